From an optimization exercise on the open Yosys and OpenROAD flow, aimed at small area; shortcuts taken in it are not production practice. Where RTL was checked, it was by simulation tests only, not by an equivalence proof against the original. Order is by start time. A run may have started before the one above it ended, and the first run may already hold edits. Some runs may be left out. An edit can pass the tests and still lose a function that they never use. Function not checked in run 2: the RTL went through the layout flow alone. The clock cells of runs 4 to 12 come from the design's own scripts or RTL, not from TritonCTS. The clock input has no modelled driver; a real chip could not lean on it and would need a root buffer or a full tree. Power is estimated from default activity; no workload was simulated.

$ cat design/flow/run.sh
#!/bin/bash
# synth_recipe.tcl (not shown) runs the flow's synth.tcl, then flattens the netlist and writes it again
# the make line also repeats each setting of config.mk as NAME=value (left out here)
make -C /OpenROAD-flow-scripts/flow DESIGN_CONFIG=/design/flow/config.mk WORK_HOME=/design/flow/orfs CLKGATE_MAP_FILE= SYNTH_SCRIPT=/design/flow/synth_recipe.tcl finish
$ cat design/flow/config.mk
export PLATFORM = sky130hd
export DESIGN_NAME = TinyCPU
export DESIGN_NICKNAME = TinyCPU
export VERILOG_FILES = /design/flow/design.v
export SDC_FILE = /design/flow/constraint.sdc
export NUM_CORES = 4
export LEC_CHECK = 0
export ABC_AREA = 1
export CAP_MARGIN = 20
export CORE_MARGIN = 2
export CORE_UTILIZATION = 40
export SLEW_MARGIN = 20
$ cat design/flow/constraint.sdc
create_clock -name core_clock -period 5.0 [get_ports {Clk}]
set_input_delay 1.0000 -clock core_clock [delete_from_list [all_inputs] [get_ports {Clk}]]
set_output_delay 1.0000 -clock core_clock [all_outputs]
set_load 0.01 [all_outputs]
$ cat design/flow/design.v
`timescale 1ns / 1ps
module TinyCPU(In,Clk,Result);
	input [11:0] In;
	input Clk;
	output [7:0] Result;
	wire [7:0] data;
	wire [3:0] instruction;
	wire clear,enableA,enableB,enableOut;
	wire s0,s1,s2,s3;
	wire [7:0] QoutA;
	wire [7:0] QoutB;
	wire [7:0] mux2;
	wire [7:0] mux8;
	wire [63:0] ALUout;
	BusSplit split(
		.In(In),
		.data(data),
		.instruction(instruction)
	);
	InstructionDecoder decoder(
		.instruction(instruction),
		.clear(clear),
		.enableA(enableA),
		.enableB(enableB),
		.enableOut(enableOut),
		.s0(s0),
		.s1(s1),
		.s2(s2),
		.s3(s3)
	);
	Register8bit regA(
		.D(data),
		.En(enableA),
		.Clk(Clk),
		.CLR(clear),
		.Qout(QoutA)
	);
	Mux2To1 mux21(
		.A(data),
		.B(Result),
		.Sel(s0),
		.Y(mux2)
	);
	Register8bit regB(
		.D(mux2),
		.En(enableB),
		.Clk(Clk),
		.CLR(clear),
		.Qout(QoutB)
	);
	ALU alu(
		.A(QoutA),
		.B(QoutB),
		.Out(ALUout)
	);
	Mux8To1 mux81(
		.A(ALUout[7:0]),
		.B(ALUout[15:8]),
		.C(ALUout[23:16]),
		.D(ALUout[31:24]),
		.E(ALUout[39:32]),
		.F(ALUout[47:40]),
		.G(ALUout[55:48]),
		.H(ALUout[63:56]),
		.Sel({s1,s2,s3}),
		.Y(mux8)
	);
	Register8bit regOut(
		.D(mux8),
		.En(enableOut),
		.Clk(Clk),
		.CLR(clear),
		.Qout(Result)
	);
endmodule 
module ALU(A,B,Out);
	input [7:0] A,B;
	output [63:0] Out;
	Adder add(
		.A(A),
		.B(B),
		.Out0(Out[7:0])
	);
	ShiftLeft shiftL(
		.A(A),
		.Out1(Out[15:8])
	);
	ShiftRight shiftR(
		.A(A),
		.Out2(Out[23:16])
	);
	assign Out[31:24] = A & B;
   assign Out[39:32] = A | B;
	assign Out[47:40] = A ^ B;
   assign Out[55:48] = ~(A & B);
	Comparator compare(
		.A(A),
		.B(B),
		.Out7(Out[63:56])
	);
endmodule 
module InstructionDecoder(instruction,clear,enableA,enableB,enableOut,s0,s1,s2,s3);
	input [3:0] instruction;
	output clear, enableA, enableB, enableOut, s0, s1, s2, s3;
	reg clear, enableA, enableB, enableOut, s0, s1, s2, s3;
	always@(instruction) begin 
		if(instruction == 4'b0000) begin
			clear = 1;
			enableA = 1;
			enableB = 1;
			enableOut = 1;
			s0 = 1'b0;
			s1 = 1'b0;
			s2 = 1'b0;
			s3 = 1'b0;
		end else if (instruction == 4'b0001) begin 
			clear = 0;
			enableA = 1;
			enableB = 0;
			enableOut = 0;
			s0 = 1'b0;
			s1 = 1'b0;
			s2 = 1'b0;
			s3 = 1'b0;
		end else if (instruction == 4'b0010) begin 
			clear = 0;
			enableA = 0;	
			enableB = 1;
			enableOut = 0;
			s0 = 1'b0;
			s1 = 1'b0;
			s2 = 1'b0;
			s3 = 1'b0;
		end else if (instruction == 4'b0011) begin 
			clear = 0;
			enableA = 0;
			enableB = 1;
			enableOut = 0;
			s0 = 1'b1;
			s1 = 1'b0;
			s2 = 1'b0;
			s3 = 1'b0;
		end else if (instruction == 4'b0100) begin 
			clear = 0;
			enableA = 0;
			enableB = 0;
			enableOut = 1;
			s0 = 1'b0;
			s1 = 1'b0;
			s2 = 1'b0;
			s3 = 1'b0;
		end else if (instruction == 4'b0101) begin 
			clear = 0;
			enableA = 0;
			enableB = 0;
			enableOut = 1;
			s0 = 1'b0;
			s1 = 1'b0;
			s2 = 1'b0;
			s3 = 1'b1;
		end else if (instruction == 4'b0110) begin 
			clear = 0;
			enableA = 0;
			enableB = 0;
			enableOut = 1;
			s0 = 1'b0;
			s1 = 1'b0;
			s2 = 1'b1;
			s3 = 1'b0;
		end else if (instruction == 4'b0111) begin 		
			clear = 0;
			enableA = 0;
			enableB = 0;
			enableOut = 1;
			s0 = 1'b0;
			s1 = 1'b0;
			s2 = 1'b1;
			s3 = 1'b1;
		end else if (instruction == 4'b1000) begin 
			clear = 0;
			enableA = 0;
			enableB = 0;
			enableOut = 1;
			s0 = 1'b0;
			s1 = 1'b1;
			s2 = 1'b0;
			s3 = 1'b0;
		end else if (instruction == 4'b1001) begin 
			clear = 0;
			enableA = 0;
			enableB = 0;
			enableOut = 1;
			s0 = 1'b0;
			s1 = 1'b1;
			s2 = 1'b0;
			s3 = 1'b1;
		end else if (instruction == 4'b1010) begin 
			clear = 0;
			enableA = 0;
			enableB = 0;
			enableOut = 1;
			s0 = 1'b0;
			s1 = 1'b1;
			s2 = 1'b1;
			s3 = 1'b0;
		end else if (instruction == 4'b1011) begin 
			clear = 0;
			enableA = 0;
			enableB = 0;
			enableOut = 1;
			s0 = 1'b0;
			s1 = 1'b1;
			s2 = 1'b1;
			s3 = 1'b1;
		end else begin
			clear = 0;
			enableA = 0;
			enableB = 0;
			enableOut = 0;
			s0 = 1'b0;
			s1 = 1'b0;
			s2 = 1'b0;
			s3 = 1'b0;
		end  
	end 
endmodule 
module BusSplit(In,data,instruction);
	input [11:0] In;
	output [7:0] data;
	output [3:0] instruction;
	assign data = In[7:0];
	assign instruction = In[11:8];
endmodule 
module Mux2To1(A,B,Sel,Y);
	input [7:0] A,B;
	input Sel;
	output [7:0] Y;
	assign Y = ({8{~Sel}} & A) | ({8{Sel}} & B);
endmodule 
module Mux8To1(A,B,C,D,E,F,G,H,Sel,Y);
	input [7:0] A,B,C,D,E,F,G,H;
	input [2:0] Sel;
	output [7:0] Y;
	wire [7:0] out1,out2,out3,out4,out5,out6;
	assign out1 = ({8{~Sel[0]}} & A) | ({8{Sel[0]}} & B);
	assign out2 = ({8{~Sel[0]}} & C) | ({8{Sel[0]}} & D);
	assign out3 = ({8{~Sel[0]}} & E) | ({8{Sel[0]}} & F);
	assign out4 = ({8{~Sel[0]}} & G) | ({8{Sel[0]}} & H);
	assign out5 = ({8{~Sel[1]}} & out1) | ({8{Sel[1]}} & out2);
	assign out6 = ({8{~Sel[1]}} & out3) | ({8{Sel[1]}} & out4);
	assign Y = ({8{~Sel[2]}} & out5) | ({8{Sel[2]}} & out6);
endmodule 
module Adder(A,B,Out0);
	input [7:0] A,B;
	output [7:0] Out0;
	reg [7:0] Out0;
	always@(A or B) begin
		Out0 <= A + B;
	end 
endmodule 
module Comparator(A,B,Out7);
	input [7:0] A,B;
	output [7:0] Out7;
	reg [7:0] Out7;
	always@(A or B) begin 
		if(A >= B)
			Out7 <= 8'b11111111;
		else 
			Out7 <= 8'b00000000;
	end 
endmodule 
module ShiftRight(A,Out2);
	input [7:0] A;
	output [7:0] Out2;
	assign Out2 = A >> 1;
endmodule 
module ShiftLeft(A,Out1);
	input [7:0] A;
	output [7:0] Out1;
	assign Out1 = A << 1;
endmodule 
module Register8bit(D,En,Clk,CLR,Qout);
	input [7:0] D;
	input En;
	input Clk,CLR;
	output [7:0] Qout;
	reg [7:0] Qout;
	always@(posedge Clk) begin 
		if(En) begin 
			if(CLR)
				Qout <= 8'b00000000;
			else 
				Qout <= D;
		end 
	end 
endmodule 
==> results.txt, run 1 <==
Max IR drop VDD=about 0.00018 V; most common cell after layout, fill and taps aside=nand2_1; via count=2000; power per cell area=208 nW/um2; first-pass iteration count of the detailed router=4; Arr. time, crit path=3.28 ns; Setup crit start kind=input port; M2 GR Usage=29.6%; FF/Latch Area=721 um2; CP max FO=14; All-Layer GR Usage=18.4%; final WL=5440 um; area of the core=5540 um2; Mapped Area=2300 um2; status=finished clean; I/O Buffers=20; Multi-input gate area=around 1300 um2; # IOs=21; Layout Cells excl Fill=402; final setup TNS=0 ns; Initial Utilization=41.4%; first-pass GRT wire length=9300 um; Max-Cap Viols=0; CP max-delay cell=clkdlybuf4s50_1; CTS clk-pin slew, worst paths=approximately 0.08 ns; Synth cell types=29; initial antenna violation count=0; Post-CTS Resized=0; syn_area_per_cell=7.29 um2; maximum root-to-sink buffer count=2; DRC viols=0; met3 Use GR=under 10%; Worst path max stage delay=0.49 ns; CTS H-tree depth=1; vias per inst=between 4 and 5; Hold Path Class=register to register; Worst Hold Launch=regOut.Qout[4]; Routed WL per cell=around 14 um; buffer count from post-CTS setup fixing=0; GRT overflow=0; Max Transition Viols Final=0; largest net degree at the start of global routing=29; worst path cell trace=clkdlybuf4s50_1, inv_1, ha_1, inv_2, nor2_1, buf_4, nand2_1, inv_1, or2_2; RSZ-0062 raised after global routing=no; FMAX=0.305 GHz; worst setup path class=input port to register; syn nets=~360; worst r2r src=regA.Qout[0]; Fillers=574; Reg2Reg Setup Slack=approximately 2.8 ns; Final nets=373; Final Wtd Congestion=roughly 0.83; reg-to-reg endpoint=regOut.Qout[4]; final hold viol count=0; CTS Hold Buffers Added=0; vias in the first global route=1928; most used routing layer=met2; die area=between 6000 and 7000 um2; relative slew slack=39.7%; Seq/Total Area, Yosys=a little under a third; count of final setup violators=0; total CTS buffers=3; most frequent cells in the layout=nand2_1 (79), inv_1 (54), a21oi_1 (36); Routed Antenna Nets=0; Final Cycle Share=65.6%; row cnt=27; worst reg2reg path depth=11; overall power=0.536 mW; Util after Layout=roughly 46%; layout cells sized above 1=5.76%; DRT iter0 DRCs=180; worst slew pin tran=0.905 ns; Worst EP required=4.99 ns; HPWL Detailed=4260 um; clk latency of the worst-skew pair=~0.26 ns; Leakage Power=1.27 nW; Min-Delay Path Depth=2; M1 GR Usage=27.3%; Die Ht=79.8 um; die width=~80 um; Tmin final=3.28 ns; Clock Tree Root=clkbuf_8; clk_skew=0.00250 ns; WHS Endpoint=regB.Qout[4]; WHS=0.659 ns; n_diodes=0; CP dominant cell by count=inv_1; Clock Sinks=24; synthesis-to-finish area growth=12.1%; cells after synthesis=315; placed cell count=399; flops & latches, synth=24; Ys Warns=4; CTS tree=yes; CP Capture Type=register
-- cell type report --
type / count / share of cell area, %
clock buffers: 3 / 1.60
inverters: 56 / 8.17
multi-input cells: 225 / 50.4
flip-flops and latches: 24 / 28.0
well taps: 72 / 3.50
repair buffers: 22 / 8.36
-- stage by stage --
stage	cell area [um2]	setup slack (ns)
2_1_floorplan	2300	2.32
3_3_place_gp	2530	1.46
3_5_place_dp	2530	1.43
4_1_cts	2570	1.69
5_1_grt	2570	1.50
6_report	2570	1.72
-- logic make-up after synthesis --
group,count (synthesis),share of synthesized area (%)
flip-flops,24,31.4
AO/OA/AOI/OAI,69,17.1
buffers and inverters,66,12.2
adder cells (fa/ha/maj),28,15.6
AND/OR/NAND/NOR,128,23.8
-- worst max path at each step --
| stage | cells after the start | slack (ns) | from | endpoint |
|---|---|---|---|---|
| global route | 9 | 1.50 | In[10] | regOut.Qout[3] |
| CTS | 9 | 1.69 | In[10] | regOut.Qout[0] |
| floorplan | 7 | 2.32 | In[10] | regOut.Qout[0] |
| detailed placement | 9 | 1.43 | In[10] | regOut.Qout[0] |
| global placement | 9 | 1.46 | In[10] | regOut.Qout[0] |
| finish | 9 | 1.72 | In[10] | regOut.Qout[2] |
-- worst max-delay path: cells and delay by family --
kind          cells  cell delay, ns
fa+ha+maj         1            0.29
simple gates      3            0.82
buf+inv           5            1.17
-- per-layer routing --
layer | wire length [um] | vias up
li1 | - | 1054
met1 | 2790 | 899
met2 | 2470 | 45
met3 | 149 | 2
met4 | 34 | 0
met5 | 0 | -
-- report_power, final --
group	switching (mW)	total, mW	leakage [nW]	internal (mW)
combinational	0.102	0.172	1.02	0.0705
sequential	0.0116	0.255	0.226	0.244
clock	0.0544	0.108	0.0216	0.0537
-- registers in the layout (all words and copies together), names as in the netlist --
| register | cells |
|---|---|
| regOut.Qout | 8 |
| regB.Qout | 8 |
| regA.Qout | 8 |
-- cells in the mapped netlist --
library cell,n,share of area (%)
a21o_1,1,0.33
a21oi_1,36,7.8
a21oi_2,2,0.76
buf_2,4,0.87
buf_4,1,0.33
buf_6,3,1.5
clkbuf_1,2,0.33
edfxtp_1,24,31
fa_1,1,0.87
ha_1,27,15
inv_1,54,8.8
inv_2,2,0.33
nand2_1,79,13
nand2_2,2,0.54
nand2_4,1,0.49
nand3_1,17,3.7
nand3b_1,1,0.33
nand4_1,1,0.27
nor2_1,21,3.4
nor2_2,1,0.27
nor2_8,1,0.87
nor3_1,2,0.44
o2111ai_1,1,0.38
o211ai_1,7,2.3
o211ai_2,1,0.54
o21ai_0,14,3.1
o21ai_1,5,1.1
o21ai_2,2,0.76
or2_2,2,0.54
==> run 2: changes to the inputs <==
==> design/flow/design.v (replaced) <==
module TinyCPU(In, Clk, Result);
	input  [11:0] In;
	input         Clk;
	output [7:0]  Result;
	reg [7:0] A, B, R;
	wire [3:0] op = In[11:8];
	wire [7:0] d  = In[7:0];
	reg  [7:0] alu;
	assign Result = R;
	wire [8:0] c;
	assign c[0] = 1'b0;
	genvar i;
	generate for (i = 0; i < 8; i = i + 1) begin : g_add
		assign c[i+1] = (A[i] & B[i]) | (c[i] & (A[i] | B[i]));
	end endgenerate
	wire [7:0] sum = A ^ B ^ c[7:0];
	wire [8:0] ge;
	assign ge[0] = 1'b1;
	generate for (i = 0; i < 8; i = i + 1) begin : g_cmp
		assign ge[i+1] = (A[i] & ~B[i]) | (ge[i] & (A[i] | ~B[i]));
	end endgenerate
	always @(*) begin
		case (op)
			4'd4:    alu = sum;
			4'd5:    alu = {A[6:0], 1'b0};
			4'd6:    alu = {1'b0, A[7:1]};
			4'd7:    alu = A & B;
			4'd8:    alu = A | B;
			4'd9:    alu = A ^ B;
			4'd10:   alu = ~(A & B);
			default: alu = {8{ge[8]}};
		endcase
	end
	always @(posedge Clk) begin
		if (op == 4'd0) begin
			A <= 8'd0; B <= 8'd0; R <= 8'd0;
		end else begin
			if (op == 4'd1) A <= d;
			if (op == 4'd2) B <= d;
			if (op == 4'd3) B <= R;
			if (op >= 4'd4 && op <= 4'd11) R <= alu;
		end
	end
endmodule
==> design/flow/flow/run.sh (new file) <==
#!/bin/bash
set -euo pipefail
export BUFFER_PORTS_ARGS="-buffer_cell sky130_fd_sc_hd__buf_1"
bash standard.sh finish > flow_standard.log 2>&1
==> design/flow/standard.sh (new file) <==
#!/bin/bash
# synth_recipe.tcl (not shown) runs the flow's synth.tcl, then flattens the netlist and writes it again
# the make line also repeats each setting of config.mk as NAME=value (left out here)
make -C /OpenROAD-flow-scripts/flow DESIGN_CONFIG=/design/flow/config.mk WORK_HOME=/design/flow/orfs CLKGATE_MAP_FILE= SYNTH_SCRIPT=/design/flow/synth_recipe.tcl "${@:-finish}"
removed: design/flow/run.sh
==> run 2 against run 1 <==
Compared with the run above: worst hold slack worse by 0.15 ns; combinational power increased by 72%; synthesized cell count decreased by 19%; critical path type is now register to register; cell area shrank 13%; clock power rose by 63%; critical endpoint is now R[6]; highest routed layer unchanged; largest cell class unchanged; area after synthesis fell by 11%; routed wire length shrank 12%.
==> results.txt, run 2 <==
Fillers=roughly 520; Initial Utilization=40.8%; cells after synthesis=256; die width=75.5 um; syn nets=approximately 300; most frequent cells in the layout=nand2_1 (40), inv_1 (36), ha_1 (34); Layout Cells excl Fill=344; Max Transition Viols Final=0; relative slew slack=55.8%; DRC viols=0; CP Capture Type=register; Routed Antenna Nets=0; All-Layer GR Usage=18.2%; Mapped Area=2040 um2; CTS H-tree depth=1; Synth cell types=37; total CTS buffers=3; vias per inst=about 5.0; Hold Path Class=register to register; Arr. time, crit path=3.64 ns; top cell type's share of synthesized area=23.5%; count of final setup violators=0; first-pass iteration count of the detailed router=4; # IOs=21; count leader, synth=nand2_1; CTS tree=yes; Tmin final=3.43 ns; Leakage Power=1.04 nW; leading area contributor after synthesis=dfxtp_1; Final nets=328; Largest regs=A x8, B x8, R x8; Setup crit start kind=register; Post-synth EDFFs=0; synthesis-to-finish area growth=9.37%; final WL=4760 um; status=finished clean; Final Wtd Congestion=0.833; Final Cycle Share=about two thirds; first-pass GRT wire length=7990 um; syn_area_per_cell=7.98 um2; final setup TNS=0 ns; WHS=0.504 ns; CP max FO=3; Post-CTS Resized=0; clk_skew=0.00615 ns; placed cell count=340; Die Ht=roughly 75 um; Synth Flop Type=dfxtp_1; I/O Buffers=20; Max IR drop VDD=0.000231 V; overall power=0.770 mW; worst slew pin tran=0.661 ns; final instance area=around 2200 um2; die area=5690 um2; buffer count from post-CTS setup fixing=0; HPWL Detailed=3740 um; area of the core=approximately 5000 um2; vias in the first global route=1570; most common cell after layout, fill and taps aside=nand2_1; power per cell area=roughly 340 nW/um2; dpl cell area=about 2200 um2; final hold viol count=0; n_diodes=0; Routed WL per cell=13.8 um; synth top area cells=dfxtp_1 (24%), ha_1 (21%), nand2_1 (7.4%), inv_1 (6.6%), fa_1 (5.9%); CTS Hold Buffers Added=0; row cnt=26; largest net degree at the start of global routing=25; CTS clk-pin slew, worst paths=0.10 ns; via count=1704; initial antenna violation count=0; RSZ-0062 raised after global routing=no; asr flop ratio synth=0%; layout cells sized above 1=about 10%; Ys Warns=1; flops & latches, synth=24; worst setup path class=register to register; Seq/Total Area, Yosys=23.5%; maximum root-to-sink buffer count=2; Commonest cells post-synth=nand2_1 (40), inv_1 (36), ha_1 (34); clk latency of the worst-skew pair=between 0.2 and 0.3 ns; FMAX=0.292 GHz; GRT overflow=0; Max-Cap Viols=0; Worst EP required=5.21 ns; Clock Sinks=24; DRT iter0 DRCs=71; Clock Tree Root=clkbuf_8
-- run 2: changes by cell type after synthesis, moves of 12 or more --
cell / before / now
inv_1: 54 / 36
dfxtp_1: 0 / 24
a21oi_1: 36 / 21
nor2_1: 21 / 9
edfxtp_1: 24 / 0
nand2_1: 79 / 40
nand3_1: 17 / 4
-- run 2: critical path, cell delays in order (launching register included) --
cell and delay, ns:
dfxtp_1 0.34, ha_1 0.24, fa_1 0.40, fa_1 0.39
fa_1 0.41, fa_1 0.38, inv_1 0.07, fa_1 0.18
fa_1 0.42, o22ai_2 0.17, a221oi_1 0.06, nor3b_2 0.17
a21oi_1 0.14
-- run 2: metrics by stage --
stage                     utilization (%)  worst slack (ns)
after floorplan                         -              1.78
after global placement               43.2              1.67
after detailed placement             43.2              1.61
after CTS                            44.6              1.58
after global routing                 44.6              1.41
final                                44.6              1.57
-- run 2: layer usage --
layer | global-route usage [%] | wire length (um)
met3 | 2.12 | 185
met1 | 28.5 | 2550
met2 | 27.3 | 1990
met4 | 2.92 | 32
met5 | 0 | 0
-- run 2: worst paths after layout --
kind,startpoint,end,slack [ns],depth (start not counted)
setup / recovery,A[0],R[6],1.57,12
setup reg to reg,A[0],R[6],1.57,12
hold reg to reg,R[3],B[3],0.50,2
hold / removal,R[3],B[3],0.50,2
-- run 2: layout make-up --
type,instances,area [um2],share of cell area [%]
Timing Repair Buffer,20,75.1,3.36
Tap cell,70,87.6,3.92
Clock inverter,1,30.0,1.34
Inverter,44,170,7.62
Sequential cell,24,480,21.5
Clock buffer,3,41.3,1.85
Multi-Input combinational cell,182,1350,60.4
-- run 2: kinds of logic (layout without fill, tap and decap cells) --
family	after synthesis	in the layout	synth area share (%)
adder cells (fa/ha/maj)	40	40	26.7
flip-flops	24	24	23.5
AO/OA/AOI/OAI	75	75	23.2
buffers and inverters	50	68	10.4
AND/OR/NAND/NOR	67	67	16.1
-- run 2: where the power goes --
part	leakage (nW)	switching, mW	internal [mW]
Clock	0.0357	0.0692	0.107
Combinational	0.803	0.179	0.117
Sequential	0.202	0.0554	0.243
Total	1.04	0.303	0.467
==> run 3: changes to the inputs <==
==> design/flow/design.v (replaced) <==
module TinyCPU(In, Clk, Result);
	input  [11:0] In;
	input         Clk;
	output [7:0]  Result;
	wire [3:0] op = In[11:8];
	wire [7:0] d  = In[7:0];
	reg  [7:0] A, nB, R;
	wire [7:0] A_n, nB_n, R_n;
	wire [7:0] b = ~nB;
	wire ld1, hA, ld2, st, hB, hold, e4, e5, e6, P, Q, N;
	wire ge;
	assign Result = R;
	always @(posedge Clk) begin
		A  <= A_n;
		nB <= nB_n;
		R  <= R_n;
	end
	Decoder dec(.op(op), .ge(ge), .ld1(ld1), .hA(hA), .ld2(ld2), .st(st), .hB(hB),
		.hold(hold), .e4(e4), .e5(e5), .e6(e6), .P(P), .Q(Q), .N(N));
	wire [8:1] g;
	Or2 cmp0(.a(A[0]), .b(nB[0]), .y(g[1]));
	wire [7:0] x, gen, S;
	wire [7:1] c, ncg;
	assign c[1] = gen[0];
	assign S[0] = x[0];
	wire [7:0] n1, nF;
	genvar i;
	generate for (i = 0; i < 8; i = i + 1) begin : sl
		Ao22 amux(.a1(ld1), .a2(d[i]), .b1(hA), .b2(A[i]), .y(A_n[i]));
		Aoi222 bmux(.a1(ld2), .a2(d[i]), .b1(st), .b2(R[i]), .c1(hB), .c2(b[i]), .y(nB_n[i]));
		HalfAdd ha(.a(A[i]), .b(b[i]), .s(x[i]), .co(gen[i]));
		if (i > 0) begin : ch
			Maj3 cmp(.a(A[i]), .b(nB[i]), .c(g[i]), .y(g[i+1]));
			Nand2 gate(.a(c[i]), .b(e4), .y(ncg[i]));
			Xnor2 sum(.a(x[i]), .b(ncg[i]), .y(S[i]));
		end
		if (i > 0 && i < 7) begin : cy
			Ao21 carry(.a1(x[i]), .a2(c[i]), .b1(gen[i]), .y(c[i+1]));
		end
		if (i == 0) begin : sh0
			Aoi22 sh(.a1(hold), .a2(R[i]), .b1(e6), .b2(A[i+1]), .y(n1[i]));
		end else if (i == 7) begin : sh7
			Aoi22 sh(.a1(hold), .a2(R[i]), .b1(e5), .b2(A[i-1]), .y(n1[i]));
		end else begin : shm
			Aoi222 sh(.a1(hold), .a2(R[i]), .b1(e5), .b2(A[i-1]), .c1(e6), .c2(A[i+1]), .y(n1[i]));
		end
		Aoi222 fsel(.a1(S[i]), .a2(P), .b1(gen[i]), .b2(Q), .c1(nB[i]), .c2(N), .y(nF[i]));
		Nand2 rout(.a(n1[i]), .b(nF[i]), .y(R_n[i]));
	end endgenerate
	assign ge = g[8];
endmodule
module Decoder(op, ge, ld1, hA, ld2, st, hB, hold, e4, e5, e6, P, Q, N);
	input [3:0] op;
	input ge;
	output ld1, hA, ld2, st, hB, hold, e4, e5, e6, P, Q, N;
	wire cmpge = (op == 4'd11) & ge;
	assign ld1  = (op == 4'd0001);
	assign hA   = (op > 4'd1);
	assign ld2  = (op == 4'd2);
	assign st   = (op == 4'd3);
	assign hB   = (op != 4'd0) & (op != 4'd2) & (op != 4'd3);
	assign hold = (op == 4'd1) | (op == 4'd2) | (op == 4'd3) | (op >= 4'd12);
	assign e4   = ~op[3] & ~op[0];    
	assign e5   = (op == 4'd5);
	assign e6   = (op == 4'd6);
	assign P    = (op == 4'd4) | (op == 4'd8) | (op == 4'd9) | (op == 4'd10) | cmpge;
	assign Q    = (op == 4'd7) | (op == 4'd8) | cmpge;
	assign N    = (op == 4'd10) | cmpge;
endmodule
module Ao21(a1, a2, b1, y);
	input a1, a2, b1;
	output y;
	assign y = (a1 & a2) | b1;
endmodule
module Xnor2(a, b, y);
	input a, b;
	output y;
	assign y = ~(a ^ b);
endmodule
module HalfAdd(a, b, s, co);
	input a, b;
	output s, co;
	assign s  = a ^ b;
	assign co = a & b;
endmodule
module Aoi222(a1, a2, b1, b2, c1, c2, y);
	input a1, a2, b1, b2, c1, c2;
	output y;
	assign y = ~((a1 & a2) | (b1 & b2) | (c1 & c2));
endmodule
module Aoi22(a1, a2, b1, b2, y);
	input a1, a2, b1, b2;
	output y;
	assign y = ~((a1 & a2) | (b1 & b2));
endmodule
module Ao22(a1, a2, b1, b2, y);
	input a1, a2, b1, b2;
	output y;
	assign y = (a1 & a2) | (b1 & b2);
endmodule
module Maj3(a, b, c, y);
	input a, b, c;
	output y;
	assign y = (a & b) | (c & (a | b));
endmodule
module Or2(a, b, y);
	input a, b;
	output y;
	assign y = a | b;
endmodule
module Nand2(a, b, y);
	input a, b;
	output y;
	assign y = ~(a & b);
endmodule
==> design/flow/flow/run.sh (replaced) <==
#!/bin/bash
# Layout flow: the standard ORFS flow (standard.sh) with two changes:
#  - synthesis maps each module with several ABC scripts and keeps the
#    smallest result (flow/abc_pre.tcl), hierarchically, then flattens as
#    synth_recipe.tcl does; registers are those of the standard synthesis;
#  - ports are buffered with the smallest buffer cell.
set -euo pipefail
W=$PWD
export BUFFER_PORTS_ARGS="-buffer_cell sky130_fd_sc_hd__buf_1"
export MY_ABC_SCRIPTS="$W/flow/amap.script:$W/flow/mapa.script:$W/flow/deep.script"
cat flow/abc_pre.tcl synth_recipe.tcl > my_synth.tcl
bash standard.sh SYNTH_SCRIPT=$W/my_synth.tcl SYNTH_HIERARCHICAL=1 finish > flow_standard.log 2>&1
==> design/flow/flow/abc_pre.tcl (new file) <==
# This flow's own technology mapping: each module is mapped by each ABC script
# in MY_ABC_SCRIPTS (colon separated) and keeps the smallest result.
proc abc {args} {
  set i [lsearch -exact $args -script]
  if { $i >= 0 } {
    set args [lreplace $args $i [expr {$i + 1}]]
  }
  set libargs {}
  foreach {k v} [lrange $args 0 end] {}
  set j [lsearch -exact $args -liberty]
  set lib [lindex $args [expr {$j + 1}]]
  set scripts [split $::env(MY_ABC_SCRIPTS) ":"]
  set mods [split [string trim [tee -q -s result.string select -list-mod =*]] "\n"]
  foreach m $mods {
    set m [string trim $m]
    if { $m eq "" || [string match "*sky130*" $m] } { continue }
    set best ""
    set best_area 1e18
    foreach s $scripts {
      design -save abc_pre_map
      yosys abc {*}$args -script $s $m
      set st [tee -q -s result.string stat -liberty $lib $m]
      set area 1e17
      regexp {Chip area for module[^:]*:\s*([0-9.eE+-]+)} $st -> area
      puts "MY_ABC module $m script $s area $area"
      design -load abc_pre_map
      if { $area < $best_area } {
        set best_area $area
        set best $s
      }
    }
    puts "MY_ABC module $m best $best area $best_area"
    yosys abc {*}$args -script $best $m
  }
}
==> design/flow/flow/amap.script (new file) <==
strash
dch -f
amap
topo
==> design/flow/flow/deep.script (new file) <==
strash
&get -n
&deepsyn -T 3
&put
dch -f
amap
topo
==> design/flow/flow/mapa.script (new file) <==
strash
dch -f
map -a
topo
--- a/design/flow/config.mk
+++ b/design/flow/config.mk
@@ -11,2 +11,4 @@
 export CORE_UTILIZATION = 40
+export CTS_BUF_LIST = sky130_fd_sc_hd__clkbuf_8
+export CTS_CLUSTER_SIZE = 30
 export SLEW_MARGIN = 20
==> run 3 against run 2 <==
Compared with the run above: combinational power fell by 36%; clock-buffer cell count unchanged; highest routed layer unchanged; clock skew down 0.0029 ns; sequential share of layout area up 12 points; fmax down 22%; area after synthesis down 38%; still clean on timing, DRC and antenna; worst hold slack lost 0.0086 ns; critical path depth stayed put; routed wire length down 23%; critical endpoint is now R[2].
==> results.txt, run 3 <==
cells after synthesis=140; CP max FO=8; adder-cell share of the synthesized area=13.5%; Mapped Area=around 1300 um2; via count=roughly 1300; overall power=0.579 mW; Post-synth EDFFs=0; Max Transition Viols Final=0; CTS tree=yes; Clock Sinks=24; top cell type's share of synthesized area=roughly 38%; Routed Antenna Nets=0; CP dominant cell by count=maj3_1; Post-CTS Resized=0; Arr. time, crit path=between 4 and 5 ns; Final Cycle Share=88.3%; final hold viol count=0; Hold Path Class=register to register; Worst EP required=5.15 ns; most frequent cells in the layout=dfxtp_1 (24), a222oi_1 (22), nand2_1 (22); Commonest cells post-synth=dfxtp_1 (24), a222oi_1 (22), nand2_1 (22); maximum root-to-sink buffer count=2; final WL=3680 um; Leakage Power=0.611 nW; GRT overflow=0; I/O Buffers=20; worst path cell trace=or2_0, maj3_1, maj3_1, maj3_1, maj3_1, maj3_1, maj3_1, maj3_1, o21ai_0, a31oi_1, a222oi_1, nand2_1; worst setup path class=register to register; All-Layer GR Usage=22.1%; worst slew pin tran=0.768 ns; Final Wtd Congestion=0.856; routed wl met3=between 300 and 400 um; CTS clk-pin slew, worst paths=0.08 ns; count of final setup violators=0; Routed WL per cell=17.7 um; Post-Synth XOR/XNOR Area=0%; Fillers=~300; Synth Area in Simple Gates=11.7%; status=finished clean; buffer count from post-CTS setup fixing=0; area of the core=3030 um2; Synth cell types=18; Synth Flop Type=dfxtp_1; PnR worst setup slack=0.586 ns; vias per inst=6.29; count leader, synth=dfxtp_1; Max-Cap Viols=0; synthesis-to-finish area growth=14.6%; Compound-Gate Fraction of Synth Area=around 32%; asr flop ratio synth=0%; combinational family with the most area after synthesis=compound AO/OA/AOI/OAI gates; synth top area cells=dfxtp_1 (38%), a222oi_1 (17%), ha_1 (7.9%), nand2_1 (6.5%), a22o_1 (5.5%); FMAX=0.227 GHz; vias in the first global route=1271; syn_area_per_cell=9.04 um2; layout cells sized above 1=just over 3%; n_diodes=0; power per cell area=approximately 400 nW/um2; HPWL Detailed=approximately 2500 um; DRC viols=0; die width=60.2 um; RSZ-0062 raised after global routing=no; dpl cell area=between 1000 and 1500 um2; Worst path max stage delay=between 0.4 and 0.5 ns; largest net degree at the start of global routing=13; final instance area=between 1000 and 1500 um2; Initial Utilization=about two fifths; Crit path max-delay family=adder cells; top sig layer=met4; Tmin final=4.41 ns; Seq/Total Area, Yosys=a little under two fifths; DRT iter0 DRCs=157; relative slew slack=48.6%; Reg2Reg Setup Slack=about 0.59 ns; row cnt=20; CTS H-tree depth=1; clk latency of the worst-skew pair=0.27 ns; initial antenna violation count=0; first-pass GRT wire length=5910 um; Clock Tree Root=clkbuf_8; Largest regs=A x8, R x8, nB x8; wire length on met1=1500 um; syn nets=161; Die Ht=60.2 um; mux cell area share after synthesis=0%; total CTS buffers=3; Final nets=~190; CP bufs+invs=0; final setup TNS=0 ns; first-pass iteration count of the detailed router=5; leading area contributor after synthesis=dfxtp_1; Ys Warns=7; Setup crit start kind=register; CTS Hold Buffers Added=0; DP Worst Slack=0.651 ns; CP Capture Type=register; met2 wire length=1780 um; flops & latches, synth=24; Max IR drop VDD=0.000184 V; # IOs=21; die area=3630 um2; CP max-delay cell=a222oi_1; clk_skew=about 0.0033 ns; most common cell after layout, fill and taps aside=dfxtp_1
-- run 3: cell count changes in the layout (fill, tap and decap cells not counted), moves of 16 or more --
| cell | before | now |
|---|---|---|
| inv_1 | 36 | 0 |
| ha_1 | 34 | 8 |
| a222oi_1 | 0 | 22 |
| a21oi_1 | 21 | 1 |
| nand2_1 | 40 | 22 |
| o21ai_0 | 24 | 8 |
-- run 3: metrics by stage --
stage                     util, %  instances  hold slack, ns
after floorplan                 -        140           0.453
after global placement       46.4        205           0.474
after detailed placement     46.5        205           0.485
after CTS                    47.9        208           0.495
after global routing         47.9        208           0.518
final                        47.9        208           0.496
-- run 3: area by class of cell --
cell class / count / area (um2) / share of cell area [%]
Clock buffer: 3 / 41.3 / 2.85
Inverter: 15 / 56.3 / 3.88
Multi-Input combinational cell: 101 / 734 / 50.6
Sequential cell: 24 / 480 / 33.1
Tap cell: 44 / 55.1 / 3.80
Timing Repair Buffer: 21 / 82.6 / 5.69
-- run 3: cell families after synthesis --
family,count (synthesis)
buffers and inverters,15
AND/OR/NAND/NOR,37
flip-flops,24
AO/OA/AOI/OAI,49
adder cells (fa/ha/maj),15
-- run 3: per-module statistics from Yosys (local to each module, per instance), a selection --
module	area (um2)	copies in the design	cells inside	flip-flops and latches
TinyCPU	510	1	32	24
Aoi22	7.51	2	1	0
Ao21	7.51	6	1	0
Maj3	10.0	7	1	0
Decoder	110	1	25	0
Aoi222	10.0	22	1	0
Nand2	3.75	15	1	0
Xnor2	8.76	7	2	0
-- run 3: metal layers --
metal / global-route usage [%] / vias up
met3: 6.06 / 10
li1: - / 610
met1: 25.9 / 619
met5: 0 / -
met2: 37.1 / 69
met4: 9.84 / 0
-- run 3: worst reg2reg max path, cell delays in order (launching register included) --
cell	delay, ns
dfxtp_1	0.35
or2_0	0.22
maj3_1	0.37
maj3_1	0.37
maj3_1	0.38
maj3_1	0.38
maj3_1	0.37
maj3_1	0.37
maj3_1	0.35
o21ai_0	0.30
a31oi_1	0.33
a222oi_1	0.42
nand2_1	0.09
-- run 3: worst paths after layout --
check                           startpoint     to  cells after the start
worst max-delay path                  A[0]   R[2]                     12
worst min-delay path                 nB[0]  nB[0]                      2
worst max register to register        A[0]   R[2]                     12
worst min register to register       nB[0]  nB[0]                      2
-- run 3: report_power, final --
part | internal (mW) | switching [mW] | total, mW
registers | 0.235 | 0.0408 | 0.276
logic | 0.0869 | 0.101 | 0.188
clock network | 0.0540 | 0.0614 | 0.115
total | 0.376 | 0.203 | 0.579
==> run 4: changes to the inputs <==
==> design/flow/flow/run.sh (replaced) <==
#!/bin/bash
# Layout flow: the standard ORFS flow (standard.sh) with three changes:
#  - synthesis maps each module with several ABC scripts and keeps the
#    smallest result (flow/abc_pre.tcl), hierarchically, then flattens as
#    synth_recipe.tcl does; registers are those of the standard synthesis;
#  - ports are buffered with the smallest buffer cell;
#  - the clock tree is two buffers driven by the clock port, each driving
#    half of the registers
#    (flow/pre_cts.tcl, in place of TritonCTS).
set -euo pipefail
W=$PWD
export BUFFER_PORTS_ARGS="-buffer_cell sky130_fd_sc_hd__buf_1"
export MY_ABC_SCRIPTS="$W/flow/amap.script:$W/flow/mapa.script:$W/flow/deep.script"
export PRE_CTS_TCL="$W/flow/pre_cts.tcl"
export MY_CLOCK_PORT=Clk
export MY_CLOCK_BUF=sky130_fd_sc_hd__buf_4
export MY_CLOCK_NBUF=2
cat flow/abc_pre.tcl synth_recipe.tcl > my_synth.tcl
bash standard.sh SYNTH_SCRIPT=$W/my_synth.tcl SYNTH_HIERARCHICAL=1 finish > flow_standard.log 2>&1
==> design/flow/flow/pre_cts.tcl (new file) <==
# Clock tree without TritonCTS, which always builds at least one H-tree level
# even for a few dozen sinks. The registers are split into MY_CLOCK_NBUF
# groups of equal size by position; the clock port drives one clock buffer
# per group, placed at the centre of its group, which drives the group's
# clock pins. Every register is one buffer away from the clock port.
rename clock_tree_synthesis orfs_clock_tree_synthesis
proc clock_tree_synthesis { args } {
  set db [ord::get_db]
  set block [ord::get_db_block]
  set port_net [$block findNet $::env(MY_CLOCK_PORT)]
  set master [$db findMaster $::env(MY_CLOCK_BUF)]
  set nbuf $::env(MY_CLOCK_NBUF)
  set sinks {}
  foreach it [$port_net getITerms] {
    set box [[$it getInst] getBBox]
    set x [expr { ([$box xMin] + [$box xMax]) / 2 }]
    set y [expr { ([$box yMin] + [$box yMax]) / 2 }]
    lappend sinks [list $it $x $y]
  }
  # split along the wider side of the sinks' bounding box
  set xs [lmap s $sinks { lindex $s 1 }]
  set ys [lmap s $sinks { lindex $s 2 }]
  set w [expr { [tcl::mathfunc::max {*}$xs] - [tcl::mathfunc::min {*}$xs] }]
  set h [expr { [tcl::mathfunc::max {*}$ys] - [tcl::mathfunc::min {*}$ys] }]
  set key [expr { $w >= $h ? 1 : 2 }]
  set sinks [lsort -integer -index $key $sinks]
  set n [llength $sinks]
  for { set k 0 } { $k < $nbuf } { incr k } {
    set lo [expr { $k * $n / $nbuf }]
    set hi [expr { ($k + 1) * $n / $nbuf - 1 }]
    set group [lrange $sinks $lo $hi]
    set buf [odb::dbInst_create $block $master clkbuf_leaf_$k]
    set leaf [odb::dbNet_create $block clknet_leaf_$k]
    $leaf setSigType CLOCK
    set sx 0
    set sy 0
    foreach s $group {
      lassign $s it x y
      set sx [expr { $sx + $x }]
      set sy [expr { $sy + $y }]
      $it disconnect
      $it connect $leaf
    }
    set m [llength $group]
    [$buf findITerm A] connect $port_net
    [$buf findITerm X] connect $leaf
    $buf setLocation [expr { $sx / $m }] [expr { $sy / $m }]
    $buf setPlacementStatus PLACED
    puts "Clock buffer [$buf getName] ($::env(MY_CLOCK_BUF)) drives $m clock pins"
  }
  global_connect
}
--- a/design/flow/config.mk
+++ b/design/flow/config.mk
@@ -10,5 +10,4 @@
 export CORE_MARGIN = 2
-export CORE_UTILIZATION = 40
-export CTS_BUF_LIST = sky130_fd_sc_hd__clkbuf_8
-export CTS_CLUSTER_SIZE = 30
+export CORE_UTILIZATION = 60
+export PLACE_DENSITY = 0.8
 export SLEW_MARGIN = 20
==> run 4 against run 3 <==
Compared with the run above: still clean on timing, DRC and antenna; cell count down 8.7%; clock power down 39%; synthesized cell count unchanged; critical endpoint is now R[1].
==> results.txt, run 4 <==
top cell type's share of synthesized area=38.0%; CP Capture Type=register; Arr. time, crit path=between 4 and 5 ns; Leakage Power=0.598 nW; status=finished clean; Final nets=186; final WL=3390 um; Util after Layout=70.5%; final hold viol count=0; count of final setup violators=0; # IOs=21; FMAX=about 0.23 GHz; syn_area_per_cell=~9.0 um2; CTS clk-pin slew, worst paths=0.11 ns; n_diodes=0; Multi-input gate area=roughly 730 um2; Post-synth EDFFs=0; dpl cell area=1380 um2; Commonest cells post-synth=dfxtp_1 (24), a222oi_1 (22), nand2_1 (22); clock group share of total power=around an eighth; placed cell count=188; Routed WL per cell=17.8 um; FF/Latch Area=480 um2; Layout Cells excl Fill=190; Seq/Total Area, Yosys=38.0%; leading area contributor after synthesis=dfxtp_1; count leader, synth=dfxtp_1; asr flop ratio synth=0%; DRT iter0 DRCs=144; layout cells sized above 1=1.84%; Crit path max-delay family=adder cells; vias per inst=6.74; Max Transition Viols Final=0; vias in the first global route=1236; Hold Path Class=register to register; most common cell after layout, fill and taps aside=dfxtp_1; sw frac=~35%; most frequent cells in the layout=dfxtp_1 (24), a222oi_1 (22), nand2_1 (22); I/O Buffers=20; Synth cell types=18; cells after synthesis=140; M2 GR Usage=50.0%; CTS Hold Buffers Added=0; overall power=~0.53 mW; CP max FO=8; Die Ht=approximately 50 um; Max-Cap Viols=0; Mapped Area=1260 um2; final instance area=1400 um2; worst setup path class=register to register; area of the core=between 1500 and 2000 um2; met3 Use GR=0.909%; synthesis-to-finish area growth=10.5%; Worst EP required=between 5 and 6 ns; Max IR drop VDD=0.000245 V; power per cell area=roughly 380 nW/um2; CP bufs+invs=0; relative slew slack=a little under a fifth; Initial Utilization=a little under two thirds; GRT overflow=0; Final Cycle Share=86.1%; clk latency of the worst-skew pair=0.15 ns; final setup TNS=0 ns; Tmin final=about 4.3 ns; Largest regs=A x8, R x8, nB x8; RSZ-0062 raised after global routing=no; Fillers=~170; die width=between 40 and 50 um; Worst path max stage delay=around 0.40 ns; Net Switching=0.189 mW; synth top area cells=dfxtp_1 (38%), a222oi_1 (17%), ha_1 (7.9%), nand2_1 (6.5%), a22o_1 (5.5%); Setup crit start kind=register; first-pass GRT wire length=5480 um; syn nets=161; initial antenna violation count=0; HPWL Detailed=2410 um; first-pass iteration count of the detailed router=6; power share of the combinational group=between 30% and 40%; M1 GR Usage=36.2%; die area=2490 um2; Post-CTS Resized=0; DRC viols=0; via count=1281; most used routing layer=met2; Synth Flop Type=dfxtp_1; flops & latches, synth=24; Ys Warns=7; worst slew pin tran=1.22 ns; clk_skew=0.000889 ns; worst path cell trace=or2_0, maj3_1, maj3_1, maj3_1, maj3_1, maj3_1, maj3_1, maj3_1, o21ai_0, a31oi_1, a222oi_1, nand2_1; Routed Antenna Nets=0; Reg2Reg Setup Slack=0.69 ns; row cnt=16; CP dominant cell by count=maj3_1; share of power burned in registers=51.8%; largest net degree at the start of global routing=13; Final Wtd Congestion=0.890; internal power=0.343 mW; buffer count from post-CTS setup fixing=0; CP max-delay cell=a222oi_1; All-Layer GR Usage=28.0%
run 4: cell counts after synthesis:
Identical to the previous run, type by type.
run 4: power groups by stage:
stage | combinational (mW) | clock, mW | sequential, mW
3_5_place_dp | 0.183 | 0 | 0.279
2_1_floorplan | 0.127 | 0 | 0.278
4_1_cts | 0.184 | 0.0501 | 0.279
5_1_grt | 0.209 | 0.0747 | 0.281
6_report | 0.186 | 0.0696 | 0.275
3_3_place_gp | 0.174 | 0 | 0.278
run 4: per-module statistics from Yosys, one instance, submodules excluded:
module / area, um2 / cells / times used
TinyCPU: 510 / 32 / 1
Decoder: 110 / 25 / 1
HalfAdd: 12.5 / 1 / 8
Aoi222: 10.0 / 1 / 22
Maj3: 10.0 / 1 / 7
Ao22: 8.76 / 1 / 8
Xnor2: 8.76 / 2 / 7
Ao21: 7.51 / 1 / 6
Aoi22: 7.51 / 1 / 2
Or2: 6.26 / 1 / 1
Nand2: 3.75 / 1 / 15
run 4: final cells by class:
cell class | instances | share of cell area [%]
timing repair buffer | 21 | 5.91
multi-input combinational | 101 | 52.2
tap | 27 | 2.42
sequential | 24 | 34.4
buffer | 2 | 1.07
inverter | 15 | 4.03
run 4: metrics by stage:
stage	hold slack (ns)	setup slack, ns
final	0.493	0.693
after global routing	0.530	0.458
after CTS	0.482	0.726
after detailed placement	0.482	0.722
after global placement	0.475	0.799
after floorplan	0.453	0.973
run 4: worst paths after layout:
| kind | start | end | depth (start not counted) |
|---|---|---|---|
| max | A[0] | R[1] | 12 |
| min reg2reg | nB[0] | nB[0] | 2 |
| max reg2reg | A[0] | R[1] | 12 |
| min | nB[0] | nB[0] | 2 |
run 4: kinds of logic (layout without fill, tap and decap cells):
family | count (synthesis) | count (layout) | synth area share (%)
fa+ha+maj | 15 | 15 | 13.5
simple gates | 37 | 37 | 11.7
buf+inv | 15 | 38 | 4.45
compound gates | 49 | 49 | 32.4
flops | 24 | 24 | 38.0
run 4: worst register-to-register path, cell delays in order, from the launching register on:
cell,delay (ns)
dfxtp_1,0.36
or2_0,0.22
maj3_1,0.36
maj3_1,0.37
maj3_1,0.37
maj3_1,0.36
maj3_1,0.36
maj3_1,0.36
maj3_1,0.35
o21ai_0,0.28
a31oi_1,0.33
a222oi_1,0.40
nand2_1,0.10
run 4: routing by layer:
metal	part of all wire, %	routed length [um]	up-vias
met2	50	1710	54
li1	-	-	608
met5	0	0	-
met1	43	1450	615
met3	5.7	193	4
met4	1.1	38	0
==> run 5: changes to the inputs <==
--- a/design/flow/config.mk
+++ b/design/flow/config.mk
@@ -8,3 +8,3 @@
 export ABC_AREA = 1
-export CAP_MARGIN = 20
+export CAP_MARGIN = 0
 export CORE_MARGIN = 2
@@ -12,2 +12,2 @@
 export PLACE_DENSITY = 0.8
-export SLEW_MARGIN = 20
+export SLEW_MARGIN = 0
==> run 5 against run 4 <==
Compared with the run above: still clean; cell count unchanged; area after synthesis unchanged; cell area stayed put; die area stayed put; combinational power barely moved; synthesized cell count unchanged; sequential cell count is the same; highest routed layer unchanged.
==> results.txt, run 5 <==
final WL=approximately 3400 um; Mapped Area=between 1000 and 1500 um2; status=finished clean; row cnt=16; CTS Hold Buffers Added=0; synth top area cells=dfxtp_1 (38%), a222oi_1 (17%), ha_1 (7.9%), nand2_1 (6.5%), a22o_1 (5.5%); reg-to-reg endpoint=R[1]; # IOs=21; CP max FO=8; WHS=0.493 ns; Max IR drop VDD=approximately 0.00025 V; Synth Flop Type=dfxtp_1; leading area contributor after synthesis=dfxtp_1; clk_skew=roughly 0.00089 ns; final setup TNS=0 ns; placed cell count=about 190; GRT overflow=0; Max Transition Viols Final=0; WHS Endpoint=nB[0]; Fillers=171; RSZ-0062 raised after global routing=no; Min-Delay Path Depth=2; worst setup path class=register to register; Post-CTS Resized=0; Tmin final=4.31 ns; first-pass GRT wire length=~5500 um; relative slew slack=18.4%; I/O Buffers=20; CTS clk-pin slew, worst paths=between 0.1 and 0.15 ns; CP Capture Type=register; flops & latches, synth=24; largest net degree at the start of global routing=13; n_diodes=0; Reg2Reg Setup Slack=0.69 ns; first-pass iteration count of the detailed router=6; vias in the first global route=about 1200; Routed WL per cell=around 18 um; DRC viols=0; Final Cycle Share=86.1%; Ys Warns=7; Post-synth EDFFs=0; Layout Cells excl Fill=190; syn_area_per_cell=9.04 um2; Max-Cap Viols=0; initial antenna violation count=0; All-Layer GR Usage=between 20% and 30%; Final Wtd Congestion=0.890; Largest regs=A x8, R x8, nB x8; count of final setup violators=0; top cell type's share of synthesized area=38.0%; asr flop ratio synth=0%; Seq/Total Area, Yosys=38.0%; buffer count from post-CTS setup fixing=0; Setup crit start kind=register; worst r2r src=A[0]; count leader, synth=dfxtp_1; Initial Utilization=approximately 64%; final hold viol count=0; vias per inst=6.74; power per cell area=380 nW/um2; most frequent cells in the layout=dfxtp_1 (24), a222oi_1 (22), nand2_1 (22); Worst Hold Launch=nB[0]; area of the core=1980 um2; via count=1281; Leakage Power=0.598 nW; die area=2490 um2; HPWL Detailed=around 2400 um; synthesis-to-finish area growth=10.5%; worst slew pin tran=1.22 ns; Synth cell types=18; Worst EP required=5.04 ns; Final nets=186; Hold Path Class=register to register; worst reg2reg path depth=12; clk latency of the worst-skew pair=~0.15 ns; Routed Antenna Nets=0; DRT iter0 DRCs=144; Commonest cells post-synth=dfxtp_1 (24), a222oi_1 (22), nand2_1 (22); most common cell after layout, fill and taps aside=dfxtp_1; die width=between 40 and 50 um; syn nets=161; Arr. time, crit path=4.34 ns; Die Ht=between 40 and 50 um; cells after synthesis=between 100 and 150; FMAX=0.232 GHz; layout cells sized above 1=approximately 1.8%
[run 5: cell counts after synthesis]
No cell type changed its count.
[run 5: layer usage]
metal	share of wire [%]	track usage, %	vias to the layer above
met5	0	0	-
met4	1.1	8.80	0
met2	50	50.0	54
met3	5.7	0.909	4
met1	43	36.2	615
li1	-	-	608
[run 5: critical path, stage by stage (launching register included)]
cell,delay (ns)
dfxtp_1,0.36
or2_0,0.22
maj3_1,0.36
maj3_1,0.37
maj3_1,0.37
maj3_1,0.36
maj3_1,0.36
maj3_1,0.36
maj3_1,0.34
o21ai_0,0.28
a31oi_1,0.33
a222oi_1,0.40
nand2_1,0.10
[run 5: modules after synthesis (local to each module, per instance)]
module   cells inside  cell area (um2)  copies in the design  flip-flops and latches
TinyCPU            32              510                     1                      24
Aoi222              1             10.0                    22                       0
Ao21                1             7.51                     6                       0
Nand2               1             3.75                    15                       0
Aoi22               1             7.51                     2                       0
HalfAdd             1             12.5                     8                       0
Ao22                1             8.76                     8                       0
Or2                 1             6.26                     1                       0
Decoder            25              110                     1                       0
Xnor2               2             8.76                     7                       0
Maj3                1             10.0                     7                       0
[run 5: cell type report]
| cell class | instances | area [um2] | share of cell area [%] |
|---|---|---|---|
| timing repair buffer | 21 | 82.6 | 5.91 |
| tap | 27 | 33.8 | 2.42 |
| buffer | 2 | 15.0 | 1.07 |
| sequential | 24 | 480 | 34.4 |
| multi-input combinational | 101 | 729 | 52.2 |
| inverter | 15 | 56.3 | 4.03 |
[run 5: cell families (layout without fill, tap and decap cells)]
kind of cell	count (synthesis)	in the layout	synth area share (%)
compound gates	49	49	32.4
fa+ha+maj	15	15	13.5
buf+inv	15	38	4.45
flops	24	24	38.0
simple gates	37	37	11.7
[run 5: how the worst max path moves through the flow]
stage / from / end / cells past startpoint
2_1_floorplan: nB[0] / R[0] / 12
3_3_place_gp: nB[0] / R[7] / 12
3_5_place_dp: A[0] / R[3] / 12
5_1_grt: A[0] / R[0] / 12
6_report: A[0] / R[1] / 12
4_1_cts: A[0] / R[3] / 12
[run 5: power by group]
part           switching, mW  internal (mW)  leakage [nW]  total, mW
logic                 0.0997         0.0867         0.389      0.186
clock network         0.0484         0.0212       0.00961     0.0696
registers             0.0404          0.235         0.200      0.275
[run 5: stage by stage]
| stage | setup slack [ns] | cell area [um2] | util (%) | total power [mW] |
|---|---|---|---|---|
| final | 0.693 | 1400 | 70.5 | 0.531 |
| after detailed placement | 0.722 | 1380 | 69.8 | 0.462 |
| after global routing | 0.458 | 1400 | 70.5 | 0.565 |
| after global placement | 0.799 | 1380 | 69.8 | 0.453 |
| after CTS | 0.726 | 1400 | 70.5 | 0.513 |
| after floorplan | 0.973 | 1260 | - | 0.406 |
==> run 6: changes to the inputs <==
--- a/design/flow/design.v
+++ b/design/flow/design.v
@@ -22,4 +22,4 @@
 	wire [7:0] x, gen, S;
-	wire [7:1] c, ncg;
-	assign c[1] = gen[0];
+	wire [7:1] cg;
+	And2 cy0(.a(gen[0]), .b(e4), .y(cg[1]));
 	assign S[0] = x[0];
@@ -33,7 +33,6 @@
 			Maj3 cmp(.a(A[i]), .b(nB[i]), .c(g[i]), .y(g[i+1]));
-			Nand2 gate(.a(c[i]), .b(e4), .y(ncg[i]));
-			Xnor2 sum(.a(x[i]), .b(ncg[i]), .y(S[i]));
+			Xor2 sum(.a(x[i]), .b(cg[i]), .y(S[i]));
 		end
 		if (i > 0 && i < 7) begin : cy
-			Ao21 carry(.a1(x[i]), .a2(c[i]), .b1(gen[i]), .y(c[i+1]));
+			Ao22 carry(.a1(gen[i]), .a2(e4), .b1(x[i]), .b2(cg[i]), .y(cg[i+1]));
 		end
@@ -69,11 +68,11 @@
 endmodule
-module Ao21(a1, a2, b1, y);
-	input a1, a2, b1;
-	output y;
-	assign y = (a1 & a2) | b1;
-endmodule
-module Xnor2(a, b, y);
+module Xor2(a, b, y);
 	input a, b;
 	output y;
-	assign y = ~(a ^ b);
+	assign y = a ^ b;
+endmodule
+module And2(a, b, y);
+	input a, b;
+	output y;
+	assign y = a & b;
 endmodule
--- a/design/flow/flow/run.sh
+++ b/design/flow/flow/run.sh
@@ -1,3 +1,3 @@
 #!/bin/bash
-# Layout flow: the standard ORFS flow (standard.sh) with three changes:
+# Layout flow: the standard ORFS flow (standard.sh) with these changes:
 #  - synthesis maps each module with several ABC scripts and keeps the
@@ -12,3 +12,5 @@
 export BUFFER_PORTS_ARGS="-buffer_cell sky130_fd_sc_hd__buf_1"
-export MY_ABC_SCRIPTS="$W/flow/amap.script:$W/flow/mapa.script:$W/flow/deep.script"
+export MY_ABC_SCRIPTS="$W/flow/amap.script:$W/flow/mapa.script"
+export MY_ABC_SCRIPTS_Decoder="$W/flow/amap.script:$W/flow/mapa.script:$W/flow/deep.script:$W/flow/deepam.script"
+export MY_ABC_DONT_USE="sky130_fd_sc_hd__a2111oi_* sky130_fd_sc_hd__nor4_* sky130_fd_sc_hd__nor4b_* sky130_fd_sc_hd__nor4bb_*"
 export PRE_CTS_TCL="$W/flow/pre_cts.tcl"
--- a/design/flow/flow/abc_pre.tcl
+++ b/design/flow/flow/abc_pre.tcl
@@ -1,3 +1,6 @@
 # This flow's own technology mapping: each module is mapped by each ABC script
-# in MY_ABC_SCRIPTS (colon separated) and keeps the smallest result.
+# in MY_ABC_SCRIPTS (colon separated), or in MY_ABC_SCRIPTS_<module> if that
+# is set, and keeps the smallest result. Cells
+# named in MY_ABC_DONT_USE (space separated patterns) are not used: cells
+# with four transistors in series drive the decoder's long nets too slowly.
 proc abc {args} {
@@ -7,7 +10,7 @@
   }
-  set libargs {}
-  foreach {k v} [lrange $args 0 end] {}
   set j [lsearch -exact $args -liberty]
   set lib [lindex $args [expr {$j + 1}]]
-  set scripts [split $::env(MY_ABC_SCRIPTS) ":"]
+  foreach c $::env(MY_ABC_DONT_USE) {
+    lappend args -dont_use $c
+  }
   set mods [split [string trim [tee -q -s result.string select -list-mod =*]] "\n"]
@@ -16,2 +19,6 @@
     if { $m eq "" || [string match "*sky130*" $m] } { continue }
+    set scripts [split $::env(MY_ABC_SCRIPTS) ":"]
+    if { [info exists ::env(MY_ABC_SCRIPTS_$m)] } {
+      set scripts [split $::env(MY_ABC_SCRIPTS_$m) ":"]
+    }
     set best ""
==> design/flow/flow/deep.script (replaced) <==
strash
&get -n
&deepsyn -I 30 -J 300 -S 7
&put
dch -f
map -a
topo
==> design/flow/flow/deepam.script (new file) <==
strash
&get -n
&deepsyn -I 30 -J 300 -S 7
&put
dch -f
amap
topo
--- a/design/flow/config.mk
+++ b/design/flow/config.mk
@@ -8,3 +8,3 @@
 export ABC_AREA = 1
-export CAP_MARGIN = 0
+export CAP_MARGIN = 20
 export CORE_MARGIN = 2
@@ -12,2 +12,2 @@
 export PLACE_DENSITY = 0.8
-export SLEW_MARGIN = 0
+export SLEW_MARGIN = 20
==> run 6 against run 5 <==
Compared with the run above: sequential share of layout area is 0.66 points higher; area after synthesis is 1.8% lower; worst hold slack better by 0.0069 ns; clock power hardly changed; critical path depth stayed put; cell area is 1.9% lower; combinational power is 2% lower; register-to-register slack worse by 0.06 ns; worst setup slack worse by 0.059 ns; critical endpoint is now R[3]; highest routed layer unchanged.
==> results.txt, run 6 <==
status=finished clean; final hold viol count=0; top cell type's share of synthesized area=38.7%; leading area contributor after synthesis=dfxtp_1; Synth cell types=17; Die Ht=49.5 um; flops & latches, synth=24; largest net degree at the start of global routing=13; M1 GR Usage=39.8%; Commonest cells post-synth=dfxtp_1 (24), a222oi_1 (22), nor2_1 (15); HPWL Detailed=2300 um; syn nets=153; Initial Utilization=63.3%; synth top area cells=dfxtp_1 (39%), a222oi_1 (18%), a22o_1 (9.9%), ha_1 (8.1%), maj3_1 (5.6%); via count=1228; DRT iter0 DRCs=161; die area=2450 um2; Worst path max stage delay=0.41 ns; row cnt=16; Routed Antenna Nets=0; final WL=3270 um; area of the core=1960 um2; RSZ-0062 raised after global routing=no; most common cell after layout, fill and taps aside=dfxtp_1; sw frac=between 30% and 40%; final setup TNS=0 ns; Setup crit start kind=register; count leader, synth=dfxtp_1; clk latency of the worst-skew pair=0.15 ns; worst slew pin tran=approximately 1.0 ns; Largest regs=A x8, R x8, nB x8; clk_skew=roughly 0.0078 ns; syn_area_per_cell=roughly 9.4 um2; Hold Path Class=register to register; Synth Flop Type=dfxtp_1; Final Wtd Congestion=0.851; asr flop ratio synth=0%; Post-CTS Resized=0; internal power=0.340 mW; initial antenna violation count=0; Arr. time, crit path=4.41 ns; most frequent cells in the layout=dfxtp_1 (24), a222oi_1 (22), buf_1 (20); Net Switching=0.189 mW; first-pass GRT wire length=5390 um; Final Cycle Share=between 80% and 90%; first-pass iteration count of the detailed router=5; cells after synthesis=132; Leakage Power=0.550 nW; CP dominant cell by count=maj3_1; met3 Use GR=3.03%; WHS=0.500 ns; share of power burned in registers=52.4%; Seq/Total Area, Yosys=38.7%; CTS Hold Buffers Added=0; Max-Cap Viols=0; relative slew slack=33.2%; Max IR drop VDD=0.000232 V; Final nets=between 150 and 200; buffer count from post-CTS setup fixing=0; dpl cell area=approximately 1400 um2; DRC viols=0; I/O Buffers=20; FMAX=0.229 GHz; GRT overflow=0; Worst EP required=5.04 ns; Routed WL per cell=18.0 um; CP max FO=8; Tmin final=4.37 ns; CP max-delay cell=a222oi_1; worst setup path class=register to register; vias in the first global route=1150; Ys Warns=7; # IOs=21; PnR worst setup slack=about 0.63 ns; count of final setup violators=0; layout cells sized above 1=roughly 2.6%; die width=49.5 um; vias per inst=approximately 6.8; clock group share of total power=13.2%; Post-synth EDFFs=0; most used routing layer=met2; worst path cell trace=or2_0, maj3_1, maj3_1, maj3_1, maj3_1, maj3_1, maj3_1, maj3_1, o21ai_0, a31oi_1, a222oi_1, nand2_1; power share of the combinational group=~34%; final instance area=1370 um2; power per cell area=386 nW/um2; All-Layer GR Usage=around 28%; M2 GR Usage=between 40 and 50%; CTS clk-pin slew, worst paths=0.11 ns; n_diodes=0; CP Capture Type=register; DP Worst Slack=0.731 ns; Mapped Area=about 1200 um2; Max Transition Viols Final=0; synthesis-to-finish area growth=10.4%
## run 6: changes by cell type after synthesis, sizes merged
| cell | change |
|---|---|
| a2111oi | -1 |
| o21ai | -7 |
| nand2 | -8 |
| nor2 | +5 |
| a211oi | +1 |
| a21o | -6 |
| nand3 | -2 |
| a22o | +6 |
| and2 | +2 |
| a21oi | +7 |
| nor2b | -1 |
| clkinv | -4 |
## run 6: final cells by class
class | count | area [um2]
Buffer | 2 | 15.0
Fill cell | 189 | 591
Inverter | 11 | 41.3
Multi-Input combinational cell | 97 | 726
Sequential cell | 24 | 480
Tap cell | 27 | 33.8
Timing Repair Buffer | 20 | 75.1
## run 6: logic make-up after synthesis
family / after synthesis / share of synthesized area [%]
simple gates: 33 / 10.8
fa+ha+maj: 15 / 13.7
compound gates: 49 / 33.5
flops: 24 / 38.7
buf+inv: 11 / 3.32
## run 6: path summary, 6_finish.rpt
kind         start     to  slack [ns]  depth (start not counted)
max           A[0]   R[3]        0.63                         12
min reg2reg  nB[0]  nB[0]        0.50                          2
min          nB[0]  nB[0]        0.50                          2
max reg2reg   A[0]   R[3]        0.63                         12
## run 6: critical path: cells and delay by family (launching register included)
family	cells	cell delay [ns]
compound gates	3	1.06
fa+ha+maj	7	2.54
flops	1	0.36
simple gates	2	0.29
## run 6: per-module statistics from Yosys (local to each module, per instance)
module   area, um2  copies in the design  flops+latches
Decoder        100                     1              0
Nand2         3.75                     8              0
And2          6.26                     1              0
TinyCPU        510                     1             24
Xor2          8.76                     7              0
Aoi222        10.0                    22              0
Maj3          10.0                     7              0
Or2           6.26                     1              0
HalfAdd       12.5                     8              0
Ao22          8.76                    14              0
Aoi22         7.51                     2              0
## run 6: power groups by stage
| stage | clock [mW] | sequential, mW | combinational (mW) |
|---|---|---|---|
| after floorplan | 0 | 0.278 | 0.126 |
| after global placement | 0 | 0.278 | 0.171 |
| after detailed placement | 0 | 0.279 | 0.180 |
| after CTS | 0.0501 | 0.281 | 0.180 |
| after global routing | 0.0785 | 0.283 | 0.202 |
| final | 0.0696 | 0.277 | 0.182 |
## run 6: stage by stage
step                      util, %  power (mW)  cells
after floorplan                 -       0.404    132
after global placement       68.9       0.449    179
after detailed placement     68.9       0.459    179
after CTS                    69.6       0.510    181
after global routing         69.9       0.564    181
final                        69.9       0.529    181
## run 6: layer usage
metal / up-vias / part of all wire, % / routed length, um
met1: 561 / 43 / 1390
met2: 73 / 45 / 1470
met4: 0 / 0.80 / 26
met5: - / 0 / 0
li1: 591 / - / -
met3: 3 / 11 / 374
==> run 7: changes to the inputs <==
--- a/design/flow/config.mk
+++ b/design/flow/config.mk
@@ -9,4 +9,4 @@
 export CAP_MARGIN = 20
-export CORE_MARGIN = 2
-export CORE_UTILIZATION = 60
+export CORE_AREA = 2 2 60 60
+export DIE_AREA = 0 0 62 62
 export PLACE_DENSITY = 0.8
==> run 7 against run 6 <==
Compared with the run above: still clean on timing, DRC and antenna; die area grew 57%; critical path depth is the same; register-to-register slack gained 0.08 ns; sequential cell count is the same; clock power grew 2%; first-iteration DRC count grew 35%; core utilization shrank 27 points; routed wire length is essentially flat; sequential power is essentially flat; synthesized cell count is the same; critical path type unchanged.
==> results.txt, run 7 <==
Fillers=323; Leakage Power=about 0.55 nW; count of final setup violators=0; initial antenna violation count=0; Routed WL per cell=16.3 um; CTS clk-pin slew, worst paths=0.12 ns; Max Transition Viols Final=0; synthesis-to-finish area growth=12.3%; area of the core=3280 um2; Worst EP required=5.03 ns; first-pass GRT wire length=4910 um; Post-CTS Resized=0; row cnt=21; most common cell after layout, fill and taps aside=dfxtp_1; Commonest cells post-synth=dfxtp_1 (24), a222oi_1 (22), nor2_1 (15); most frequent cells in the layout=dfxtp_1 (24), a222oi_1 (22), buf_1 (20); worst slew pin tran=1.04 ns; CP bufs+invs=0; Worst path max stage delay=approximately 0.37 ns; final setup TNS=0 ns; syn nets=153; placed cell count=198; cells after synthesis=around 130; CP max FO=8; Hold Path Class=register to register; via count=1219; worst reg2reg path depth=12; vias per inst=6.10; Crit path max-delay family=adder cells; Seq/Total Area, Yosys=38.7%; Final Wtd Congestion=0.904; I/O Buffers=20; clk latency of the worst-skew pair=~0.15 ns; RSZ-0062 raised after global routing=no; vias in the first global route=1057; CTS Hold Buffers Added=0; synth top area cells=dfxtp_1 (39%), a222oi_1 (18%), a22o_1 (9.9%), ha_1 (8.1%), maj3_1 (5.6%); Ys Warns=7; asr flop ratio synth=0%; overall power=0.529 mW; Initial Utilization=37.8%; CP max-delay cell=a222oi_1; Setup crit start kind=register; worst setup path class=register to register; All-Layer GR Usage=16.6%; DRC viols=0; WHS=0.506 ns; Arr. time, crit path=4.32 ns; leading area contributor after synthesis=dfxtp_1; Max IR drop VDD=0.000123 V; Synth cell types=17; final hold viol count=0; layout cells sized above 1=under 10%; clk_skew=0.00884 ns; flops & latches, synth=24; Min-Delay Path Depth=2; GRT overflow=0; Synth Flop Type=dfxtp_1; count leader, synth=dfxtp_1; CP Capture Type=register; CP dominant cell by count=maj3_1; Max-Cap Viols=0; final WL=roughly 3300 um; Largest regs=A x8, R x8, nB x8; syn_area_per_cell=~9.4 um2; first-pass iteration count of the detailed router=8; Post-synth EDFFs=0; top cell type's share of synthesized area=38.7%; HPWL Detailed=2310 um; Die Ht=between 60 and 70 um; Layout Cells excl Fill=200; FMAX=0.233 GHz; n_diodes=0; Tmin final=4.29 ns; Mapped Area=roughly 1200 um2; CP Depth=12; worst path cell trace=or2_0, maj3_1, maj3_1, maj3_1, maj3_1, maj3_1, maj3_1, maj3_1, o21ai_0, a31oi_1, a222oi_1, nand2_1; DRT iter0 DRCs=217; largest net degree at the start of global routing=13; # IOs=21; Final Cycle Share=85.8%; Final nets=between 150 and 200; die area=between 3000 and 4000 um2; power per cell area=379 nW/um2; relative slew slack=30.2%; buffer count from post-CTS setup fixing=0; die width=between 60 and 70 um; Routed Antenna Nets=0; status=finished clean
-- run 7: Yosys stat by module (local to each module, per instance), excerpt --
| module | flip-flops and latches | cells inside |
|---|---|---|
| Ao22 | 0 | 1 |
| Decoder | 0 | 23 |
| HalfAdd | 0 | 1 |
| Nand2 | 0 | 1 |
| TinyCPU | 24 | 32 |
| Xor2 | 0 | 2 |
-- run 7: tightest hold or removal path, cell delays in order, from the launching register on --
cell and delay [ns]:
dfxtp_1 0.35, clkinv_1 0.06, a222oi_1 0.05
-- run 7: power breakdown --
part / internal [mW] / switching (mW) / total, mW / leakage, nW
registers: 0.235 / 0.0431 / 0.278 / 0.200
logic: 0.0838 / 0.0954 / 0.179 / 0.340
clock network: 0.0212 / 0.0501 / 0.0713 / 0.00961
total: 0.340 / 0.189 / 0.529 / 0.550
-- run 7: cells by family (layout without fill, tap and decap cells) --
family / Yosys count / after routing / synth area share (%)
buf+inv: 11 / 33 / 3.32
compound gates: 49 / 49 / 33.5
flops: 24 / 24 / 38.7
fa+ha+maj: 15 / 15 / 13.7
simple gates: 33 / 33 / 10.8
-- run 7: metrics by stage --
step	area [um2]	worst slack (ns)	util (%)
finish	1400	0.711	42.5
global route	1400	0.493	42.5
CTS	1390	0.755	42.3
detailed placement	1380	0.772	41.9
global placement	1380	0.844	41.9
floorplan	1240	1.07	-
-- run 7: final timing paths --
path                               to  slack, ns  startpoint
worst max register to register   R[3]       0.71       nB[0]
worst min-delay path            nB[7]       0.51       nB[7]
worst max-delay path             R[3]       0.71       nB[0]
worst min register to register  nB[7]       0.51       nB[7]
-- run 7: cell type report --
cell class	instances	area [um2]	area share [%]
multi-input cells	97	726	52.0
flip-flops and latches	24	480	34.4
inverters	11	41.3	2.96
repair buffers	20	75.1	5.38
well taps	46	57.6	4.13
plain buffers	2	15.0	1.08
-- run 7: routing by layer --
metal	part of all wire [%]	track usage [%]
met4	0.37	0.912
met3	10	1.04
met2	45	28.6
met5	0	0
met1	44	23.9
==> run 8: changes to the inputs <==
--- a/design/flow/config.mk
+++ b/design/flow/config.mk
@@ -9,4 +9,4 @@
 export CAP_MARGIN = 20
-export CORE_AREA = 2 2 60 60
-export DIE_AREA = 0 0 62 62
+export CORE_MARGIN = 2
+export CORE_UTILIZATION = 36
 export PLACE_DENSITY = 0.8
==> run 8 against run 7 <==
Compared with the run above: still clean; first-iteration DRC count fell by 30%; sequential share of layout area did not move; critical path depth did not move; area after synthesis did not move; clock skew fell by 0.0042 ns; clock power fell by 1%; cell area did not move; power fell by 0.45%; critical path type unchanged; largest power group unchanged.
==> results.txt, run 8 <==
crit path capture=R[7]; area of the core=3340 um2; count of final setup violators=0; Worst EP required=5.04 ns; clk latency of the worst-skew pair=0.15 ns; internal power=roughly 0.34 mW; row cnt=21; status=finished clean; first-pass iteration count of the detailed router=6; I/O Buffers=20; Mapped Area=1240 um2; DRC viols=0; Seq/Total Area, Yosys=38.7%; top cell type's share of synthesized area=38.7%; Worst Hold Launch=nB[3]; clock group share of total power=13.4%; All-Layer GR Usage=16.2%; die area=3940 um2; Die Ht=62.7 um; layout cells sized above 1=around 2.6%; Synth cell types=17; CP max FO=8; Commonest cells post-synth=dfxtp_1 (24), a222oi_1 (22), nor2_1 (15); count leader, synth=dfxtp_1; GRT overflow=0; Final nets=177; most common cell after layout, fill and taps aside=dfxtp_1; Routed WL per cell=16.3 um; via count=~1200; largest net degree at the start of global routing=13; die width=62.7 um; WHS=0.503 ns; Reg2Reg Setup Slack=between 0.7 and 0.8 ns; Max-Cap Viols=0; power share of the combinational group=roughly a third; power per cell area=377 nW/um2; share of power burned in registers=a little over half; Max IR drop VDD=roughly 0.00014 V; syn_area_per_cell=9.41 um2; HPWL Detailed=2280 um; relative slew slack=37.7%; worst reg2reg path depth=12; worst slew pin tran=0.929 ns; buffer count from post-CTS setup fixing=0; Tmin final=4.29 ns; CTS clk-pin slew, worst paths=between 0.1 and 0.15 ns; placed cell count=198; final WL=3260 um; Largest regs=A x8, R x8, nB x8; CP Capture Type=register; Setup crit start kind=register; Routed Antenna Nets=0; initial antenna violation count=0; syn nets=153; Arr. time, crit path=4.33 ns; Final Cycle Share=85.8%; Initial Utilization=37.2%; Leakage Power=approximately 0.55 nW; clk_skew=roughly 0.0046 ns; Post-CTS Resized=0; final setup TNS=0 ns; Hold Path Class=register to register; Critical path origin=A[0]; sw frac=35.4%; DP Worst Slack=0.793 ns; cells after synthesis=132; synth top area cells=dfxtp_1 (39%), a222oi_1 (18%), a22o_1 (9.9%), ha_1 (8.1%), maj3_1 (5.6%); Final Wtd Congestion=0.887; CTS Hold Buffers Added=0; leading area contributor after synthesis=dfxtp_1; vias in the first global route=1095; Net Switching=~0.19 mW; flops & latches, synth=24; most frequent cells in the layout=dfxtp_1 (24), a222oi_1 (22), buf_1 (20); DRT iter0 DRCs=~150; PnR worst setup slack=0.710 ns; reg-to-reg endpoint=R[7]; first-pass GRT wire length=5290 um; # IOs=21; FMAX=0.233 GHz; asr flop ratio synth=0%; Max Transition Viols Final=0; Layout Cells excl Fill=200; n_diodes=0; Ys Warns=7; worst setup path class=register to register; final hold viol count=0; synthesis-to-finish area growth=12.3%; Util after Layout=41.8%; worst r2r src=A[0]; Post-synth EDFFs=0; vias per inst=roughly 6.1; RSZ-0062 raised after global routing=no; Synth Flop Type=dfxtp_1
==> run 8: cell counts in the layout (fill, tap and decap cells not counted) <==
No cell type changed its count.
==> run 8: area by class of cell <==
type | instances | area (um2)
buffer | 2 | 15.0
multi-input combinational | 97 | 726
sequential | 24 | 480
fill | 338 | 1940
inverter | 11 | 41.3
tap | 46 | 57.6
timing repair buffer | 20 | 75.1
==> run 8: kinds of logic (layout without fill, tap and decap cells) <==
family	Yosys count	count (layout)	share of synthesized area, %
buf+inv	11	33	3.32
simple gates	33	33	10.8
fa+ha+maj	15	15	13.7
compound gates	49	49	33.5
flops	24	24	38.7
==> run 8: power by group through the flow <==
stage / registers (mW) / logic, mW / clock network [mW]
after floorplan: 0.278 / 0.126 / 0
after global placement: 0.280 / 0.173 / 0
after detailed placement: 0.280 / 0.178 / 0
after CTS: 0.280 / 0.179 / 0.0501
after global routing: 0.282 / 0.204 / 0.0823
final: 0.276 / 0.180 / 0.0705
==> run 8: stage by stage <==
stage	instance area (um2)	total power, mW
finish	1400	0.526
global route	1400	0.568
CTS	1390	0.508
detailed placement	1380	0.458
global placement	1380	0.453
floorplan	1240	0.404
==> run 8: metal layers <==
layer | GRT usage, % | routed length [um] | vias up
li1 | - | - | 586
met1 | 24.1 | 1580 | 568
met2 | 25.5 | 1410 | 56
met3 | 0.721 | 236 | 4
met4 | 4.17 | 35 | 0
met5 | 0 | 0 | -
==> run 8: critical path, cell delays in order, from the launching register on <==
cell and delay (ns):
dfxtp_1 0.36, or2_0 0.21, maj3_1 0.36, maj3_1 0.36, maj3_1 0.36, maj3_1 0.36
maj3_1 0.36, maj3_1 0.36, maj3_1 0.35, o21ai_0 0.28, a31oi_1 0.33, a222oi_1 0.40
nand2_1 0.09
==> run 8: worst min path at each step <==
| stage | slack, ns | cells after the start | end |
|---|---|---|---|
| floorplan | 0.45 | 2 | nB[0] |
| global placement | 0.48 | 2 | nB[0] |
| detailed placement | 0.49 | 2 | nB[3] |
| CTS | 0.48 | 1 | nB[4] |
| global route | 0.53 | 1 | nB[4] |
| finish | 0.50 | 2 | nB[3] |
==> run 8: modules after synthesis, one instance, submodules excluded, excerpt <==
module,cells,flip-flops and latches
And2,1,0
Ao22,1,0
Aoi222,1,0
HalfAdd,1,0
Maj3,1,0
Nand2,1,0
TinyCPU,32,24
==> run 9: changes to the inputs <==
--- a/design/flow/flow/run.sh
+++ b/design/flow/flow/run.sh
@@ -14,3 +14,3 @@
 export MY_ABC_SCRIPTS_Decoder="$W/flow/amap.script:$W/flow/mapa.script:$W/flow/deep.script:$W/flow/deepam.script"
-export MY_ABC_DONT_USE="sky130_fd_sc_hd__a2111oi_* sky130_fd_sc_hd__nor4_* sky130_fd_sc_hd__nor4b_* sky130_fd_sc_hd__nor4bb_*"
+export MY_ABC_DONT_USE="sky130_fd_sc_hd__a2111oi_* sky130_fd_sc_hd__nor4_* sky130_fd_sc_hd__nor4b_* sky130_fd_sc_hd__nor4bb_* sky130_fd_sc_hd__nor3_1 sky130_fd_sc_hd__nor3b_1"
 export PRE_CTS_TCL="$W/flow/pre_cts.tcl"
--- a/design/flow/flow/abc_pre.tcl
+++ b/design/flow/flow/abc_pre.tcl
@@ -2,5 +2,5 @@
 # in MY_ABC_SCRIPTS (colon separated), or in MY_ABC_SCRIPTS_<module> if that
-# is set, and keeps the smallest result. Cells
-# named in MY_ABC_DONT_USE (space separated patterns) are not used: cells
-# with four transistors in series drive the decoder's long nets too slowly.
+# is set, and keeps the smallest result. Cells named in MY_ABC_DONT_USE
+# (space separated patterns) are not used: NOR-type cells with three or four
+# transistors in series drive the decoder's long nets too slowly.
 proc abc {args} {
@@ -25,4 +25,6 @@
     set best_area 1e18
+    design -save abc_pre_map
+    set k 0
     foreach s $scripts {
-      design -save abc_pre_map
+      design -load abc_pre_map
       yosys abc {*}$args -script $s $m
@@ -32,10 +34,11 @@
       puts "MY_ABC module $m script $s area $area"
-      design -load abc_pre_map
+      design -save abc_map_$k
       if { $area < $best_area } {
         set best_area $area
-        set best $s
+        set best $k
       }
+      incr k
     }
-    puts "MY_ABC module $m best $best area $best_area"
-    yosys abc {*}$args -script $best $m
+    puts "MY_ABC module $m best [lindex $scripts $best] area $best_area"
+    design -load abc_map_$best
   }
==> run 9 against run 8 <==
Compared with the run above: still clean; power rose by 0.34%; area after synthesis rose by 0.20%; die area rose by 0.19%; sequential cell count did not move; cell count rose by 0.50%; worst hold slack improved by 0.0044 ns; synthesized cell count rose by 0.76%; global-route usage rose by 0.44 points; critical path type unchanged; largest power group unchanged; highest routed layer unchanged.
==> results.txt, run 9 <==
status=finished clean; cells after synthesis=between 100 and 150; synthesis-to-finish area growth=11.9%; final hold viol count=0; Ys Warns=7; power per cell area=379 nW/um2; leading area contributor after synthesis=dfxtp_1; relative slew slack=33.1%; CP bufs+invs=0; Final nets=178; RSZ-0062 raised after global routing=no; GRT overflow=0; CTS clk-pin slew, worst paths=between 0.1 and 0.15 ns; Synth cell types=16; Routed Antenna Nets=0; syn_area_per_cell=9.36 um2; Mapped Area=1240 um2; Compound-Gate Fraction of Synth Area=33.5%; CP dominant cell by count=maj3_1; Synth Area in Simple Gates=between 10% and 20%; FMAX=between 0.2 and 0.25 GHz; final WL=3390 um; vias per inst=6.24; top cell type's share of synthesized area=slightly below 40%; dpl cell area=1380 um2; DRC viols=0; Crit path max-delay family=adder cells; first-pass iteration count of the detailed router=8; Worst path max stage delay=0.40 ns; worst setup path class=register to register; asr flop ratio synth=0%; Post-CTS Resized=0; count leader, synth=dfxtp_1; CP Depth=12; Min-Delay Path Depth=2; worst path cell trace=or2_0, maj3_1, maj3_1, maj3_1, maj3_1, maj3_1, maj3_1, maj3_1, o21ai_0, a31oi_1, a222oi_1, nand2_1; worst slew pin tran=0.998 ns; Hold Path Class=register to register; # IOs=21; adder-cell share of the synthesized area=13.7%; Seq/Total Area, Yosys=between 30% and 40%; Max Transition Viols Final=0; via count=around 1300; worst reg2reg path depth=12; Final Wtd Congestion=0.835; Max-Cap Viols=0; final setup TNS=0 ns; vias in the first global route=1162; CTS Hold Buffers Added=0; die area=approximately 4000 um2; I/O Buffers=20; All-Layer GR Usage=16.6%; Synth Flop Type=dfxtp_1; CP max-delay cell=a222oi_1; largest net degree at the start of global routing=13; layout cells sized above 1=slightly below 2%; final instance area=~1400 um2; Max IR drop VDD=roughly 0.00018 V; die width=62.8 um; most common cell after layout, fill and taps aside=dfxtp_1; Routed WL per cell=between 15 and 20 um; buffer count from post-CTS setup fixing=0; HPWL Detailed=between 2000 and 2500 um; Arr. time, crit path=4.33 ns; Fillers=337; Commonest cells post-synth=dfxtp_1 (24), a222oi_1 (22), nor2_1 (16); initial antenna violation count=0; n_diodes=0; syn nets=roughly 150; Post-Synth XOR/XNOR Area=0%; clk latency of the worst-skew pair=0.15 ns; Tmin final=4.29 ns; Leakage Power=~0.55 nW; area of the core=3340 um2; row cnt=21; FF/Latch Area=about 480 um2; count of final setup violators=0; Final Cycle Share=85.9%; combinational family with the most area after synthesis=compound AO/OA/AOI/OAI gates; Worst EP required=5.04 ns; clk_skew=0.00186 ns; Largest regs=A x8, R x8, nB x8; first-pass GRT wire length=~5500 um; Post-synth EDFFs=0; flops & latches, synth=24; Setup crit start kind=register; synth top area cells=dfxtp_1 (39%), a222oi_1 (18%), a22o_1 (9.8%), ha_1 (8.0%), maj3_1 (5.6%); Initial Utilization=a little under two fifths; CP max FO=8; mux cell area share after synthesis=0%; Die Ht=62.8 um; CP Capture Type=register; DRT iter0 DRCs=148; most frequent cells in the layout=dfxtp_1 (24), a222oi_1 (22), buf_1 (20); Multi-input gate area=approximately 700 um2
-- run 9: cell count changes after synthesis --
cell / before / now
clkinv_1: 11 / 12
nor2_1: 15 / 16
nor3_1: 1 / 0
-- run 9: report_power, final --
part | internal [mW] | switching, mW
clock network | 0.0212 | 0.0487
logic | 0.0838 | 0.0970
registers | 0.235 | 0.0424
-- run 9: cell type report --
| type | instances | area share, % |
|---|---|---|
| multi-input cells | 97 | 51.7 |
| flip-flops and latches | 24 | 34.5 |
| repair buffers | 20 | 5.39 |
| well taps | 46 | 4.13 |
| inverters | 12 | 3.23 |
| plain buffers | 2 | 1.08 |
-- run 9: Yosys stat by module, one instance, submodules excluded --
module   cell area (um2)  flip-flops and latches  copies in the design  cells inside
Aoi222              10.0                       0                    22             1
Or2                 6.26                       0                     1             1
Nand2               3.75                       0                     8             1
And2                6.26                       0                     1             1
Ao22                8.76                       0                    14             1
Aoi22               7.51                       0                     2             1
Maj3                10.0                       0                     7             1
Decoder              103                       0                     1            24
HalfAdd             12.5                       0                     8             1
Xor2                8.76                       0                     7             2
TinyCPU              510                      24                     1            32
-- run 9: cell families (layout without fill, tap and decap cells) --
logic type	count (synthesis)	in the layout
simple gates	33	33
buf+inv	12	34
compound gates	49	49
fa+ha+maj	15	15
flops	24	24
-- run 9: tightest hold or removal path, stage by stage (launching register included) --
cell      delay (ns)
dfxtp_1         0.35
clkinv_1        0.06
a222oi_1        0.06
-- run 9: final timing paths --
check | start | endpoint | slack [ns]
hold / removal | nB[0] | nB[0] | 0.51
setup / recovery | nB[0] | R[6] | 0.71
hold reg to reg | nB[0] | nB[0] | 0.51
setup reg to reg | nB[0] | R[6] | 0.71
-- run 9: routing by layer --
metal,vias up,GRT usage (%),routed length (um),share of wire [%]
li1,586,-,-,-
met5,-,0,0,0
met2,69,25.5,1480,44
met4,0,2.50,29,0.86
met3,6,2.16,309,9.1
met1,594,25.1,1570,46
-- run 9: metrics by stage --
stage	util, %	setup slack [ns]	power (mW)	hold slack [ns]	instances
finish	41.7	0.707	0.528	0.507	201
detailed placement	41.3	0.767	0.459	0.490	199
CTS	41.7	0.761	0.510	0.490	201
global placement	41.3	0.850	0.453	0.483	199
floorplan	-	1.07	0.405	0.453	133
global route	41.7	0.523	0.563	0.530	201
==> run 10: changes to the inputs <==
--- a/design/flow/design.v
+++ b/design/flow/design.v
@@ -55,3 +55,3 @@
 	wire cmpge = (op == 4'd11) & ge;
-	assign ld1  = (op == 4'd0001);
+	assign ld1  = (op == 4'd1);
 	assign hA   = (op > 4'd1);
--- a/design/flow/flow/run.sh
+++ b/design/flow/flow/run.sh
@@ -14,3 +14,3 @@
 export MY_ABC_SCRIPTS_Decoder="$W/flow/amap.script:$W/flow/mapa.script:$W/flow/deep.script:$W/flow/deepam.script"
-export MY_ABC_DONT_USE="sky130_fd_sc_hd__a2111oi_* sky130_fd_sc_hd__nor4_* sky130_fd_sc_hd__nor4b_* sky130_fd_sc_hd__nor4bb_* sky130_fd_sc_hd__nor3_1 sky130_fd_sc_hd__nor3b_1"
+export MY_ABC_DONT_USE="sky130_fd_sc_hd__a2111oi_* sky130_fd_sc_hd__nor4_* sky130_fd_sc_hd__nor4b_* sky130_fd_sc_hd__nor4bb_* sky130_fd_sc_hd__nor3_1 sky130_fd_sc_hd__nor3b_1 *_2 *_4 *_6 *_8 *_12 *_16"
 export PRE_CTS_TCL="$W/flow/pre_cts.tcl"
--- a/design/flow/flow/abc_pre.tcl
+++ b/design/flow/flow/abc_pre.tcl
@@ -1,6 +1 @@
-# This flow's own technology mapping: each module is mapped by each ABC script
-# in MY_ABC_SCRIPTS (colon separated), or in MY_ABC_SCRIPTS_<module> if that
-# is set, and keeps the smallest result. Cells named in MY_ABC_DONT_USE
-# (space separated patterns) are not used: NOR-type cells with three or four
-# transistors in series drive the decoder's long nets too slowly.
 proc abc {args} {
==> run 10 against run 9 <==
Compared with the run above: still clean; sequential cell count unchanged; power rose by 0.19%; worst hold slack lost 0.0092 ns; cell count unchanged.
==> results.txt, run 10 <==
syn nets=154; overall power=0.529 mW; placed cell count=199; crit path capture=R[0]; n_diodes=0; Mapped Area=1240 um2; cells after synthesis=roughly 130; Worst EP required=5.05 ns; Layout Cells excl Fill=around 200; Post-synth EDFFs=0; CP Depth=12; CP max FO=8; vias per inst=6.13; Multi-input gate area=a little over 700 um2; power per cell area=around 380 nW/um2; clk latency of the worst-skew pair=0.16 ns; Arr. time, crit path=between 4 and 5 ns; Max IR drop VDD=0.000108 V; CP dominant cell by count=maj3_1; I/O Buffers=20; All-Layer GR Usage=16.4%; worst reg2reg path depth=12; count of final setup violators=0; Final Cycle Share=86.2%; first-pass GRT wire length=5400 um; synth top area cells=dfxtp_1 (39%), a222oi_1 (18%), a22o_1 (9.9%), ha_1 (8.0%), maj3_1 (5.6%); Reg2Reg Setup Slack=0.69 ns; via count=1232; Final Wtd Congestion=around 0.83; Fillers=358; buffer count from post-CTS setup fixing=0; Synth Flop Type=dfxtp_1; vias in the first global route=1126; most common cell after layout, fill and taps aside=dfxtp_1; final setup TNS=0 ns; power share of the combinational group=between 30% and 40%; largest net degree at the start of global routing=13; reg-to-reg endpoint=R[0]; RSZ-0062 raised after global routing=no; relative slew slack=around 40%; Util after Layout=between 40% and 50%; Synth cell types=16; CTS Hold Buffers Added=0; # IOs=21; Max-Cap Viols=0; area of the core=3340 um2; CTS clk-pin slew, worst paths=0.12 ns; initial antenna violation count=0; HPWL Detailed=roughly 2300 um; Largest regs=A x8, R x8, nB x8; worst path cell trace=or2_0, maj3_1, maj3_1, maj3_1, maj3_1, maj3_1, maj3_1, maj3_1, o21ai_0, a31oi_1, a222oi_1, nand2_1; DRT iter0 DRCs=212; Ys Warns=7; worst setup path class=register to register; Final nets=178; synthesis-to-finish area growth=11.9%; Commonest cells post-synth=dfxtp_1 (24), a222oi_1 (22), nor2_1 (16); clock group share of total power=13.4%; asr flop ratio synth=0%; share of power burned in registers=52.7%; worst r2r src=nB[0]; Critical path origin=nB[0]; Routed WL per cell=approximately 17 um; Die Ht=62.8 um; FMAX=0.232 GHz; FF/Latch Area=slightly below 500 um2; die area=3940 um2; leading area contributor after synthesis=dfxtp_1; status=finished clean; worst slew pin tran=0.892 ns; final hold viol count=0; Routed Antenna Nets=0; clk_skew=0.0134 ns; Crit path max-delay family=adder cells; Leakage Power=0.549 nW; top cell type's share of synthesized area=38.6%; Setup crit start kind=register; Net Switching=0.190 mW; Tmin final=4.31 ns; Hold Path Class=register to register; Post-CTS Resized=0; flops & latches, synth=24; Initial Utilization=a little under two fifths; syn_area_per_cell=9.35 um2; Worst path max stage delay=0.41 ns; count leader, synth=dfxtp_1; sw frac=35.8%; CP bufs+invs=0; CP max-delay cell=a222oi_1; first-pass iteration count of the detailed router=8; GRT overflow=0; die width=62.8 um; most frequent cells in the layout=dfxtp_1 (24), a222oi_1 (22), buf_1 (20); Seq/Total Area, Yosys=about two fifths; WHS=0.498 ns; row cnt=21; layout cells sized above 1=1.29%; CP Capture Type=register; DRC viols=0; internal power=about 0.34 mW; Max Transition Viols Final=0; final WL=3360 um
## run 10: cell count changes after synthesis
cell / delta
and2_1: +1
and2_2: -1
## run 10: final cells by class
class / count / share of cell area (%)
tap: 46 / 4.14
buffer: 2 / 1.08
inverter: 12 / 3.24
timing repair buffer: 20 / 5.40
multi-input combinational: 97 / 51.6
sequential: 24 / 34.5
## run 10: worst reg2reg max path, stage by stage, from the launching register on
cell and delay, ns:
dfxtp_1 0.35, or2_0 0.23, maj3_1 0.36, maj3_1 0.36, maj3_1 0.36, maj3_1 0.36, maj3_1 0.36, maj3_1 0.37
maj3_1 0.35, o21ai_0 0.28, a31oi_1 0.32, a222oi_1 0.41, nand2_1 0.09
## run 10: routing by layer
layer	part of all wire, %	vias up	global-route usage [%]
li1	-	590	-
met1	46	576	24.6
met2	44	64	26.3
met3	10	2	1.44
met4	0.80	0	1.94
met5	0	-	0
## run 10: modules after synthesis (local to each module, per instance), a selection
module | flip-flops and latches | times used
Aoi22 | 0 | 2
TinyCPU | 24 | 1
Xor2 | 0 | 7
Decoder | 0 | 1
Ao22 | 0 | 14
HalfAdd | 0 | 8
Nand2 | 0 | 8
## run 10: logic make-up (layout without fill, tap and decap cells)
| logic type | after synthesis | count (layout) | synth area share [%] |
|---|---|---|---|
| AO/OA/AOI/OAI | 49 | 49 | 33.5 |
| adder cells (fa/ha/maj) | 15 | 15 | 13.7 |
| buffers and inverters | 12 | 34 | 3.62 |
| flip-flops | 24 | 24 | 38.6 |
| AND/OR/NAND/NOR | 33 | 33 | 10.6 |
## run 10: power groups by stage
stage	sequential, mW	combinational (mW)	clock [mW]
2_1_floorplan	0.278	0.126	0
5_1_grt	0.283	0.202	0.0788
4_1_cts	0.282	0.177	0.0501
6_report	0.279	0.179	0.0710
3_3_place_gp	0.281	0.171	0
3_5_place_dp	0.281	0.177	0
## run 10: how the worst min path moves through the flow
stage / start / end / slack (ns) / cells after the start
3_5_place_dp: nB[0] / nB[0] / 0.48 / 2
6_report: nB[0] / nB[0] / 0.50 / 2
3_3_place_gp: nB[0] / nB[0] / 0.47 / 2
4_1_cts: nB[7] / nB[7] / 0.48 / 2
2_1_floorplan: nB[0] / nB[0] / 0.45 / 2
5_1_grt: nB[0] / nB[0] / 0.52 / 2
## run 10: metrics by stage
stage	setup slack [ns]	cell area, um2
5_1_grt	0.488	1390
2_1_floorplan	1.07	1240
4_1_cts	0.746	1390
3_5_place_dp	0.771	1380
3_3_place_gp	0.851	1380
6_report	0.692	1390
==> run 11: changes to the inputs <==
--- a/design/flow/flow/pre_cts.tcl
+++ b/design/flow/flow/pre_cts.tcl
@@ -2,6 +2,21 @@
 # even for a few dozen sinks. The registers are split into MY_CLOCK_NBUF
-# groups of equal size by position; the clock port drives one clock buffer
-# per group, placed at the centre of its group, which drives the group's
-# clock pins. Every register is one buffer away from the clock port.
+# groups of equal size by position (along x or along y, whichever gives the
+# smaller largest group outline); the clock port drives one buffer per group,
+# placed at the centre of its group, which drives the group's clock pins.
+# Every register is one buffer away from the clock port.
 rename clock_tree_synthesis orfs_clock_tree_synthesis
+proc my_cts_groups { sinks key nbuf } {
+  set sinks [lsort -integer -index $key $sinks]
+  set n [llength $sinks]
+  set groups {}
+  for { set k 0 } { $k < $nbuf } { incr k } {
+    lappend groups [lrange $sinks [expr { $k * $n / $nbuf }] [expr { ($k + 1) * $n / $nbuf - 1 }]]
+  }
+  return $groups
+}
+proc my_cts_hpwl { group } {
+  set xs [lmap s $group { lindex $s 1 }]
+  set ys [lmap s $group { lindex $s 2 }]
+  return [expr { [tcl::mathfunc::max {*}$xs] - [tcl::mathfunc::min {*}$xs] + [tcl::mathfunc::max {*}$ys] - [tcl::mathfunc::min {*}$ys] }]
+}
 proc clock_tree_synthesis { args } {
@@ -19,14 +34,14 @@
   }
-  # split along the wider side of the sinks' bounding box
-  set xs [lmap s $sinks { lindex $s 1 }]
-  set ys [lmap s $sinks { lindex $s 2 }]
-  set w [expr { [tcl::mathfunc::max {*}$xs] - [tcl::mathfunc::min {*}$xs] }]
-  set h [expr { [tcl::mathfunc::max {*}$ys] - [tcl::mathfunc::min {*}$ys] }]
-  set key [expr { $w >= $h ? 1 : 2 }]
-  set sinks [lsort -integer -index $key $sinks]
-  set n [llength $sinks]
-  for { set k 0 } { $k < $nbuf } { incr k } {
-    set lo [expr { $k * $n / $nbuf }]
-    set hi [expr { ($k + 1) * $n / $nbuf - 1 }]
-    set group [lrange $sinks $lo $hi]
+  set best {}
+  set best_cost 0
+  foreach key {1 2} {
+    set groups [my_cts_groups $sinks $key $nbuf]
+    set cost [tcl::mathfunc::max {*}[lmap g $groups { my_cts_hpwl $g }]]
+    if { $best eq {} || $cost < $best_cost } {
+      set best $groups
+      set best_cost $cost
+    }
+  }
+  set k 0
+  foreach group $best {
     set buf [odb::dbInst_create $block $master clkbuf_leaf_$k]
@@ -49,2 +64,3 @@
     puts "Clock buffer [$buf getName] ($::env(MY_CLOCK_BUF)) drives $m clock pins"
+    incr k
   }
--- a/design/flow/config.mk
+++ b/design/flow/config.mk
@@ -11,3 +11,3 @@
 export CORE_UTILIZATION = 36
-export PLACE_DENSITY = 0.8
+export PLACE_DENSITY = 0.9
 export SLEW_MARGIN = 20
==> run 11 against run 10 <==
Compared with the run above: sequential cell count unchanged; clock power increased by 0.6%; combinational power about the same.
==> results.txt, run 11 <==
# IOs=21; DRT iter0 DRCs=197; Post-CTS Resized=0; Initial Utilization=between 30% and 40%; FF/Latch Area=480 um2; M1 GR Usage=23.2%; buffer count from post-CTS setup fixing=0; flops & latches, synth=24; leading area contributor after synthesis=dfxtp_1; DRC viols=0; layout cells sized above 1=1.92%; Fillers=roughly 360; Multi-input gate area=about 720 um2; Synth cell types=16; top cell type's share of synthesized area=38.6%; Hold Path Class=register to register; synth top area cells=dfxtp_1 (39%), a222oi_1 (18%), a22o_1 (9.9%), ha_1 (8.0%), maj3_1 (5.6%); reg-to-reg endpoint=R[2]; die area=3940 um2; largest net degree at the start of global routing=13; FMAX=approximately 0.23 GHz; Leakage Power=roughly 0.55 nW; Commonest cells post-synth=dfxtp_1 (24), a222oi_1 (22), nor2_1 (16); Routed WL per cell=between 15 and 20 um; most frequent cells in the layout=dfxtp_1 (24), a222oi_1 (22), buf_1 (20); CP max-delay cell=a222oi_1; Final Wtd Congestion=roughly 0.90; row cnt=21; All-Layer GR Usage=16.6%; Min-Delay Path Depth=1; Largest regs=A x8, R x8, nB x8; Synth Flop Type=dfxtp_1; WHS Endpoint=nB[0]; first-pass iteration count of the detailed router=6; Post-synth EDFFs=0; Max Transition Viols Final=0; most used routing layer=met2; relative slew slack=34.5%; syn nets=approximately 150; M2 GR Usage=26.2%; Setup crit start kind=register; die width=62.8 um; worst r2r src=nB[0]; DP Worst Slack=0.786 ns; Arr. time, crit path=4.32 ns; GRT overflow=0; Final nets=about 180; Tmin final=4.29 ns; HPWL Detailed=2280 um; CTS clk-pin slew, worst paths=0.12 ns; CP Capture Type=register; met3 Use GR=1.80%; Final Cycle Share=85.8%; clk latency of the worst-skew pair=0.15 ns; final hold viol count=0; syn_area_per_cell=9.35 um2; vias in the first global route=around 1200; worst slew pin tran=~1 ns; asr flop ratio synth=0%; count leader, synth=dfxtp_1; first-pass GRT wire length=around 5500 um; via count=1214; Seq/Total Area, Yosys=between 30% and 40%; CTS Hold Buffers Added=0; Max-Cap Viols=0; area of the core=3340 um2; PnR worst setup slack=0.710 ns; worst path cell trace=or2_0, maj3_1, maj3_1, maj3_1, maj3_1, maj3_1, maj3_1, maj3_1, o21ai_0, a31oi_1, a222oi_1, nand2_1; Reg2Reg Setup Slack=0.71 ns; Worst path max stage delay=0.37 ns; Ys Warns=7; count of final setup violators=0; most common cell after layout, fill and taps aside=dfxtp_1; RSZ-0062 raised after global routing=no; final setup TNS=0 ns; status=finished clean; Routed Antenna Nets=0; worst reg2reg path depth=12; I/O Buffers=20; n_diodes=0; clk_skew=0.00825 ns; Die Ht=about 63 um; initial antenna violation count=0; vias per inst=about 6; Worst EP required=5.03 ns; synthesis-to-finish area growth=12.5%; CP max FO=8; worst setup path class=register to register; CP dominant cell by count=maj3_1; cells after synthesis=133; Max IR drop VDD=0.000185 V; final WL=3160 um; power per cell area=around 380 nW/um2; Worst Hold Launch=R[0]; Mapped Area=1240 um2
==> run 11: cell counts after synthesis <==
Identical to the previous run, type by type.
==> run 11: kinds of logic (layout without fill, tap and decap cells) <==
group | count (synthesis) | count (layout) | synth area share [%]
buf+inv | 12 | 35 | 3.62
compound gates | 49 | 49 | 33.5
simple gates | 33 | 33 | 10.6
flops | 24 | 24 | 38.6
fa+ha+maj | 15 | 15 | 13.7
==> run 11: per-stage QoR <==
step / total power [mW] / cells / hold slack (ns) / area [um2] / util (%)
floorplan: 0.404 / 133 / 0.453 / 1240 / -
global placement: 0.452 / 200 / 0.475 / 1380 / 41.5
detailed placement: 0.459 / 200 / 0.485 / 1380 / 41.5
CTS: 0.511 / 202 / 0.488 / 1400 / 41.9
global route: 0.570 / 202 / 0.530 / 1400 / 41.9
finish: 0.529 / 202 / 0.498 / 1400 / 41.9
==> run 11: layout make-up <==
cell class | instances | area share [%]
plain buffers | 2 | 1.07
well taps | 46 | 4.11
multi-input cells | 97 | 51.3
flip-flops and latches | 24 | 34.3
repair buffers | 21 | 5.90
inverters | 12 | 3.22
==> run 11: how the worst max path moves through the flow <==
stage	start	endpoint	slack, ns	cells after the start
6_report	nB[0]	R[2]	0.71	12
5_1_grt	nB[0]	R[3]	0.37	12
4_1_cts	nB[0]	R[0]	0.78	12
3_5_place_dp	nB[0]	R[0]	0.79	12
3_3_place_gp	nB[0]	R[0]	0.87	12
2_1_floorplan	nB[0]	R[7]	1.07	12
==> run 11: modules after synthesis, one instance, submodules excluded <==
module | area (um2) | copies in the design | cells | flops+latches
Xor2 | 8.76 | 7 | 2 | 0
Nand2 | 3.75 | 8 | 1 | 0
Decoder | 101 | 1 | 24 | 0
Aoi22 | 7.51 | 2 | 1 | 0
TinyCPU | 510 | 1 | 32 | 24
Or2 | 6.26 | 1 | 1 | 0
And2 | 6.26 | 1 | 1 | 0
Aoi222 | 10.0 | 22 | 1 | 0
Maj3 | 10.0 | 7 | 1 | 0
Ao22 | 8.76 | 14 | 1 | 0
HalfAdd | 12.5 | 8 | 1 | 0
==> run 11: critical path, delay by kind of cell (launching register included) <==
kind	cells	cell delay, ns
adders and majority gates	7	2.51
AOI/OAI and AO/OA	3	0.97
DFF	1	0.35
and+or+nand+nor	2	0.33
==> run 11: power by group <==
part	leakage [nW]	total, mW	switching (mW)	internal [mW]
registers	0.200	0.277	0.0426	0.235
clock network	0.00961	0.0714	0.0502	0.0212
logic	0.344	0.180	0.0960	0.0843
total	0.554	0.529	0.189	0.340
==> run 11: layer usage <==
metal,vias to the layer above,share of wire [%]
met5,-,0
met4,0,0.95
met3,4,13
met2,77,44
met1,545,43
li1,588,-
==> run 12: changes to the inputs <==
--- a/design/flow/config.mk
+++ b/design/flow/config.mk
@@ -11,3 +11,3 @@
 export CORE_UTILIZATION = 36
-export PLACE_DENSITY = 0.9
+export PLACE_DENSITY = 0.8
 export SLEW_MARGIN = 20
==> run 12 against run 11 <==
Compared with the run above: worst hold slack better by 0.00060 ns; sequential share of layout area up 0.19 points; register-to-register slack worse by 0.03 ns; cell area down 0.54%; worst setup slack worse by 0.029 ns; sequential cell count unchanged; combinational power about the same; sequential power about the same.
==> results.txt, run 12 <==
status=finished clean; Commonest cells post-synth=dfxtp_1 (24), a222oi_1 (22), nor2_1 (16); Final Wtd Congestion=0.834; Routed WL per cell=16.8 um; flops & latches, synth=24; first-pass iteration count of the detailed router=8; final setup TNS=0 ns; row cnt=21; Post-synth EDFFs=0; first-pass GRT wire length=~5400 um; syn_area_per_cell=approximately 9.4 um2; DRC viols=0; Leakage Power=0.549 nW; CP Capture Type=register; vias in the first global route=about 1100; RSZ-0062 raised after global routing=no; worst slew pin tran=0.906 ns; Worst EP required=5.04 ns; CP max FO=8; top sig layer=met4; layout cells sized above 1=1.29%; power per cell area=between 300 and 400 nW/um2; Final Cycle Share=a little under nine tenths; CTS Hold Buffers Added=0; top cell type's share of synthesized area=38.6%; Synth cell types=16; CTS clk-pin slew, worst paths=0.12 ns; Max Transition Viols Final=0; leading area contributor after synthesis=dfxtp_1; met2 wire length=1460 um; Max-Cap Viols=0; clk latency of the worst-skew pair=around 0.15 ns; Largest regs=A x8, R x8, nB x8; asr flop ratio synth=0%; FF/Latch Area=480 um2; Seq/Total Area, Yosys=38.6%; initial antenna violation count=0; clk_skew=~0.0030 ns; # IOs=21; cells after synthesis=133; Tmin final=between 4 and 5 ns; DP Worst Slack=around 0.77 ns; most common cell after layout, fill and taps aside=dfxtp_1; Final nets=between 150 and 200; Hold Path Class=register to register; Initial Utilization=37.3%; wire length on met1=1490 um; routed wl met3=approximately 370 um; Util after Layout=41.7%; area of the core=3340 um2; largest net degree at the start of global routing=13; die area=3940 um2; Routed Antenna Nets=0; via count=1243; All-Layer GR Usage=between 15 and 20%; count of final setup violators=0; I/O Buffers=20; vias per inst=6.18; final WL=3380 um; WHS=0.499 ns; DRT iter0 DRCs=264; syn nets=around 150; count leader, synth=dfxtp_1; most frequent cells in the layout=dfxtp_1 (24), a222oi_1 (22), buf_1 (20); final hold viol count=0; Setup crit start kind=register; Max IR drop VDD=about 0.00011 V; worst setup path class=register to register; Multi-input gate area=718 um2; n_diodes=0; Die Ht=62.8 um; synth top area cells=dfxtp_1 (39%), a222oi_1 (18%), a22o_1 (9.9%), ha_1 (8.0%), maj3_1 (5.6%); synthesis-to-finish area growth=11.9%; PnR worst setup slack=0.682 ns; Mapped Area=1240 um2; Arr. time, crit path=4.36 ns; relative slew slack=39.2%; die width=62.8 um; FMAX=between 0.2 and 0.25 GHz; Post-CTS Resized=0; Fillers=roughly 350; HPWL Detailed=2320 um; GRT overflow=0; Ys Warns=7; buffer count from post-CTS setup fixing=0; Synth Flop Type=dfxtp_1
run 12: cell counts after synthesis:
Identical to the previous run, type by type.
run 12: power by group:
group | internal (mW) | switching (mW) | total [mW]
logic | 0.0834 | 0.0958 | 0.179
clock network | 0.0212 | 0.0513 | 0.0725
registers | 0.235 | 0.0439 | 0.279
run 12: cell families after synthesis:
group | synth area share (%)
DFF | 38.6
buffers and inverters | 3.62
adders and majority gates | 13.7
and+or+nand+nor | 10.6
AOI/OAI and AO/OA | 33.5
run 12: routing by layer:
| metal | global-route usage, % | vias up |
|---|---|---|
| met5 | 0 | - |
| li1 | - | 588 |
| met1 | 25.5 | 576 |
| met2 | 25.8 | 76 |
| met3 | 1.26 | 3 |
| met4 | 2.22 | 0 |
run 12: path summary, 6_finish.rpt:
kind                            start    end  slack, ns  depth (start not counted)
worst max-delay path            nB[0]   R[0]       0.68                         12
worst min-delay path            nB[7]  nB[7]       0.50                          2
worst max register to register  nB[0]   R[0]       0.68                         12
worst min register to register  nB[7]  nB[7]       0.50                          2
run 12: worst max-delay path, cell delays in order (launching register included):
cell	delay (ns)
dfxtp_1	0.35
or2_0	0.23
maj3_1	0.36
maj3_1	0.36
maj3_1	0.36
maj3_1	0.36
maj3_1	0.36
maj3_1	0.37
maj3_1	0.35
o21ai_0	0.28
a31oi_1	0.32
a222oi_1	0.42
nand2_1	0.09
run 12: through the flow:
stage | area (um2) | power, mW | instances
after floorplan | 1240 | 0.404 | 133
after global placement | 1380 | 0.452 | 199
after detailed placement | 1380 | 0.459 | 199
after CTS | 1390 | 0.509 | 201
after global routing | 1390 | 0.569 | 201
final | 1390 | 0.530 | 201
run 12: area by class of cell:
type / count / share of cell area [%]
Buffer: 2 / 1.08
Inverter: 12 / 3.24
Multi-Input combinational cell: 97 / 51.6
Sequential cell: 24 / 34.5
Tap cell: 46 / 4.14
Timing Repair Buffer: 20 / 5.40
run 12: Yosys stat by module, one instance, submodules excluded:
module   times used  area (um2)  flops+latches
And2              1        6.26              0
Ao22             14        8.76              0
Aoi22             2        7.51              0
Aoi222           22        10.0              0
Decoder           1         101              0
HalfAdd           8        12.5              0
Maj3              7        10.0              0
Nand2             8        3.75              0
Or2               1        6.26              0
TinyCPU           1         510             24
Xor2              7        8.76              0

==> afterwards: timing with drivers on the ports <==
The flow's constraints put no driver on any port. The routed layouts listed below were extracted and timed again, unchanged, in two steps. Step 1, drivers: a clkbuf_16 drives Clk and a buf_2 each remaining input, both assumed. Step 2 also shifts input and output timing later by t, the mid clock arrival at the registers, as if the neighbouring blocks saw the same clock. Slacks: ideal ports / drivers / drivers and shift; pairs: ideal ports / drivers.
run	shift t [ns]	setup slack, ns	hold WS [ns]	worst register clock-pin slew, ns	pins driven straight from the clock port
run 1	0.282	1.719 / 1.722 / 1.440	0.659 / 0.659 / 0.659	0.08 / 0.08	1
run 2	0.295	1.571 / 1.571 / 1.571	0.504 / 0.504 / 0.504	0.10 / 0.10	1
run 3	0.290	0.586 / 0.586 / 0.586	0.496 / 0.496 / 0.496	0.08 / 0.08	1
run 4	0.174	0.693 / 0.693 / 0.693	0.493 / 0.493 / 0.493	0.11 / 0.11	2
run 5	0.174	0.693 / 0.693 / 0.693	0.493 / 0.493 / 0.493	0.11 / 0.11	2
run 6	0.177	0.635 / 0.635 / 0.635	0.500 / 0.500 / 0.500	0.11 / 0.11	2
run 7	0.179	0.711 / 0.711 / 0.711	0.506 / 0.506 / 0.506	0.12 / 0.12	2
run 8	0.178	0.710 / 0.710 / 0.710	0.503 / 0.503 / 0.503	0.11 / 0.11	2
run 9	0.179	0.707 / 0.707 / 0.707	0.507 / 0.507 / 0.507	0.11 / 0.11	2
run 10	0.183	0.692 / 0.692 / 0.692	0.498 / 0.498 / 0.498	0.12 / 0.12	2
run 11	0.179	0.710 / 0.710 / 0.710	0.498 / 0.498 / 0.498	0.12 / 0.12	2
run 12	0.181	0.682 / 0.682 / 0.682	0.499 / 0.499 / 0.499	0.12 / 0.12	2
After both steps every run listed still meets setup and hold. The setup slack of run 1, which loses most, moves by +0.003 ns with the drivers and by -0.279 ns with both steps.
